Background: an optimization exercise with open tools, aiming at small area. Do not read the settings as production practice. RTL that was checked went through simulation tests only; none was proved equivalent to the original. Order is by start time. A run may have started before the one above it ended, and the first run may already hold edits. Some runs may be left out. An edit can pass the tests and still lose a function that they never use. Function not checked in run 1: the RTL went through the layout flow alone. Power is estimated from default activity; no workload was simulated.

## config.mk

```make
export PLATFORM = sky130hd
export DESIGN_NAME = Project10_Pong_Top
export DESIGN_NICKNAME = Project10_Pong_Top
export VERILOG_FILES = /design/flow/design.v
export SDC_FILE = /design/flow/constraint.sdc
export NUM_CORES = 4
export LEC_CHECK = 0
export CAP_MARGIN = 20
export CORE_MARGIN = 2
export CORE_UTILIZATION = 40
export SLEW_MARGIN = 20
```

## constraint.sdc

```tcl
create_clock -name core_clock -period 10.0 [get_ports {i_Clk}]
set_input_delay 2.0000 -clock core_clock [delete_from_list [all_inputs] [get_ports {i_Clk}]]
set_output_delay 2.0000 -clock core_clock [all_outputs]
set_load 0.01 [all_outputs]
```

## design.v

```verilog
`default_nettype none
module Debounce_Switch (input i_Clk, input i_Rst, input i_Switch, output o_Switch);
  parameter c_DEBOUNCE_LIMIT = 500;
  reg [17:0] r_Count;
  reg r_State;
  always @(posedge i_Clk)
  begin
    if (i_Rst)
    begin
      r_State <= 1'b0;
      r_Count <= 0;
    end
    else if (i_Switch !== r_State && r_Count < c_DEBOUNCE_LIMIT)
      r_Count <= r_Count + 1;
    else if (r_Count == c_DEBOUNCE_LIMIT)
    begin
      r_State <= i_Switch;
      r_Count <= 0;
    end 
    else
      r_Count <= 0;
  end
  assign o_Switch = r_State;
endmodule
`default_nettype none
module Sync_To_Count 
 #(parameter TOTAL_COLS = 800,
   parameter TOTAL_ROWS = 525)
  (input            i_Clk,
   input            i_Rst,
   input            i_HSync,
   input            i_VSync, 
   output reg       o_HSync,
   output reg       o_VSync,
   output reg [9:0] o_Col_Count,
   output reg [9:0] o_Row_Count);
   wire w_Frame_Start;
  always @(posedge i_Clk)
  begin
    if (i_Rst)
    begin
      o_VSync <= 1'b0;
      o_HSync <= 1'b0;
    end
    else
    begin
      o_VSync <= i_VSync;
      o_HSync <= i_HSync;
    end
  end
  always @(posedge i_Clk)
  begin
    if (i_Rst || w_Frame_Start == 1'b1)
    begin
      o_Col_Count <= 0;
      o_Row_Count <= 0;
    end
    else
    begin
      if (o_Col_Count == TOTAL_COLS-1)
      begin
        if (o_Row_Count == TOTAL_ROWS-1)
        begin
          o_Row_Count <= 0;
        end
        else
        begin
          o_Row_Count <= o_Row_Count + 1;
        end
        o_Col_Count <= 0;
      end
      else
      begin
        o_Col_Count <= o_Col_Count + 1;
      end
    end
  end
  assign w_Frame_Start = (~o_VSync & i_VSync);
endmodule
`default_nettype none
module VGA_Sync_Pulses 
 #(parameter TOTAL_COLS  = 800, 
   parameter TOTAL_ROWS  = 525,
   parameter ACTIVE_COLS = 640, 
   parameter ACTIVE_ROWS = 480)
  (input            i_Clk,
   input            i_Rst,
   output           o_HSync,
   output           o_VSync,
   output reg [9:0] o_Col_Count,
   output reg [9:0] o_Row_Count
  );  
  always @(posedge i_Clk)
  begin
    if (i_Rst)
    begin
      o_Col_Count <= 0;
      o_Row_Count <= 0;
    end
    else if (o_Col_Count == TOTAL_COLS-1)
    begin
      o_Col_Count <= 0;
      if (o_Row_Count == TOTAL_ROWS-1)
        o_Row_Count <= 0;
      else
        o_Row_Count <= o_Row_Count + 1;
    end
    else
      o_Col_Count <= o_Col_Count + 1;
  end
  assign o_HSync = o_Col_Count < ACTIVE_COLS ? 1'b1 : 1'b0;
  assign o_VSync = o_Row_Count < ACTIVE_ROWS ? 1'b1 : 1'b0;
endmodule
`default_nettype none
module VGA_Sync_Porch #(parameter VIDEO_WIDTH = 3,   
                        parameter TOTAL_COLS  = 3,   
                        parameter TOTAL_ROWS  = 3,   
                        parameter ACTIVE_COLS = 2,
                        parameter ACTIVE_ROWS = 2)
  (input i_Clk,
   input i_Rst,
   input i_HSync,
   input i_VSync,
   input [VIDEO_WIDTH-1:0] i_Red_Video,
   input [VIDEO_WIDTH-1:0] i_Grn_Video,
   input [VIDEO_WIDTH-1:0] i_Blu_Video,
   output reg o_HSync,
   output reg o_VSync,
   output reg [VIDEO_WIDTH-1:0] o_Red_Video,
   output reg [VIDEO_WIDTH-1:0] o_Grn_Video,
   output reg [VIDEO_WIDTH-1:0] o_Blu_Video
   );
  parameter c_FRONT_PORCH_HORZ = 18;
  parameter c_BACK_PORCH_HORZ  = 50;
  parameter c_FRONT_PORCH_VERT = 10;
  parameter c_BACK_PORCH_VERT  = 33;
  wire w_HSync;
  wire w_VSync;
  wire [9:0] w_Col_Count;
  wire [9:0] w_Row_Count;
  reg [VIDEO_WIDTH-1:0] r_Red_Video;
  reg [VIDEO_WIDTH-1:0] r_Grn_Video;
  reg [VIDEO_WIDTH-1:0] r_Blu_Video;
  Sync_To_Count #(.TOTAL_COLS(TOTAL_COLS),
                  .TOTAL_ROWS(TOTAL_ROWS)) UUT 
  (.i_Clk      (i_Clk),
   .i_Rst      (i_Rst),
   .i_HSync    (i_HSync),
   .i_VSync    (i_VSync),
   .o_HSync    (w_HSync),
   .o_VSync    (w_VSync),
   .o_Col_Count(w_Col_Count),
   .o_Row_Count(w_Row_Count)
  );
  always @(posedge i_Clk)
  begin
    if (i_Rst)
    begin
      o_HSync <= 1'b0;
      o_VSync <= 1'b0;
    end
    else
    begin
    if ((w_Col_Count < c_FRONT_PORCH_HORZ + ACTIVE_COLS) || 
        (w_Col_Count > TOTAL_COLS - c_BACK_PORCH_HORZ - 1))
      o_HSync <= 1'b1;
    else
      o_HSync <= w_HSync;
    if ((w_Row_Count < c_FRONT_PORCH_VERT + ACTIVE_ROWS) ||
        (w_Row_Count > TOTAL_ROWS - c_BACK_PORCH_VERT - 1))
      o_VSync <= 1'b1;
    else
      o_VSync <= w_VSync;
    end
  end
  always @(posedge i_Clk)
  begin
    if (i_Rst)
    begin
      r_Red_Video <= 0;
      r_Grn_Video <= 0;
      r_Blu_Video <= 0;
      o_Red_Video <= 0;
      o_Grn_Video <= 0;
      o_Blu_Video <= 0;
    end
    else
    begin
    r_Red_Video <= i_Red_Video;
    r_Grn_Video <= i_Grn_Video;
    r_Blu_Video <= i_Blu_Video;
    o_Red_Video <= r_Red_Video;
    o_Grn_Video <= r_Grn_Video;
    o_Blu_Video <= r_Blu_Video;
    end
  end
endmodule
`default_nettype none
module Pong_Paddle_Ctrl
  #(parameter c_PLAYER_PADDLE_X=0,
    parameter c_PADDLE_HEIGHT=6,
    parameter c_GAME_HEIGHT=30)
  (input            i_Clk,
   input            i_Rst,
   input [5:0]      i_Col_Count_Div,
   input [5:0]      i_Row_Count_Div,
   input            i_Paddle_Up,
   input            i_Paddle_Dn,
   output reg       o_Draw_Paddle,
   output reg [5:0] o_Paddle_Y);
  parameter c_PADDLE_SPEED = 2500;
  reg [31:0] r_Paddle_Count;
  wire w_Paddle_Count_En;
  assign w_Paddle_Count_En = i_Paddle_Up ^ i_Paddle_Dn;
  always @(posedge i_Clk)
  begin
    if (i_Rst)
    begin
      r_Paddle_Count <= 0;
      o_Paddle_Y     <= 0;
    end
    else
    begin
    if (w_Paddle_Count_En == 1'b1)
    begin
      if (r_Paddle_Count == c_PADDLE_SPEED)
        r_Paddle_Count <= 0;
      else
        r_Paddle_Count <= r_Paddle_Count + 1;
    end
    if (i_Paddle_Up == 1'b1 && r_Paddle_Count == c_PADDLE_SPEED &&
        o_Paddle_Y !== 0)
      o_Paddle_Y <= o_Paddle_Y - 1;
    else if (i_Paddle_Dn == 1'b1 && r_Paddle_Count == c_PADDLE_SPEED &&
             o_Paddle_Y !== c_GAME_HEIGHT-c_PADDLE_HEIGHT-1)
      o_Paddle_Y <= o_Paddle_Y + 1;
    end
  end
  always @(posedge i_Clk)
  begin
    if (i_Rst)
      o_Draw_Paddle <= 1'b0;
    else if (i_Col_Count_Div == c_PLAYER_PADDLE_X &&
        i_Row_Count_Div >= o_Paddle_Y &&
        i_Row_Count_Div <= o_Paddle_Y + c_PADDLE_HEIGHT)
      o_Draw_Paddle <= 1'b1;
    else
      o_Draw_Paddle <= 1'b0;
  end
endmodule  
`default_nettype none
module Pong_Ball_Ctrl 
  #(parameter c_GAME_WIDTH=40, 
    parameter c_GAME_HEIGHT=30) 
  (input            i_Clk,
   input            i_Rst,
   input            i_Game_Active,
   input [5:0]      i_Col_Count_Div,
   input [5:0]      i_Row_Count_Div,
   output reg       o_Draw_Ball,
   output reg [5:0] o_Ball_X,
   output reg [5:0] o_Ball_Y);
  parameter c_BALL_SPEED = 2500;
  reg [5:0]  r_Ball_X_Prev;
  reg [5:0]  r_Ball_Y_Prev;
  reg [31:0] r_Ball_Count;
  always @(posedge i_Clk)
  begin
    if (i_Rst)
    begin
      o_Ball_X      <= 0;
      o_Ball_Y      <= 0;
      r_Ball_X_Prev <= 0;
      r_Ball_Y_Prev <= 0;
      r_Ball_Count  <= 0;
    end
    else if (i_Game_Active == 1'b0)
    begin
      o_Ball_X      <= c_GAME_WIDTH/2;
      o_Ball_Y      <= c_GAME_HEIGHT/2;
      r_Ball_X_Prev <= c_GAME_WIDTH/2 + 1;
      r_Ball_Y_Prev <= c_GAME_HEIGHT/2 - 1;
    end
    else
    begin
      if (r_Ball_Count < c_BALL_SPEED)
        r_Ball_Count <= r_Ball_Count + 1;
      else
      begin
        r_Ball_Count <= 0;
        r_Ball_X_Prev <= o_Ball_X;
        r_Ball_Y_Prev <= o_Ball_Y;
        if ((r_Ball_X_Prev < o_Ball_X && o_Ball_X == c_GAME_WIDTH-1) ||
            (r_Ball_X_Prev > o_Ball_X && o_Ball_X != 0))
          o_Ball_X <= o_Ball_X - 1;
        else
          o_Ball_X <= o_Ball_X + 1;
        if ((r_Ball_Y_Prev < o_Ball_Y && o_Ball_Y == c_GAME_HEIGHT-1) ||
            (r_Ball_Y_Prev > o_Ball_Y && o_Ball_Y != 0))
          o_Ball_Y <= o_Ball_Y - 1;
        else
          o_Ball_Y <= o_Ball_Y + 1;
      end
    end
  end  
  always @(posedge i_Clk)
  begin
    if (i_Rst)
      o_Draw_Ball <= 1'b0;
    else if (i_Col_Count_Div == o_Ball_X && i_Row_Count_Div == o_Ball_Y)
      o_Draw_Ball <= 1'b1;
    else
      o_Draw_Ball <= 1'b0;
  end
endmodule  
module Pong_Top
  #(parameter c_TOTAL_COLS=800,
    parameter c_TOTAL_ROWS=525,
    parameter c_ACTIVE_COLS=640,
    parameter c_ACTIVE_ROWS=480)
  (input            i_Clk,
   input            i_Rst,
   input            i_HSync,
   input            i_VSync,
   input            i_Game_Start,
   input            i_Paddle_Up_P1,
   input            i_Paddle_Dn_P1,
   input            i_Paddle_Up_P2,
   input            i_Paddle_Dn_P2,
   output reg       o_HSync,
   output reg       o_VSync,
   output [3:0] o_Red_Video,
   output [3:0] o_Grn_Video,
   output [3:0] o_Blu_Video);
  parameter c_GAME_WIDTH  = 40;
  parameter c_GAME_HEIGHT = 30;
  parameter c_SCORE_LIMIT = 9;
  parameter c_PADDLE_HEIGHT = 6;
  parameter c_PADDLE_COL_P1 = 0;   
  parameter c_PADDLE_COL_P2 = c_GAME_WIDTH-1;  
  parameter IDLE    = 3'b000;
  parameter RUNNING = 3'b001;
  parameter P1_WINS = 3'b010;
  parameter P2_WINS = 3'b011;
  parameter CLEANUP = 3'b100;
  reg [2:0] r_SM_Main;
  wire       w_HSync, w_VSync;
  wire [9:0] w_Col_Count, w_Row_Count;
  wire       w_Draw_Paddle_P1, w_Draw_Paddle_P2;
  wire [5:0] w_Paddle_Y_P1, w_Paddle_Y_P2;
  wire       w_Draw_Ball, w_Draw_Any;
  wire       w_Game_Active;
  wire [5:0] w_Ball_X, w_Ball_Y;
  reg [3:0] r_P1_Score;
  reg [3:0] r_P2_Score;
  wire [5:0] w_Col_Count_Div, w_Row_Count_Div;
  Sync_To_Count #(.TOTAL_COLS(c_TOTAL_COLS),
                  .TOTAL_ROWS(c_TOTAL_ROWS)) Sync_To_Count_Inst
    (.i_Clk(i_Clk),
     .i_Rst(i_Rst),
     .i_HSync(i_HSync),
     .i_VSync(i_VSync),
     .o_HSync(w_HSync),
     .o_VSync(w_VSync),
     .o_Col_Count(w_Col_Count),
     .o_Row_Count(w_Row_Count));
  always @(posedge i_Clk)
  begin
    if (i_Rst)
    begin
      o_HSync <= 1'b0;
      o_VSync <= 1'b0;
    end
    else
    begin
      o_HSync <= w_HSync;
      o_VSync <= w_VSync;
    end
  end
  assign w_Col_Count_Div = w_Col_Count[9:4];
  assign w_Row_Count_Div = w_Row_Count[9:4];
  Pong_Paddle_Ctrl #(.c_PLAYER_PADDLE_X(c_PADDLE_COL_P1),
                     .c_GAME_HEIGHT(c_GAME_HEIGHT)) P1_Inst
    (.i_Clk(i_Clk),
     .i_Rst(i_Rst),
     .i_Col_Count_Div(w_Col_Count_Div),
     .i_Row_Count_Div(w_Row_Count_Div),
     .i_Paddle_Up(i_Paddle_Up_P1),
     .i_Paddle_Dn(i_Paddle_Dn_P1),
     .o_Draw_Paddle(w_Draw_Paddle_P1),
     .o_Paddle_Y(w_Paddle_Y_P1));
  Pong_Paddle_Ctrl #(.c_PLAYER_PADDLE_X(c_PADDLE_COL_P2),
                     .c_GAME_HEIGHT(c_GAME_HEIGHT)) P2_Inst
    (.i_Clk(i_Clk),
     .i_Rst(i_Rst),
     .i_Col_Count_Div(w_Col_Count_Div),
     .i_Row_Count_Div(w_Row_Count_Div),
     .i_Paddle_Up(i_Paddle_Up_P2),
     .i_Paddle_Dn(i_Paddle_Dn_P2),
     .o_Draw_Paddle(w_Draw_Paddle_P2),
     .o_Paddle_Y(w_Paddle_Y_P2));
  Pong_Ball_Ctrl Pong_Ball_Ctrl_Inst
    (.i_Clk(i_Clk),
     .i_Rst(i_Rst),
     .i_Game_Active(w_Game_Active),
     .i_Col_Count_Div(w_Col_Count_Div),
     .i_Row_Count_Div(w_Row_Count_Div),
     .o_Draw_Ball(w_Draw_Ball),
     .o_Ball_X(w_Ball_X),
     .o_Ball_Y(w_Ball_Y));
  always @(posedge i_Clk)
  begin
    if (i_Rst)
    begin
      r_SM_Main  <= IDLE;
      r_P1_Score <= 0;
      r_P2_Score <= 0;
    end
    else
    case (r_SM_Main)
    IDLE :
    begin
      if (i_Game_Start == 1'b1)
        r_SM_Main <= RUNNING;
    end
    RUNNING :
    begin
      if (w_Ball_X == 0 && 
          (w_Ball_Y < w_Paddle_Y_P1 || 
           w_Ball_Y > w_Paddle_Y_P1 + c_PADDLE_HEIGHT))
        r_SM_Main <= P2_WINS;
      else if (w_Ball_X == c_GAME_WIDTH-1 && 
               (w_Ball_Y < w_Paddle_Y_P2 ||
                w_Ball_Y > w_Paddle_Y_P2  + c_PADDLE_HEIGHT))
        r_SM_Main <= P1_WINS;
    end
    P1_WINS :
    begin
      if (r_P1_Score == c_SCORE_LIMIT-1)
        r_P1_Score <= 0;
      else
      begin
        r_P1_Score <= r_P1_Score + 1;
        r_SM_Main <= CLEANUP;
      end
    end
    P2_WINS :
    begin
      if (r_P2_Score == c_SCORE_LIMIT-1)
        r_P2_Score <= 0;
      else
      begin
        r_P2_Score <= r_P2_Score + 1;
        r_SM_Main <= CLEANUP;
      end
    end
    CLEANUP :
      r_SM_Main <= IDLE;
    endcase
  end
  assign w_Game_Active = (r_SM_Main == RUNNING) ? 1'b1 : 1'b0;
  assign w_Draw_Any = w_Draw_Ball | w_Draw_Paddle_P1 | w_Draw_Paddle_P2;
  assign o_Red_Video = w_Draw_Any ? 4'b1111 : 4'b0000;
  assign o_Grn_Video = w_Draw_Any ? 4'b1111 : 4'b0000;
  assign o_Blu_Video = w_Draw_Any ? 4'b1111 : 4'b0000;
endmodule  
module Project10_Pong_Top
  (input  i_Clk,        
   input  i_Rst,        
   input  i_Switch_1,
   input  i_Switch_2,
   input  i_Switch_3,
   input  i_Switch_4,
   output o_VGA_HSync,
   output o_VGA_VSync,
   output o_VGA_Red_0,
   output o_VGA_Red_1,
   output o_VGA_Red_2,
   output o_VGA_Grn_0,
   output o_VGA_Grn_1,
   output o_VGA_Grn_2,
   output o_VGA_Blu_0,
   output o_VGA_Blu_1,
   output o_VGA_Blu_2   
   );
  parameter c_VIDEO_WIDTH = 3;
  parameter c_TOTAL_COLS  = 800;
  parameter c_TOTAL_ROWS  = 525;
  parameter c_ACTIVE_COLS = 640;
  parameter c_ACTIVE_ROWS = 480;
  wire w_HSync_VGA, w_VSync_VGA;
  wire w_HSync_Pong, w_VSync_Pong;
  wire w_Switch_1, w_Switch_2, w_Switch_3, w_Switch_4;
  wire w_RX_DV;
  assign w_RX_DV = 1;  
  wire [c_VIDEO_WIDTH-1:0] w_Red_Video_Pong, w_Red_Video_Porch;
  wire [c_VIDEO_WIDTH-1:0] w_Grn_Video_Pong, w_Grn_Video_Porch;
  wire [c_VIDEO_WIDTH-1:0] w_Blu_Video_Pong, w_Blu_Video_Porch;
  VGA_Sync_Pulses #(.TOTAL_COLS(c_TOTAL_COLS),
                    .TOTAL_ROWS(c_TOTAL_ROWS),
                    .ACTIVE_COLS(c_ACTIVE_COLS),
                    .ACTIVE_ROWS(c_ACTIVE_ROWS)) VGA_Sync_Pulses_Inst 
  (.i_Clk(i_Clk),
   .i_Rst(i_Rst),
   .o_HSync(w_HSync_VGA),
   .o_VSync(w_VSync_VGA),
   .o_Col_Count(),
   .o_Row_Count()
  );
  Debounce_Switch Switch_1
    (.i_Clk(i_Clk),
   .i_Rst(i_Rst),
     .i_Switch(i_Switch_1),
     .o_Switch(w_Switch_1));
  Debounce_Switch Switch_2
    (.i_Clk(i_Clk),
   .i_Rst(i_Rst),
     .i_Switch(i_Switch_2),
     .o_Switch(w_Switch_2));
  Debounce_Switch Switch_3
    (.i_Clk(i_Clk),
   .i_Rst(i_Rst),
     .i_Switch(i_Switch_3),
     .o_Switch(w_Switch_3));
  Debounce_Switch Switch_4
    (.i_Clk(i_Clk),
   .i_Rst(i_Rst),
     .i_Switch(i_Switch_4),
     .o_Switch(w_Switch_4));
  Pong_Top #(.c_TOTAL_COLS(c_TOTAL_COLS),
             .c_TOTAL_ROWS(c_TOTAL_ROWS),
             .c_ACTIVE_COLS(c_ACTIVE_COLS),
             .c_ACTIVE_ROWS(c_ACTIVE_ROWS)) Pong_Inst
  (.i_Clk(i_Clk),
   .i_Rst(i_Rst),
   .i_HSync(w_HSync_VGA),
   .i_VSync(w_VSync_VGA),
   .i_Game_Start(w_RX_DV),
   .i_Paddle_Up_P1(w_Switch_1),
   .i_Paddle_Dn_P1(w_Switch_2),
   .i_Paddle_Up_P2(w_Switch_3),
   .i_Paddle_Dn_P2(w_Switch_4),
   .o_HSync(w_HSync_Pong),
   .o_VSync(w_VSync_Pong),
   .o_Red_Video(w_Red_Video_Pong),
   .o_Grn_Video(w_Grn_Video_Pong),
   .o_Blu_Video(w_Blu_Video_Pong));
  VGA_Sync_Porch  #(.VIDEO_WIDTH(c_VIDEO_WIDTH),
                    .TOTAL_COLS(c_TOTAL_COLS),
                    .TOTAL_ROWS(c_TOTAL_ROWS),
                    .ACTIVE_COLS(c_ACTIVE_COLS),
                    .ACTIVE_ROWS(c_ACTIVE_ROWS))
  VGA_Sync_Porch_Inst
   (.i_Clk(i_Clk),
   .i_Rst(i_Rst),
    .i_HSync(w_HSync_Pong),
    .i_VSync(w_VSync_Pong),
    .i_Red_Video(w_Red_Video_Pong),
    .i_Grn_Video(w_Grn_Video_Pong),
    .i_Blu_Video(w_Blu_Video_Pong),
    .o_HSync(o_VGA_HSync),
    .o_VSync(o_VGA_VSync),
    .o_Red_Video(w_Red_Video_Porch),
    .o_Grn_Video(w_Grn_Video_Porch),
    .o_Blu_Video(w_Blu_Video_Porch));
  assign o_VGA_Red_0 = w_Red_Video_Porch[0];
  assign o_VGA_Red_1 = w_Red_Video_Porch[1];
  assign o_VGA_Red_2 = w_Red_Video_Porch[2];
  assign o_VGA_Grn_0 = w_Grn_Video_Porch[0];
  assign o_VGA_Grn_1 = w_Grn_Video_Porch[1];
  assign o_VGA_Grn_2 = w_Grn_Video_Porch[2];
  assign o_VGA_Blu_0 = w_Blu_Video_Porch[0];
  assign o_VGA_Blu_1 = w_Blu_Video_Porch[1];
  assign o_VGA_Blu_2 = w_Blu_Video_Porch[2];
endmodule
```

## run.sh

```bash
#!/bin/bash
# synth_recipe.tcl (not shown) runs the flow's synth.tcl, then flattens the netlist and writes it again
# the make line also repeats each setting of config.mk as NAME=value (left out here)
make -C /OpenROAD-flow-scripts/flow DESIGN_CONFIG=/design/flow/config.mk WORK_HOME=/design/flow/orfs CLKGATE_MAP_FILE= SYNTH_SCRIPT=/design/flow/synth_recipe.tcl finish
```

==> results of run 1 <==
==> power groups by stage <==
stage          Sequential (mW)  Combinational [mW]  Clock [mW]
5_1_grt                   1.21               0.175        1.25
2_1_floorplan             1.22               0.122           0
3_5_place_dp              1.23               0.150           0
4_1_cts                   1.21               0.152        1.20
3_3_place_gp              1.23               0.147           0
6_report                  1.21               0.151        1.16
==> worst paths after layout <==
| check | startpoint | endpoint | slack, ns | depth (start not counted) |
|---|---|---|---|---|
| worst max-delay path | i_Rst | Pong_Inst.P1_Inst.r_Paddle_Count[0] | 6.27 | 4 |
| worst min-delay path | Pong_Inst.o_HSync | VGA_Sync_Porch_Inst.UUT.o_HSync | 0.44 | 1 |
| worst max register to register | Pong_Inst.Pong_Ball_Ctrl_Inst.o_Ball_Y[4] | Pong_Inst.Pong_Ball_Ctrl_Inst.o_Ball_Y[5] | 6.29 | 14 |
| worst min register to register | Pong_Inst.o_HSync | VGA_Sync_Porch_Inst.UUT.o_HSync | 0.44 | 1 |
==> registers in the layout, summed over array words and instances (netlist names), 10 cells and up <==
name	flops
Pong_Inst.P1_Inst.r_Paddle_Count	32
Pong_Inst.P2_Inst.r_Paddle_Count	32
Pong_Inst.Pong_Ball_Ctrl_Inst.r_Ball_Count	32
Pong_Inst.Sync_To_Count_Inst.o_Col_Count	10
Pong_Inst.Sync_To_Count_Inst.o_Row_Count	10
Switch_1.r_Count	18
Switch_2.r_Count	18
Switch_3.r_Count	18
Switch_4.r_Count	18
VGA_Sync_Porch_Inst.UUT.o_Col_Count	10
VGA_Sync_Porch_Inst.UUT.o_Row_Count	10
VGA_Sync_Pulses_Inst.o_Col_Count	10
VGA_Sync_Pulses_Inst.o_Row_Count	10
==> per-layer routing <==
metal / GRT usage / share of wire
met1: 0.1961 / 0.49
met2: 0.2530 / 0.46
met3: 0.02353 / 0.029
met4: 0.03497 / 0.015
met5: 0 / 0
==> per-stage QoR <==
stage / hold slack [ns] / area (um^2) / worst slack [ns] / utilization / power (mW)
2_1_floorplan: 0.4130 / 14430 / 6.667 / - / 1.345
3_3_place_gp: 0.4239 / 14950 / 5.722 / 0.4223 / 1.377
3_5_place_dp: 0.4297 / 14950 / 5.668 / 0.4223 / 1.382
4_1_cts: 0.4429 / 16000 / 6.203 / 0.4519 / 2.562
5_1_grt: 0.4635 / 16010 / 5.996 / 0.4524 / 2.635
6_report: 0.4362 / 16010 / 6.266 / 0.4524 / 2.520
==> area by class of cell <==
class / count / share of cell area
clock buffer: 46 / 0.05994
clock inverter: 12 / 0.005626
inverter: 74 / 0.01735
multi-input combinational: 1243 / 0.5046
sequential: 292 / 0.3651
tap: 461 / 0.03602
timing repair buffer: 20 / 0.01141
==> logic make-up (layout without fill, tap and decap cells) <==
family / count (synthesis) / count (layout)
simple gates: 691 / 691
flops: 292 / 292
compound gates: 222 / 222
xor+xnor: 173 / 173
buf+inv: 125 / 152
fa+ha+maj: 106 / 106
mux: 15 / 15
other cells: 1 / 36
==> layout by cell type, fill, tap and decap left out, drive strengths merged, types with 7 or more instances in the layout <==
master | Yosys | routed
nor4 | 33 | 33
nor2b | 16 | 16
clkdlybuf4s50 | 0 | 15
or2 | 7 | 7
o21a | 9 | 9
conb | 1 | 36
clkbuf | 28 | 47
xnor2 | 86 | 86
or4 | 8 | 8
ha | 101 | 101
nand3 | 73 | 73
nand4 | 51 | 51
and2 | 7 | 7
and3 | 33 | 33
nor2 | 255 | 255
nor3 | 44 | 44
xor2 | 87 | 87
o211ai | 7 | 7
clkinv | 0 | 9
or3 | 20 | 20
a211oi | 12 | 12
and4 | 13 | 13
nand2 | 102 | 102
a21o | 23 | 23
dfxtp | 292 | 292
inv | 74 | 74
o21ai | 48 | 48
a21oi | 75 | 75
nand2b | 7 | 7
mux2i | 14 | 14
o31ai | 12 | 12
==> results.txt, run 1 <==
* Wire length of the first global-routing pass at 47,260 um
* Period minus WS final at 3.734 ns
* Cell internal pwr at 1.948 mW
* Starting utilization of the core area at 0.4039
* Largest family of logic cells by synthesized area: simple AND/OR/NAND/NOR gates
* First-pass DRT Iterations at 5
* Height of the die at 193.1 um
* Final weighted congestion in routability-driven placement at 0.7834
* Type of destination of the critical path: register
* Setup_tns at 0 ns
* Combined buffer and inverter count along the critical path at 2
* Number of antenna violations at the first check in global routing at 0
* Number of different library cells in the post-synthesis netlist at 71
* Leakage power figure at 5.942 nW
* Post-DP HPWL at 18,470 um
* Path class of the lowest-slack min-delay path: reg -> reg
* Via/cell ratio at 5.068
* Post-synthesis compound-gate area fraction at 0.09828
* Setup violators final at 0
* Period utilization at 0.3734
* Most common cell in the synthesized netlist: dfxtp_1
* Standard cell core area at 0.03540 mm^2
* Area occupied by registers at 0.005846 mm^2
* Post-synth top cells: 292 x dfxtp_1, 253 x nor2_1, 102 x nand2_1, 101 x ha_1, 86 x xnor2_1
* Hold bufs inserted after CTS at 0
* Worst slew margin relative to its limit at 0.3130
* Outcome: finished clean
* Measured slew at the worst slew-check pin at 1.031 ns
* Floorplan die width at 193.1 um
* Fraction of synthesized cell area taken by the top area cell type at 0.4089
* Final Hold Fails at 0
* PD cells at 157.4 mW/mm^2
* Die area at 0.03727 mm^2
* Part of the power in the clock network at 0.462
* CTS tree: yes
* Switching power total at 0.5723 mW
* List of cells traversed by the critical path: buf_2 -> buf_4 -> a21o_1 -> nor3_1
* Flip-flop and latch count after synthesis at 292
* Fmax at 267.8 MHz
* Clock-pin slew reported for the worst setup and hold paths after clock tree synthesis at 0.06 ns
* Area fraction in and, or, nand and nor cells after synthesis at 0.2444
* Arithmetic-cell share of the synthesized area counting full adders, half adders and majority gates at 0.09470
* Total inserted antenna cells at 0
* Relative contribution of sequential cells to total power at 0.478
* Required time at the endpoint of the critical path at 10.34 ns
* Average wire per standard cell at 12.55 um
* Fraction of layout instances using a drive strength above 1 at 0.05513
* Max H-tree Level at 2
* Nature of the critical path startpoint: input port
* Final setup skew at 0.009912 ns
* Count of filler cells inserted in the layout at 3,453
* Family of cells with the greatest summed delay on the critical path: buffers and inverters
* Count of standard-cell rows at 69
* Setup repair after global routing missed its margin: false
* Via count of the first global-routing pass at 10,270
* Final Net Count at 1,776
* Netlist area before placement at 0.01430 mm^2
* Maximum cell stage delay along the critical path at 0.80 ns
* Average cell area after synthesis at 8.798 um^2
* Total global routing track utilization at 0.1481
* Max-slew violation count at 0
* Count of unresolved DRC violations after routing at 0
* Fraction of power spent switching nets at 0.2271
* Remaining Overflow, GRT at 0
* Top fanout value on the critical path at 41
* Post-CTS Resized at 0
* Most used DFF post-synth: dfxtp_1
* Share of the yosys chip area belonging to registers at 0.4089
* Standard cell with the maximum stage delay on the critical path: a21o_1
* Kind of critical path: in -> reg
* Remaining antenna violation count at 0
* Fraction of power consumed by combinational cells at 0.060
* Cell Count, Final, Fillers Out at 2,148
* Total of max-cap violations at 0
* 1st-iter DRT viols at 501
* Top Ports at 17
* Synth Instances at 1,625
* Yosys warnings at 11
* Sink count of the clock tree at 292
* Maximum clock insertion buffer count at 3
* Number of enable flip-flop cells after synthesis at 0
* Synth-to-layout area growth at 12.00%
* Post-CTS Setup Repair Bufs at 0
* Vias post-DR at 10,890
* Maximum number of pins on one net before global-route repair at 42
* Share of cell area taken by muxes after synthesis at 0.01059
* Cell total after placement at 2,089
* Dominant cells by area after synthesis: dfxtp_1 41%, ha_1 8.8%, nor2_1 6.6%
* Multi-input gate area at 0.008079 mm^2
* Xor and xnor fraction of the mapped netlist area at 0.1070
* Cell taking the most area after synthesis: dfxtp_1
* Number of buffers added by the clock tree synthesis step at 34
* Async SR Flop Fraction at 0
* DRT Wirelength at 26,970 um
* Data arrival, critical path at 4.07 ns
* Clock tree root driver cell: clkbuf_16
* Insertion delay of the later-clocked pin in the worst-skew pair at 0.50 ns
* Port Buffers at 16
* Worst IR Drop VDD at 0.1407 mV
==> inputs of run 2 (changes only) <==
==> design.v (replaced) <==
`default_nettype none
module Project10_Pong_Top
  (input  i_Clk,
   input  i_Rst,
   input  i_Switch_1,
   input  i_Switch_2,
   input  i_Switch_3,
   input  i_Switch_4,
   output o_VGA_HSync,
   output o_VGA_VSync,
   output o_VGA_Red_0,
   output o_VGA_Red_1,
   output o_VGA_Red_2,
   output o_VGA_Grn_0,
   output o_VGA_Grn_1,
   output o_VGA_Grn_2,
   output o_VGA_Blu_0,
   output o_VGA_Blu_1,
   output o_VGA_Blu_2);
  reg r_Rst_D;
  always @(posedge i_Clk) r_Rst_D <= i_Rst;
  reg [9:0] r_Col, r_Row;
  always @(posedge i_Clk)
    if (i_Rst || r_Rst_D) begin
      r_Col <= 0;
      r_Row <= 0;
    end else if (r_Col == 799) begin
      r_Col <= 0;
      r_Row <= (r_Row == 524) ? 10'd0 : r_Row + 1'b1;
    end else
      r_Col <= r_Col + 1'b1;
  wire [5:0] w_Col_Div = r_Col[9:4];
  wire [5:0] w_Row_Div = r_Row[9:4];
  assign o_VGA_HSync = ~r_Rst_D & ~(r_Col >= 661 && r_Col <= 752);
  assign o_VGA_VSync = ~r_Rst_D &
    ~((r_Col >= 3 && (r_Row == 490 || r_Row == 491)) ||
      (r_Col <  3 && (r_Row == 491 || r_Row == 492)));
  wire [3:0] w_Sw_In = {i_Switch_4, i_Switch_3, i_Switch_2, i_Switch_1};
  reg  [3:0] r_Sw;
  reg  [8:0] r_Db_Count [0:3];
  genvar gi;
  generate for (gi = 0; gi < 4; gi = gi + 1) begin : g_db
    always @(posedge i_Clk)
      if (i_Rst) begin
        r_Sw[gi] <= 1'b0;
        r_Db_Count[gi] <= 0;
      end else if (w_Sw_In[gi] != r_Sw[gi] && r_Db_Count[gi] != 500)
        r_Db_Count[gi] <= r_Db_Count[gi] + 1'b1;
      else if (r_Db_Count[gi] == 500) begin
        r_Sw[gi] <= w_Sw_In[gi];
        r_Db_Count[gi] <= 0;
      end else
        r_Db_Count[gi] <= 0;
  end endgenerate
  reg [11:0] r_P1_Count, r_P2_Count;
  reg [4:0]  r_P1_Y, r_P2_Y;
  wire w_P1_At = (r_P1_Count == 2500);
  wire w_P2_At = (r_P2_Count == 2500);
  always @(posedge i_Clk)
    if (i_Rst) begin
      r_P1_Count <= 0;
      r_P1_Y <= 0;
    end else begin
      if (r_Sw[0] ^ r_Sw[1])
        r_P1_Count <= w_P1_At ? 12'd0 : r_P1_Count + 1'b1;
      if (r_Sw[0] && w_P1_At && r_P1_Y != 0)
        r_P1_Y <= r_P1_Y - 1'b1;
      else if (r_Sw[1] && w_P1_At && r_P1_Y != 23)
        r_P1_Y <= r_P1_Y + 1'b1;
    end
  always @(posedge i_Clk)
    if (i_Rst) begin
      r_P2_Count <= 0;
      r_P2_Y <= 0;
    end else begin
      if (r_Sw[2] ^ r_Sw[3])
        r_P2_Count <= w_P2_At ? 12'd0 : r_P2_Count + 1'b1;
      if (r_Sw[2] && w_P2_At && r_P2_Y != 0)
        r_P2_Y <= r_P2_Y - 1'b1;
      else if (r_Sw[3] && w_P2_At && r_P2_Y != 23)
        r_P2_Y <= r_P2_Y + 1'b1;
    end
  localparam IDLE = 3'd0, RUNNING = 3'd1, P1_WINS = 3'd2, P2_WINS = 3'd3, CLEANUP = 3'd4;
  reg [2:0] r_SM;
  reg [3:0] r_P1_Score, r_P2_Score;
  wire w_Active = (r_SM == RUNNING);
  reg [11:0] r_Ball_Count;
  reg [5:0]  r_Ball_X;
  reg [4:0]  r_Ball_Y;
  reg        r_Ball_R;    
  reg        r_Ball_D;    
  wire w_Ball_At = (r_Ball_Count == 2500);
  always @(posedge i_Clk)
    if (i_Rst)
      r_Ball_Count <= 0;
    else if (w_Active)
      r_Ball_Count <= w_Ball_At ? 12'd0 : r_Ball_Count + 1'b1;
  always @(posedge i_Clk)
    if (!w_Active) begin
      r_Ball_X <= 20;
      r_Ball_Y <= 15;
      r_Ball_R <= 1'b0;
      r_Ball_D <= 1'b1;
    end else if (w_Ball_At) begin
      if (r_Ball_R ? (r_Ball_X == 39) : (r_Ball_X != 0)) begin
        r_Ball_X <= r_Ball_X - 1'b1;
        r_Ball_R <= 1'b0;
      end else begin
        r_Ball_X <= r_Ball_X + 1'b1;
        r_Ball_R <= 1'b1;
      end
      if (r_Ball_D ? (r_Ball_Y == 29) : (r_Ball_Y != 0)) begin
        r_Ball_Y <= r_Ball_Y - 1'b1;
        r_Ball_D <= 1'b0;
      end else begin
        r_Ball_Y <= r_Ball_Y + 1'b1;
        r_Ball_D <= 1'b1;
      end
    end
  wire [5:0] w_B1 = {1'b0, r_Ball_Y} - {1'b0, r_P1_Y};
  wire [5:0] w_B2 = {1'b0, r_Ball_Y} - {1'b0, r_P2_Y};
  wire w_Miss1 = (r_Ball_X == 0)  && !(w_B1 < 7);
  wire w_Miss2 = (r_Ball_X == 39) && !(w_B2 < 7);
  always @(posedge i_Clk)
    if (i_Rst) begin
      r_SM <= IDLE;
      r_P1_Score <= 0;
      r_P2_Score <= 0;
    end else
      case (r_SM)
        IDLE: r_SM <= RUNNING;
        RUNNING:
          if (w_Miss1) r_SM <= P2_WINS;
          else if (w_Miss2) r_SM <= P1_WINS;
        P1_WINS:
          if (r_P1_Score == 8) r_P1_Score <= 0;
          else begin
            r_P1_Score <= r_P1_Score + 1'b1;
            r_SM <= CLEANUP;
          end
        P2_WINS:
          if (r_P2_Score == 8) r_P2_Score <= 0;
          else begin
            r_P2_Score <= r_P2_Score + 1'b1;
            r_SM <= CLEANUP;
          end
        default: r_SM <= IDLE;
      endcase
  wire [5:0] w_D1 = w_Row_Div - {1'b0, r_P1_Y};
  wire [5:0] w_D2 = w_Row_Div - {1'b0, r_P2_Y};
  wire w_Draw =
    (w_Col_Div == r_Ball_X && w_Row_Div == {1'b0, r_Ball_Y}) ||
    (w_Col_Div == 0  && w_D1 < 7) ||
    (w_Col_Div == 39 && w_D2 < 7);
  reg [2:0] r_Video;
  always @(posedge i_Clk)
    if (i_Rst)
      r_Video <= 3'b000;
    else
      r_Video <= {r_Video[1:0], w_Draw};
  assign o_VGA_Red_0 = r_Video[2];
  assign o_VGA_Red_1 = r_Video[2];
  assign o_VGA_Red_2 = r_Video[2];
  assign o_VGA_Grn_0 = r_Video[2];
  assign o_VGA_Grn_1 = r_Video[2];
  assign o_VGA_Grn_2 = r_Video[2];
  assign o_VGA_Blu_0 = r_Video[2];
  assign o_VGA_Blu_1 = r_Video[2];
  assign o_VGA_Blu_2 = r_Video[2];
endmodule
==> run 2 against run 1 <==
Utilization hardly changed; final cell count is 47% lower; still clean on timing, DRC and antenna; critical path depth is 2 higher; critical path type is now reg -> out; flip-flop and latch count is 158 lower; area after synthesis is 48% lower; routed wire length is 47% lower; register-to-register slack better by 0.80 ns.
==> results.txt, run 2 <==
* Number of antenna violations at the first check in global routing at 0 (unchanged)
* Netlist area before placement at 0.007500 mm^2 (-48%)
* Async SR Flop Fraction at 0 (unchanged)
* Fmax at 222.2 MHz (-17%)
* Clock-pin slew reported for the worst setup and hold paths after clock tree synthesis at 0.06 ns (about the same)
* Nature of the critical path startpoint: register
* Required time at the endpoint of the critical path at 8.00 ns (-2.34 ns)
* Count of filler cells inserted in the layout at 1,841 (-47%)
* Total inserted antenna cells at 0 (unchanged)
* Post-synth top cells: 145 x nor2_1, 134 x dfxtp_1, 67 x xor2_1, 66 x nand2_1, 58 x ha_1
* Count of standard-cell rows at 50 (-28%)
* Final setup skew at 0.01128 ns (+0.001373 ns)
* Area occupied by registers at 0.002683 mm^2 (-54%)
* Worst hold slack at 0.4601 ns (+0.02387 ns)
* Maximum clock insertion buffer count at 2 (-1)
* Maximum cell stage delay along the critical path at 0.57 ns (-0.23 ns)
* Post-DP HPWL at 9787 um (-47%)
* Remaining antenna violation count at 0 (unchanged)
* Sink count of the clock tree at 134 (-54%)
* Number of cells on the worst hold path at 1 (unchanged)
* Cell taking the most area after synthesis: dfxtp_1
* Worst slew margin relative to its limit at 0.4016 (+0.08857)
* Yosys warnings at 2 (-9)
* Switching power total at 0.2863 mW (-50%)
* Max-slew violation count at 0 (unchanged)
* Via/cell ratio at 5.063 (about the same)
* Wire length of the first global-routing pass at 24,770 um (-48%)
* Arithmetic-cell share of the synthesized area counting full adders, half adders and majority gates at 0.1181 (+0.02342)
* Number of different library cells in the post-synthesis netlist at 60 (-15%)
* 1st-iter DRT viols at 248 (-50%)
* Worst IR Drop VDD at 0.1123 mV (-20%)
* Fraction of power spent switching nets at 0.2315 (+0.004444)
* Top fanout value on the critical path at 6 (-85%)
* Hold path start: r_Video[0]
* Type of destination of the critical path: primary output
* Setup_tns at 0 ns (unchanged)
* Post-CTS Resized at 0 (unchanged)
* Xor and xnor fraction of the mapped netlist area at 0.1273 (+0.02026)
* Average wire per standard cell at 12.49 um (-0.52%)
* Standard cell with the maximum stage delay on the critical path: clkdlybuf4s50_1
* Floorplan die width at 140.9 um (-27%)
* Instance area after placement at 0.007791 mm^2 (-48%)
* Remaining Overflow, GRT at 0 (unchanged)
* Most used DFF post-synth: dfxtp_1
* DRT Wirelength at 14,180 um (-47%)
* Number of enable flip-flop cells after synthesis at 0 (unchanged)
* Fin area at 0.008408 mm^2 (-47%)
* Most frequent standard cell in the layout excluding fill and tap cells: nor2_1
* Worst r2r src: r_Ball_X[0]
* Combined buffer and inverter count along the critical path at 1 (-1)
* PD cells at 147.1 mW/mm^2 (-6.6%)
* Path class of the lowest-slack min-delay path: reg -> reg
* Count of unresolved DRC violations after routing at 0 (unchanged)
* Flip-flop and latch count after synthesis at 134 (-54%)
* Final Net Count at 960 (-46%)
* Height of the die at 140.9 um (-27%)
* Share of the yosys chip area belonging to registers at 0.3577 (-0.05120)
* Standard cell core area at 0.01858 mm^2 (-48%)
* Part of the power in the clock network at 0.531 (+0.069)
* Most common cell in the synthesized netlist: nor2_1
* Relative contribution of sequential cells to total power at 0.441 (-0.037)
* Hold bufs inserted after CTS at 0 (unchanged)
* Fraction of synthesized cell area taken by the top area cell type at 0.3577 (-0.05120)
* CTS tree: yes
* Number of flip-flops under the largest register name at 36
* Fraction of layout instances using a drive strength above 1 at 0.04772 (-0.007403)
* Fraction of power consumed by combinational cells at 0.029 (-0.031)
* Vias post-DR at 5,747 (-47%)
* Period minus WS final at 4.501 ns (+0.7670 ns)
* Family of cells with the greatest summed delay on the critical path: simple AND/OR/NAND/NOR gates
* Leakage power figure at 3.236 nW (-46%)
* Commonest cells after routing, fill and taps aside: 145 x nor2_1, 134 x dfxtp_1, 67 x xor2_1
* First-pass DRT Iterations at 4 (-1)
* Clock tree root driver cell: clkbuf_16
* Post-CTS Setup Repair Bufs at 0 (unchanged)
* Register name with the most flops: r_Db_Count
* Worst R2R Setup Slack at 7.09 ns (+0.80 ns)
* Die area at 0.01986 mm^2 (-47%)
* Top Ports at 17 (unchanged)
* Post-synthesis compound-gate area fraction at 0.09910 (+0.0008145)
* Total global routing track utilization at 0.1499 (+0.001723)
* Data arrival, critical path at 2.50 ns (-1.57 ns)
* Period utilization at 0.4501 (+0.07670)
* Share of cell area taken by muxes after synthesis at 0.01268 (+0.002089)
* Synth Instances at 886 (-45%)
* Via count of the first global-routing pass at 5,485 (-47%)
* Starting utilization of the core area at 0.4036 (about the same)
* Worst reg-to-reg path cell count at 10 (-4)
* Final Hold Fails at 0 (unchanged)
* List of cells traversed by the critical path: nor3_1 -> nand4b_1 -> a21oi_1 -> o22ai_1 -> a41oi_1 -> clkdlybuf4s50_1
* Final weighted congestion in routability-driven placement at 0.7893 (+0.75%)
* Area fraction in and, or, nand and nor cells after synthesis at 0.2387 (-0.005616)
* Final core utilization at 0.4525 (about the same)
* Capture point of the worst reg-to-reg path: r_Ball_X[5]
* Multi-input gate area at 0.004469 mm^2 (-45%)
* Max H-tree Level at 4 (+2)
* Setup violators final at 0 (unchanged)
* Kind of critical path: reg -> out
* Synth-to-layout area growth at 12.11%
* Cell internal pwr at 0.9503 mW (-51%)
* Number of buffers added by the clock tree synthesis step at 17 (-50%)
* Port Buffers at 16 (unchanged)
* Average cell area after synthesis at 8.465 um^2 (-3.8%)
* Insertion delay of the later-clocked pin in the worst-skew pair at 0.43 ns (-0.07 ns)
* Dominant cells by area after synthesis: dfxtp_1 36%, ha_1 9.7%, xor2_1 7.8%
* Outcome: finished clean
* Setup repair after global routing missed its margin: false
* Total of max-cap violations at 0 (unchanged)
* Largest family of logic cells by synthesized area: simple AND/OR/NAND/NOR gates
* End point of the worst hold path: r_Video[1]
* Measured slew at the worst slew-check pin at 0.8958 ns (-0.1347 ns)
* Maximum number of pins on one net before global-route repair at 40 (-4.8%)
==> run 2: cell count changes after synthesis, sizes merged, moves of 30 or more <==
| cell | delta |
|---|---|
| a21oi | -32 |
| dfxtp | -158 |
| ha | -43 |
| nand2 | -36 |
| nand3 | -36 |
| nand4 | -30 |
| nor2 | -109 |
| nor3 | -30 |
| o21ai | -32 |
| xnor2 | -44 |
==> run 2: kinds of logic (layout without fill, tap and decap cells) <==
group,Yosys count,count (layout)
xor+xnor,109,109
fa+ha+maj,66,66
compound gates,115,115
flops,134,134
buf+inv,82,97
simple gates,371,371
mux,9,9
==> run 2: metal layers <==
metal,vias up,GRT usage,routed length [um]
li1,3038,-,-
met1,2643,0.1924,7147
met2,47,0.2488,6511
met3,19,0.03261,338
met4,0,0.05421,178
met5,-,0,0
==> run 2: how the worst max path moves through the flow <==
stage             start          end  depth (start not counted)
6_report       r_Col[7]  o_VGA_VSync                          6
5_1_grt        r_Col[6]  o_VGA_VSync                          6
4_1_cts        r_Col[6]  o_VGA_VSync                          6
3_5_place_dp   r_Col[6]  o_VGA_VSync                          6
3_3_place_gp   r_Col[6]  o_VGA_VSync                          6
2_1_floorplan  r_Col[6]  o_VGA_VSync                          6
==> run 2: final cells by class <==
class                           count  area share
Clock buffer                       17     0.05060
Clock inverter                     15     0.02277
Inverter                           47     0.02098
Multi-Input combinational cell    670      0.5315
Sequential cell                   134      0.3190
Tap cell                          234     0.03482
Timing Repair Buffer               18     0.02024
==> run 2: power groups by stage <==
stage | registers [mW] | logic [mW] | clock network, mW
finish | 0.545 | 0.0353 | 0.657
global route | 0.546 | 0.0398 | 0.699
CTS | 0.545 | 0.0359 | 0.672
detailed placement | 0.557 | 0.0355 | 0
global placement | 0.557 | 0.0352 | 0
floorplan | 0.554 | 0.0259 | 0
==> run 2: through the flow <==
step	power [mW]	setup slack (ns)	cells
3_3_place_gp	0.5918	5.979	1103
5_1_grt	1.284	5.346	1135
2_1_floorplan	0.5800	6.575	886
6_report	1.237	5.499	1135
4_1_cts	1.253	5.467	1135
3_5_place_dp	0.5921	5.929	1103
==> run 2: worst reg2reg max path, stage by stage, from the launching register on <==
cell and delay (ns):
dfxtp_1 0.55, nand4_1 0.17, o31ai_1 0.33, and2_1 0.34, ha_1 0.30, a211oi_1 0.32, o21ai_0 0.19, nand4_1 0.12
nor3b_1 0.26, xnor2_1 0.16, nor2_1 0.05
==> inputs of run 3 (changes only) <==
==> design.v (replaced) <==
`default_nettype none
module Project10_Pong_Top
  (input  i_Clk,
   input  i_Rst,
   input  i_Switch_1,
   input  i_Switch_2,
   input  i_Switch_3,
   input  i_Switch_4,
   output o_VGA_HSync,
   output o_VGA_VSync,
   output o_VGA_Red_0,
   output o_VGA_Red_1,
   output o_VGA_Red_2,
   output o_VGA_Grn_0,
   output o_VGA_Grn_1,
   output o_VGA_Grn_2,
   output o_VGA_Blu_0,
   output o_VGA_Blu_1,
   output o_VGA_Blu_2);
  reg r_Rst_D;
  always @(posedge i_Clk) r_Rst_D <= i_Rst;
  reg [9:0] r_Col, r_Row;
  wire w_Clr_Cnt = i_Rst | r_Rst_D;
  wire w_Col_Wrap = r_Col[9] & r_Col[8] & (&r_Col[4:0]);    
  wire w_Row_Wrap = r_Row[9] & r_Row[3] & r_Row[2];                    
  always @(posedge i_Clk) begin
    if (w_Clr_Cnt || w_Col_Wrap) r_Col <= 0;
    else r_Col <= r_Col + 1'b1;
    if (w_Clr_Cnt || (w_Col_Wrap && w_Row_Wrap)) r_Row <= 0;
    else if (w_Col_Wrap) r_Row <= r_Row + 1'b1;
  end
  wire [5:0] w_Col_Div = r_Col[9:4];
  wire [5:0] w_Row_Div = r_Row[9:4];
  assign o_VGA_HSync = ~r_Rst_D & ~(r_Col >= 661 && r_Col <= 752);
  assign o_VGA_VSync = ~r_Rst_D &
    ~((r_Col >= 3 && (r_Row == 490 || r_Row == 491)) ||
      (r_Col <  3 && (r_Row == 491 || r_Row == 492)));
  localparam [8:0] DB_SEED = 9'd68;
  localparam [8:0] DB_MASK = 9'd443;
  localparam [8:0] DB_VAL  = 9'd273;
  wire [3:0] w_Sw_In = {i_Switch_4, i_Switch_3, i_Switch_2, i_Switch_1};
  reg  [3:0] r_Sw;
  genvar gi;
  generate for (gi = 0; gi < 4; gi = gi + 1) begin : g_db
    reg  [8:0] r_Cnt;
    wire w_At  = ((r_Cnt & DB_MASK) == DB_VAL);
    wire w_Adv = (w_Sw_In[gi] ^ r_Sw[gi]) & ~w_At & ~i_Rst;
    always @(posedge i_Clk) begin
      r_Cnt <= w_Adv ? {~r_Cnt[7:0], r_Cnt[3] ^ r_Cnt[8]} : DB_SEED;
      if (i_Rst)
        r_Sw[gi] <= 1'b0;
      else if (w_At)
        r_Sw[gi] <= w_Sw_In[gi];
    end
  end endgenerate
  localparam [11:0] CT_MASK = 12'd4023;
  localparam [11:0] CT_VAL  = 12'd1204;
  reg [11:0] r_P1_Count, r_P2_Count;
  reg [4:0]  r_P1_Y, r_P2_Y;
  wire w_P1_At = ((r_P1_Count & CT_MASK) == CT_VAL);
  wire w_P2_At = ((r_P2_Count & CT_MASK) == CT_VAL);
  wire w_P1_En = r_Sw[0] ^ r_Sw[1];
  wire w_P2_En = r_Sw[2] ^ r_Sw[3];
  always @(posedge i_Clk)
    if (i_Rst || (w_P1_En && w_P1_At))
      r_P1_Count <= 0;
    else if (w_P1_En)
      r_P1_Count <= {r_P1_Count[10:0], ~(r_P1_Count[0] ^ r_P1_Count[11])};
  always @(posedge i_Clk)
    if (i_Rst || (w_P2_En && w_P2_At))
      r_P2_Count <= 0;
    else if (w_P2_En)
      r_P2_Count <= {r_P2_Count[10:0], ~(r_P2_Count[0] ^ r_P2_Count[11])};
  always @(posedge i_Clk)
    if (i_Rst)
      r_P1_Y <= 0;
    else if (r_Sw[0] && w_P1_At && r_P1_Y != 0)
      r_P1_Y <= r_P1_Y - 1'b1;
    else if (r_Sw[1] && w_P1_At && r_P1_Y != 23)
      r_P1_Y <= r_P1_Y + 1'b1;
  always @(posedge i_Clk)
    if (i_Rst)
      r_P2_Y <= 0;
    else if (r_Sw[2] && w_P2_At && r_P2_Y != 0)
      r_P2_Y <= r_P2_Y - 1'b1;
    else if (r_Sw[3] && w_P2_At && r_P2_Y != 23)
      r_P2_Y <= r_P2_Y + 1'b1;
  localparam IDLE = 3'd0, RUNNING = 3'd1, P1_WINS = 3'd2, P2_WINS = 3'd3, CLEANUP = 3'd4;
  reg [2:0] r_SM;
  reg [3:0] r_P1_Score, r_P2_Score;
  wire w_Active = (r_SM == RUNNING);
  reg [11:0] r_Ball_Count;
  reg [5:0]  r_Ball_Z;
  reg [4:0]  r_Ball_Y;
  reg        r_Ball_R;
  reg        r_Ball_D;    
  wire w_Ball_At = ((r_Ball_Count & CT_MASK) == CT_VAL);
  wire w_At_Right = r_Ball_R & (r_Ball_Z == 39);     
  wire w_At_Left  = ~r_Ball_R & (&r_Ball_Z);         
  always @(posedge i_Clk)
    if (i_Rst || (w_Active && w_Ball_At))
      r_Ball_Count <= 0;
    else if (w_Active)
      r_Ball_Count <= {r_Ball_Count[10:0], ~(r_Ball_Count[0] ^ r_Ball_Count[11])};
  always @(posedge i_Clk)
    if (!w_Active) begin
      r_Ball_Z <= ~6'd20;
      r_Ball_R <= 1'b0;
      r_Ball_Y <= 15;
      r_Ball_D <= 1'b1;
    end else if (w_Ball_At) begin
      if (w_At_Right) begin
        r_Ball_Z <= ~6'd38;
        r_Ball_R <= 1'b0;
      end else if (w_At_Left) begin
        r_Ball_Z <= 6'd1;
        r_Ball_R <= 1'b1;
      end else
        r_Ball_Z <= r_Ball_Z + 1'b1;
      if (r_Ball_D ? (r_Ball_Y == 29) : (r_Ball_Y != 0)) begin
        r_Ball_Y <= r_Ball_Y - 1'b1;
        r_Ball_D <= 1'b0;
      end else begin
        r_Ball_Y <= r_Ball_Y + 1'b1;
        r_Ball_D <= 1'b1;
      end
    end
  wire [4:0] w_Miss_Pad = r_Ball_R ? r_P2_Y : r_P1_Y;
  wire [5:0] w_Miss_Off = {1'b0, r_Ball_Y} - {1'b0, w_Miss_Pad};
  wire w_Miss = (w_At_Right | w_At_Left) & ~(w_Miss_Off < 7);
  always @(posedge i_Clk)
    if (i_Rst) begin
      r_SM <= IDLE;
      r_P1_Score <= 0;
      r_P2_Score <= 0;
    end else
      case (r_SM)
        IDLE: r_SM <= RUNNING;
        RUNNING:
          if (w_Miss) r_SM <= r_Ball_R ? P1_WINS : P2_WINS;
        P1_WINS:
          if (r_P1_Score == 8) r_P1_Score <= 0;
          else begin
            r_P1_Score <= r_P1_Score + 1'b1;
            r_SM <= CLEANUP;
          end
        P2_WINS:
          if (r_P2_Score == 8) r_P2_Score <= 0;
          else begin
            r_P2_Score <= r_P2_Score + 1'b1;
            r_SM <= CLEANUP;
          end
        default: r_SM <= IDLE;
      endcase
  wire [4:0] w_Draw_Pad = w_Col_Div[0] ? r_P2_Y : r_P1_Y;
  wire [5:0] w_Draw_Off = w_Row_Div - {1'b0, w_Draw_Pad};
  wire w_Ball_Col = ((w_Col_Div ^ r_Ball_Z) == {6{~r_Ball_R}});
  wire w_Draw =
    (w_Ball_Col && w_Row_Div == {1'b0, r_Ball_Y}) ||
    ((w_Col_Div == 0 || w_Col_Div == 39) && w_Draw_Off < 7);
  reg [2:0] r_Video;
  always @(posedge i_Clk)
    if (i_Rst)
      r_Video <= 3'b000;
    else
      r_Video <= {r_Video[1:0], w_Draw};
  assign o_VGA_Red_0 = r_Video[2];
  assign o_VGA_Red_1 = r_Video[2];
  assign o_VGA_Red_2 = r_Video[2];
  assign o_VGA_Grn_0 = r_Video[2];
  assign o_VGA_Grn_1 = r_Video[2];
  assign o_VGA_Grn_2 = r_Video[2];
  assign o_VGA_Blu_0 = r_Video[2];
  assign o_VGA_Blu_1 = r_Video[2];
  assign o_VGA_Blu_2 = r_Video[2];
endmodule
==> run 3 against run 2 <==
Count of clock-buffer cells in the layout stayed put; area after synthesis is 14% lower; die area is 14% lower; final cell count is 15% lower; global-route usage is 0.59 points higher; critical endpoint unchanged; highest routed layer unchanged.
==> results.txt, run 3 <==
* Required time at the endpoint of the critical path at 8.00 ns (about the same)
* Total inserted antenna cells at 0 (unchanged)
* Outcome: finished clean
* Most used DFF post-synth: dfxtp_1
* Switching power total at 0.2816 mW (-1.6%)
* Clock-pin slew reported for the worst setup and hold paths after clock tree synthesis at 0.06 ns (about the same)
* Number of enable flip-flop cells after synthesis at 0 (unchanged)
* Kind of critical path: reg -> out
* Max-slew violation count at 0 (unchanged)
* Average wire per standard cell at 12.58 um (+0.74%)
* Data arrival, critical path at 2.63 ns (+0.13 ns)
* Clock tree root driver cell: clkbuf_16
* Relative contribution of sequential cells to total power at 0.450 (+0.009)
* Cell internal pwr at 0.9315 mW (-2.0%)
* Sink count of the clock tree at 134 (unchanged)
* Cell taking the most area after synthesis: dfxtp_1
* Period utilization at 0.4628 (+0.01272)
* Standard cell core area at 0.01577 mm^2 (-15%)
* Number of buffers added by the clock tree synthesis step at 17 (unchanged)
* DRT Wirelength at 12,140 um (-14%)
* Insertion delay of the later-clocked pin in the worst-skew pair at 0.41 ns (-0.02 ns)
* Top Ports at 17 (unchanged)
* Async SR Flop Fraction at 0 (unchanged)
* Count of standard-cell rows at 46 (-8.0%)
* Standard cell with the maximum stage delay on the critical path: nor4_1
* Total Power at 1.213 mW (-1.9%)
* Netlist area before placement at 0.006416 mm^2 (-14%)
* Height of the die at 130.7 um (-7.3%)
* 1st-iter DRT viols at 189 (-24%)
* Vias post-DR at 4,843 (-16%)
* Synth-to-layout area growth at 13.51%
* Total of max-cap violations at 0 (unchanged)
* Wire length of the first global-routing pass at 21,420 um (-14%)
* Total global routing track utilization at 0.1558 (+0.005904)
* Hold bufs inserted after CTS at 0 (unchanged)
* Fmax at 216.1 MHz (-2.7%)
* Die area at 0.01707 mm^2 (-14%)
* First-pass DRT Iterations at 5 (+1)
* Most frequent standard cell in the layout excluding fill and tap cells: dfxtp_1
* Post-DP HPWL at 8379 um (-14%)
* Max H-tree Level at 4 (unchanged)
* CTS tree: yes
* Yosys warnings at 1 (-1)
* Top fanout value on the critical path at 14 (+8)
* Type of destination of the critical path: primary output
* Starting utilization of the core area at 0.4069 (+0.003219)
* List of cells traversed by the critical path: nor4_1 -> nand3_1 -> a2111oi_0 -> a21oi_1 -> clkdlybuf4s50_1
* Commonest cells after routing, fill and taps aside: 134 x dfxtp_1, 113 x nand2_1, 84 x nor2_1
* Register name with the most flops: g_db.r_Cnt
* Remaining antenna violation count at 0 (unchanged)
* Average cell area after synthesis at 8.694 um^2 (+2.7%)
* Maximum cell stage delay along the critical path at 0.55 ns (-0.02 ns)
* Fraction of power consumed by combinational cells at 0.025 (-0.004)
* Worst IR Drop VDD at 0.1627 mV (+45%)
* Via/cell ratio at 5.019 (-0.88%)
* Share of the yosys chip area belonging to registers at 0.4181 (+0.06041)
* Period minus WS final at 4.628 ns (+0.1272 ns)
* Leakage power figure at 2.656 nW (-18%)
* Post-CTS Setup Repair Bufs at 0 (unchanged)
* Via count of the first global-routing pass at 4,773 (-13%)
* Synth Instances at 738 (-17%)
* Dominant cells by area after synthesis: dfxtp_1 42%, nand2_1 6.6%, ha_1 6.2%
* Nature of the critical path startpoint: register
* Floorplan die width at 130.7 um (-7.3%)
* Post-synth top cells: 134 x dfxtp_1, 113 x nand2_1, 84 x nor2_1, 59 x a21oi_1, 35 x xnor2_1
* Setup_tns at 0 ns (unchanged)
* Final setup skew at 0.007365 ns (-0.003919 ns)
* Measured slew at the worst slew-check pin at 0.9671 ns (+0.07128 ns)
* Fraction of layout instances using a drive strength above 1 at 0.06676 (+0.01903)
* Port Buffers at 16 (unchanged)
* Number of cells on the worst hold path at 1 (unchanged)
* Worst slew margin relative to its limit at 0.3506 (-0.05092)
* Part of the power in the clock network at 0.525 (-0.006)
* Setup repair after global routing missed its margin: false
* Final Hold Fails at 0 (unchanged)
* Worst reg-to-reg path cell count at 10 (unchanged)
* Flip-flop and latch count after synthesis at 134 (unchanged)
* Count of unresolved DRC violations after routing at 0 (unchanged)
* Remaining Overflow, GRT at 0 (unchanged)
* Number of antenna violations at the first check in global routing at 0 (unchanged)
* Most common cell in the synthesized netlist: dfxtp_1
* Final core utilization at 0.4618 (+0.009313)
* Fraction of power spent switching nets at 0.2321 (+0.0006043)
* Number of different library cells in the post-synthesis netlist at 64 (+6.7%)
* Number of flip-flops under the largest register name at 36 (unchanged)
* Final Net Count at 779 (-19%)
* Post-CTS Resized at 0 (unchanged)
* PD cells at 166.6 mW/mm^2 (+13%)
* Maximum clock insertion buffer count at 2 (unchanged)
* Setup violators final at 0 (unchanged)
* Maximum number of pins on one net before global-route repair at 54 (+35%)
* Count of filler cells inserted in the layout at 1,521 (-17%)
* Fraction of synthesized cell area taken by the top area cell type at 0.4181 (+0.06041)
* Final weighted congestion in routability-driven placement at 0.8289 (+5.0%)
* Path class of the lowest-slack min-delay path: reg -> reg
## run 3: changes by cell type after synthesis, sizes merged, moves of 15 or more
cell   change
a21oi     +17
ha        -26
inv       -27
nand2     +47
nand4     -15
nor2      -61
xor2      -46
## run 3: through the flow
stage	area [um^2]	worst slack, ns	hold WS (ns)	cells
6_report	7283	5.372	0.3810	965
5_1_grt	7283	5.104	0.3894	965
4_1_cts	7283	5.330	0.3837	965
3_5_place_dp	6674	5.789	0.3686	933
3_3_place_gp	6674	5.821	0.3607	933
2_1_floorplan	6416	6.399	0.3581	738
## run 3: area by class of cell
type / instances / area [um^2] / share of cell area
Clock inverter: 15 / 183.9 / 0.02525
Multi-Input combinational cell: 545 / 3476 / 0.4772
Timing Repair Buffer: 18 / 170.2 / 0.02336
Sequential cell: 134 / 2683 / 0.3683
Inverter: 20 / 75.07 / 0.01031
Clock buffer: 17 / 425.4 / 0.05841
Tap cell: 216 / 270.3 / 0.03711
## run 3: cells by family after synthesis
kind of cell,count (synthesis),synth area share
fa+ha+maj,37,0.07800
flops,134,0.4181
buf+inv,59,0.04095
xor+xnor,56,0.07644
compound gates,126,0.1227
mux,16,0.02496
simple gates,310,0.2389
## run 3: worst paths after layout
path | start | slack, ns | endpoint
setup / recovery | r_Col[4] | 5.37 | o_VGA_VSync
hold / removal | g_db[1].r_Cnt[5] | 0.38 | g_db[1].r_Cnt[6]
setup reg to reg | r_P1_Y[1] | 7.09 | r_P1_Y[4]
hold reg to reg | g_db[1].r_Cnt[5] | 0.38 | g_db[1].r_Cnt[6]
## run 3: power groups by stage
stage               sequential, mW  clock [mW]  combinational [mW]
finish                       0.546       0.637              0.0297
detailed placement           0.558           0              0.0303
CTS                          0.546       0.655              0.0303
floorplan                    0.557           0              0.0214
global route                 0.547       0.677              0.0339
global placement             0.558           0              0.0296
## run 3: worst max-delay path: cells and delay by family, from the launching register on
| kind | cells | cell delay, ns |
|---|---|---|
| buf+inv | 1 | 0.49 |
| simple gates | 2 | 0.68 |
| compound gates | 2 | 0.58 |
| flops | 1 | 0.48 |
## run 3: metal layers
layer,track usage,vias to the layer above,part of all wire
met5,0,-,0
met4,0.05444,0,0.0095
met3,0.04072,10,0.028
met2,0.2705,49,0.49
met1,0.1870,2254,0.47
li1,-,2530,-
==> inputs of run 4 (changes only) <==
==> flow/run.sh (new file) <==
#!/bin/bash
# Own layout flow: the standard ORFS flow (standard.sh) with three changes
# that only affect how the layout is built:
#  - synthesis maps logic with an area-oriented ABC script (flow/abc_area.script)
#    instead of ORFS's speed script; everything else in synthesis is unchanged
#    (same synth_recipe.tcl, same registers);
#  - clock tree synthesis uses small clock buffers and no dummy loads;
#  - port buffers are minimum-size buffers.
# Each tool's output goes to the ORFS logs under orfs/logs and to flow_make.log.
set -euo pipefail
W=$(pwd)
F=$W/flow

# Synthesis script: ORFS synth.tcl with the ABC call pointed at our script.
sed "s#log_cmd abc {\*}\$abc_args#log_cmd abc {*}[lreplace \$abc_args 1 1 $F/abc_area.script]#" \
  "$FLOW_HOME/scripts/synth.tcl" > "$W/own_synth.tcl"
grep -q "abc_area.script" "$W/own_synth.tcl"
sed "s#source \$::env(SCRIPTS_DIR)/synth.tcl#source $W/own_synth.tcl#" \
  "$W/synth_recipe.tcl" > "$W/own_synth_recipe.tcl"
grep -q "own_synth.tcl" "$W/own_synth_recipe.tcl"

cat >> "$W/config.mk" <<'EOT'
export CTS_ARGS = -sink_clustering_enable -repair_clock_nets -dont_use_dummy_load -buf_list sky130_fd_sc_hd__clkbuf_4 -root_buf sky130_fd_sc_hd__clkbuf_8
export BUFFER_PORTS_ARGS = -buffer_cell sky130_fd_sc_hd__buf_1
EOT

sed "s#$W/synth_recipe.tcl#$W/own_synth_recipe.tcl#g" "$W/standard.sh" > "$W/own_standard.sh"
grep -q "own_synth_recipe.tcl" "$W/own_standard.sh"
bash "$W/own_standard.sh" > "$W/flow_make.log" 2>&1
==> flow/abc_area.script (new file) <==
strash
balance
rewrite
refactor
balance
rewrite
rewrite -z
balance
refactor -z
rewrite -z
balance
dch -f
amap
==> standard.sh (new file) <==
#!/bin/bash
# synth_recipe.tcl (not shown) runs the flow's synth.tcl, then flattens the netlist and writes it again
# the make line also repeats each setting of config.mk as NAME=value (left out here)
make -C /OpenROAD-flow-scripts/flow DESIGN_CONFIG=/design/flow/config.mk WORK_HOME=/design/flow/orfs CLKGATE_MAP_FILE= SYNTH_SCRIPT=/design/flow/synth_recipe.tcl "${@:-finish}"
--- a/config.mk
+++ b/config.mk
@@ -9,3 +9,5 @@
 export CORE_MARGIN = 2
 export CORE_UTILIZATION = 40
 export SLEW_MARGIN = 20
+export CTS_ARGS = -sink_clustering_enable -repair_clock_nets -dont_use_dummy_load -buf_list sky130_fd_sc_hd__clkbuf_4 -root_buf sky130_fd_sc_hd__clkbuf_8
+export BUFFER_PORTS_ARGS = -buffer_cell sky130_fd_sc_hd__buf_1
removed: run.sh
==> run 4 against run 3 <==
Area after synthesis down 7.7%; final area decreased by 13%; sequential share of layout area grew 5.6 points; final cell count is 5.8% lower; count of clock-buffer cells in the layout is the same; clock power is 61% lower; synthesized cell count shrank 5.8%; sequential power grew 2%; via count rose by 3.1%; global-route usage rose by 0.95 points; utilization is 2.5 points lower; hold slack lost 0.0011 ns; largest cell class unchanged; largest power group is now registers.
==> results.txt, run 4 <==
* Setup repair after global routing missed its margin: false
* Most common cell in the synthesized netlist: dfxtp_1
* Cell Count, Final, Fillers Out at 909 (-5.8%)
* Async SR Flop Fraction at 0 (unchanged)
* Count of unresolved DRC violations after routing at 0 (unchanged)
* Vias post-DR at 4,994 (+3.1%)
* Met3 demand-to-capacity share in global routing at 0.04800 (+0.007287)
* Post-synthesis compound-gate area fraction at 0.2055 (+0.08283)
* Fmax at 226.5 MHz (+4.9%)
* Post-CTS Resized at 0 (unchanged)
* Top Ports at 17 (unchanged)
* First-pass DRT Iterations at 5 (unchanged)
* Family of cells with the greatest summed delay on the critical path: simple AND/OR/NAND/NOR gates
* Arithmetic-cell share of the synthesized area counting full adders, half adders and majority gates at 0.08448 (+0.006474)
* Outcome: finished clean
* Standard cell core area at 0.01448 mm^2 (-8.2%)
* DRT Wirelength at 12,130 um (about the same)
* Flip-flop and latch count after synthesis at 134 (unchanged)
* Sink count of the clock tree at 134 (unchanged)
* Worst IR Drop VDD at 0.06424 mV (-61%)
* GR Layer Usage met1 at 0.2085 (+0.02151)
* Nature of the critical path startpoint: register
* Instance area after placement at 0.006192 mm^2 (-7.2%)
* Worst slew margin relative to its limit at 0.4413 (+0.09063)
* Via count of the first global-routing pass at 4,783 (+0.21%)
* Post-DP HPWL at 8843 um (+5.5%)
* Measured slew at the worst slew-check pin at 0.8361 ns (-0.1310 ns)
* Area fraction in and, or, nand and nor cells after synthesis at 0.1892 (-0.04966)
* Final Net Count at 770 (-1.2%)
* Fraction of layout instances using a drive strength above 1 at 0.03034 (-0.03641)
* Fin area at 0.006326 mm^2 (-13%)
* Commonest cells after routing, fill and taps aside: 134 x dfxtp_1, 119 x nor2_1, 89 x clkinv_1
* Height of the die at 125.7 um (-3.8%)
* Die area at 0.01580 mm^2 (-7.4%)
* Period minus WS final at 4.414 ns (-0.2141 ns)
* Insertion delay of the later-clocked pin in the worst-skew pair at 0.43 ns (+0.02 ns)
* Netlist area before placement at 0.005924 mm^2 (-7.7%)
* Path class of the lowest-slack min-delay path: reg -> reg
* Starting utilization of the core area at 0.4092 (+0.002322)
* Period utilization at 0.4414 (-0.02141)
* Most frequent cell on the critical path: a21oi_1
* Number of enable flip-flop cells after synthesis at 0 (unchanged)
* Number of different library cells in the post-synthesis netlist at 44 (-31%)
* List of cells traversed by the critical path: clkinv_1 -> nand3_1 -> or3_1 -> a21oi_1 -> or4_1 -> o41ai_1 -> a21oi_1 -> buf_1
* Most frequent standard cell in the layout excluding fill and tap cells: dfxtp_1
* Final weighted congestion in routability-driven placement at 0.9516 (+15%)
* PD cells at 133.7 mW/mm^2 (-20%)
* Hold bufs inserted after CTS at 0 (unchanged)
* Final core utilization at 0.4369 (-0.02492)
* Setup violators final at 0 (unchanged)
* Type of destination of the critical path: primary output
* Total global routing track utilization at 0.1652 (+0.009469)
* Maximum cell stage delay along the critical path at 0.55 ns (about the same)
* Total of max-cap violations at 0 (unchanged)
* Cell taking the most area after synthesis: dfxtp_1
* Via/cell ratio at 5.494 (+9.5%)
* Top fanout value on the critical path at 11 (-3)
* Required time at the endpoint of the critical path at 8.00 ns (about the same)
* Register name with the most flops: g_db.r_Cnt
* Remaining Overflow, GRT at 0 (unchanged)
* Fraction of synthesized cell area taken by the top area cell type at 0.4528 (+0.03470)
* Floorplan die width at 125.7 um (-3.8%)
* Max H-tree Level at 4 (unchanged)
* Port Buffers at 16 (unchanged)
* Clock tree root driver cell: clkbuf_8
* Remaining antenna violation count at 0 (unchanged)
* Worst R2R Setup Slack at 6.49 ns (-0.60 ns)
* Share of cell area taken by muxes after synthesis at 0 (-0.02496)
* Number of antenna violations at the first check in global routing at 0 (unchanged)
* Maximum clock insertion buffer count at 2 (unchanged)
* Xor and xnor fraction of the mapped netlist area at 0.001478 (-0.07496)
* Share of the yosys chip area belonging to registers at 0.4528 (+0.03470)
* Number of buffers added by the clock tree synthesis step at 17 (unchanged)
* Total inserted antenna cells at 0 (unchanged)
* Final Hold Fails at 0 (unchanged)
* Wire length of the first global-routing pass at 21,670 um (+1.2%)
* Average cell area after synthesis at 8.524 um^2 (-2.0%)
* Layer carrying the most global-route usage: met2
* Yosys warnings at 1 (unchanged)
* Number of flip-flops under the largest register name at 36 (unchanged)
* Post-CTS Setup Repair Bufs at 0 (unchanged)
* Dominant cells by area after synthesis: dfxtp_1 45%, nor2_1 7.5%, ha_1 6.8%
* Cell total after placement at 892 (-4.4%)
* Average wire per standard cell at 13.34 um (+6.1%)
* Worst hold slack at 0.3799 ns (-0.001066 ns)
* Leakage power figure at 2.237 nW (-16%)
* Largest family of logic cells by synthesized area: compound AO/OA/AOI/OAI gates
* Maximum number of pins on one net before global-route repair at 26 (-52%)
* Data arrival, critical path at 2.41 ns (-0.22 ns)
* Final setup skew at 0.02808 ns (+0.02072 ns)
* Count of standard-cell rows at 44 (-4.3%)
* Synth-to-layout area growth at 6.779%
* Kind of critical path: reg -> out
* Max-slew violation count at 0 (unchanged)
* Most used DFF post-synth: dfxtp_1
* Met2 GRT Util at 0.2642 (-0.006298)
* CTS tree: yes
* 1st-iter DRT viols at 364 (+93%)
* Combined buffer and inverter count along the critical path at 2 (+1)
* Clock-pin slew reported for the worst setup and hold paths after clock tree synthesis at 0.12 ns (+0.06 ns)
* Post-synth top cells: 134 x dfxtp_1, 119 x nor2_1, 89 x clkinv_1, 57 x o22ai_1, 34 x nand2_1
* Synth Instances at 695 (-5.8%)
* Standard cell with the maximum stage delay on the critical path: dfxtp_1
* Setup_tns at 0 ns (unchanged)
[run 4: power by group]
| part | internal (mW) | switching [mW] | leakage [nW] | total, mW |
|---|---|---|---|---|
| logic | 0.0140 | 0.0270 | 1.07 | 0.0411 |
| clock network | 0.0832 | 0.165 | 0.0808 | 0.248 |
| registers | 0.547 | 0.00963 | 1.09 | 0.557 |
[run 4: metrics by stage]
step           power, mW  worst slack (ns)
2_1_floorplan     0.5975             6.405
3_3_place_gp      0.6085             6.135
3_5_place_dp      0.6105             6.047
4_1_cts           0.8573             5.577
5_1_grt           0.8884             5.377
6_report          0.8455             5.586
[run 4: layout make-up]
cell class | count | area (um^2)
Fill cell | 1410 | 8153
Multi-Input combinational cell | 464 | 2848
Sequential cell | 134 | 2683
Inverter | 89 | 334.1
Tap cell | 184 | 230.2
Clock buffer | 17 | 133.9
Timing Repair Buffer | 21 | 97.59
[run 4: cells by family after synthesis]
kind of cell | count (synthesis)
buf+inv | 97
xor+xnor | 1
fa+ha+maj | 37
compound gates | 184
simple gates | 242
flops | 134
[run 4: final timing paths]
kind,startpoint,endpoint,depth (start not counted)
setup reg to reg,r_Ball_R,r_SM[0],14
hold reg to reg,g_db[0].r_Cnt[2],g_db[0].r_Cnt[3],1
hold / removal,g_db[0].r_Cnt[2],g_db[0].r_Cnt[3],1
setup / recovery,r_Col[4],o_VGA_VSync,8
[run 4: layer usage]
metal,share of wire,routed length (um),up-vias
met4,0.015,185,0
met3,0.042,514,18
met1,0.48,5859,2305
met5,0,0,-
li1,-,-,2581
met2,0.46,5571,90
==> inputs of run 5 (changes only) <==
==> flow/abc_area.script (replaced) <==
strash
&get -n
&dc2
&syn2
&dch
&put
balance
rewrite
refactor
balance
rewrite
rewrite -z
balance
refactor -z
rewrite -z
balance
dch -f
amap
==> run 5 against run 4 <==
Sequential share of layout area rose by 0.68 points; non-clock buffer count down 3; hold slack got worse by 0.0052 ns; utilization fell by 0.53 points; sequential power decreased by 1%; flip-flop and latch count unchanged; count of clock-buffer cells in the layout did not move; routed wire length fell by 2.2%; first-iteration DRC count is 1.6% higher; critical path type unchanged; critical endpoint unchanged.
==> results.txt, run 5 <==
* Outcome: finished clean
* Setup repair after global routing missed its margin: false
* Number of flip-flops under the largest register name at 36 (unchanged)
* Clock tree root driver cell: clkbuf_8
* Post-CTS Resized at 0 (unchanged)
* Setup violators final at 0 (unchanged)
* Number of cells on the worst hold path at 1 (unchanged)
* Type of destination of the critical path: primary output
* Share of the yosys chip area belonging to registers at 0.4588 (+0.006008)
* Period utilization at 0.4119 (-0.02954)
* Count of standard-cell rows at 44 (unchanged)
* Fraction of synthesized cell area taken by the top area cell type at 0.4588 (+0.006008)
* Fraction of power spent switching nets at 0.2286 (-0.009354)
* Measured slew at the worst slew-check pin at 0.9655 ns (+0.1294 ns)
* Wire length of the first global-routing pass at 20,700 um (-4.5%)
* Final weighted congestion in routability-driven placement at 0.8138 (-14%)
* Top Ports at 17 (unchanged)
* Count of unresolved DRC violations after routing at 0 (unchanged)
* Total inserted antenna cells at 0 (unchanged)
* Cell internal pwr at 0.6370 mW (-1.1%)
* Number of different library cells in the post-synthesis netlist at 46 (+4.5%)
* First-pass DRT Iterations at 5 (unchanged)
* Post-synthesis compound-gate area fraction at 0.2024 (-0.003051)
* Number of antenna violations at the first check in global routing at 0 (unchanged)
* Leakage power figure at 2.200 nW (-1.7%)
* Port Buffers at 16 (unchanged)
* Vias post-DR at 4,832 (-3.2%)
* Required time at the endpoint of the critical path at 8.00 ns (about the same)
* Synth Instances at 676 (-2.7%)
* Synth-to-layout area growth at 6.484%
* Most common cell in the synthesized netlist: dfxtp_1
* Die area at 0.01560 mm^2 (-1.3%)
* Share of cell area taken by muxes after synthesis at 0 (unchanged)
* Top fanout value on the critical path at 8 (-3)
* Fraction of power consumed by combinational cells at 0.035 (-0.014)
* Worst reg-to-reg path cell count at 13 (-1)
* Clock-pin slew reported for the worst setup and hold paths after clock tree synthesis at 0.12 ns (about the same)
* Final Hold Fails at 0 (unchanged)
* Most used DFF post-synth: dfxtp_1
* Remaining Overflow, GRT at 0 (unchanged)
* Standard cell core area at 0.01442 mm^2 (-0.38%)
* Netlist area before placement at 0.005847 mm^2 (-1.3%)
* Data arrival, critical path at 2.12 ns (-0.29 ns)
* Worst r2r src: r_P1_Count[9]
* Most frequent standard cell in the layout excluding fill and tap cells: dfxtp_1
* Cell taking the most area after synthesis: dfxtp_1
* Floorplan die width at 124.9 um (-0.64%)
* Starting utilization of the core area at 0.4054 (-0.003816)
* Final setup skew at 0.03829 ns (+0.01020 ns)
* Worst R2R Setup Slack at 6.67 ns (+0.18 ns)
* Arithmetic-cell share of the synthesized area counting full adders, half adders and majority gates at 0.08560 (+0.001121)
* Insertion delay of the later-clocked pin in the worst-skew pair at 0.43 ns (about the same)
* Average wire per standard cell at 13.37 um (+0.20%)
* Number of enable flip-flop cells after synthesis at 0 (unchanged)
* Setup_tns at 0 ns (unchanged)
* Post-synth top cells: 134 x dfxtp_1, 129 x nor2_1, 71 x clkinv_1, 53 x o22ai_1, 40 x nand2_1
* Kind of critical path: reg -> out
* Met1 layer wirelength in the final routing at 5749 um (-1.9%)
* Number of buffers added by the clock tree synthesis step at 17 (unchanged)
* Path class of the lowest-slack min-delay path: reg -> reg
* Max H-tree Level at 4 (unchanged)
* Period minus WS final at 4.119 ns (-0.2954 ns)
* Xor and xnor fraction of the mapped netlist area at 0.002996 (+0.001518)
* Switching power total at 0.1888 mW (-6.2%)
* Yosys warnings at 1 (unchanged)
* End point of the worst hold path: g_db[0].r_Cnt[6]
* Via count of the first global-routing pass at 4,622 (-3.4%)
* Fraction of layout instances using a drive strength above 1 at 0.02703 (-0.003318)
* Dominant cells by area after synthesis: dfxtp_1 46%, nor2_1 8.3%, ha_1 6.8%
* Worst IR Drop VDD at 0.05827 mV (-9.3%)
* Hold path start: g_db[0].r_Cnt[5]
* Hold bufs inserted after CTS at 0 (unchanged)
* Total of max-cap violations at 0 (unchanged)
* Max-slew violation count at 0 (unchanged)
* CTS tree: yes
* Remaining antenna violation count at 0 (unchanged)
* Capture point of the worst reg-to-reg path: r_P1_Y[4]
* Maximum number of pins on one net before global-route repair at 25 (-3.8%)
* Async SR Flop Fraction at 0 (unchanged)
* Post-DP HPWL at 8505 um (-3.8%)
* Final Net Count at 748 (-2.9%)
* Height of the die at 124.9 um (-0.64%)
* Total global routing track utilization at 0.1588 (-0.006436)
* Nature of the critical path startpoint: register
* Part of the power in the clock network at 0.298 (+0.005)
* Max layer used: met4
* Register name with the most flops: g_db.r_Cnt
* Met2 wire length at 5540 um (-0.56%)
* Total Power at 0.8257 mW (-2.3%)
* Commonest cells after routing, fill and taps aside: 134 x dfxtp_1, 129 x nor2_1, 71 x clkinv_1
* Fmax at 242.8 MHz (+7.2%)
* Routed wl met3 at 436 um (-15%)
* Post-CTS Setup Repair Bufs at 0 (unchanged)
* 1st-iter DRT viols at 370 (+1.6%)
* Largest family of logic cells by synthesized area: compound AO/OA/AOI/OAI gates
* Via/cell ratio at 5.448 (-0.84%)
* PD cells at 132.6 mW/mm^2 (-0.77%)
* Maximum clock insertion buffer count at 2 (unchanged)
* DRT Wirelength at 11,860 um (-2.2%)
* Worst slew margin relative to its limit at 0.3564 (-0.08492)
* Flip-flop and latch count after synthesis at 134 (unchanged)
* Area fraction in and, or, nand and nor cells after synthesis at 0.1943 (+0.005079)
* Relative contribution of sequential cells to total power at 0.667 (+0.009)
* Average cell area after synthesis at 8.649 um^2 (+1.5%)
* Sink count of the clock tree at 134 (unchanged)
-- run 5: kinds of logic after synthesis --
family	count (synthesis)
XOR/XNOR	2
buffers and inverters	79
AND/OR/NAND/NOR	247
adder cells (fa/ha/maj)	37
flip-flops	134
AO/OA/AOI/OAI	177
-- run 5: routing by layer --
metal / global-route usage / vias up
li1: - / 2505
met1: 0.1971 / 2239
met2: 0.2633 / 78
met3: 0.04725 / 10
met4: 0.05686 / 0
met5: 0 / -
-- run 5: metrics by stage --
stage	util	instance area [um^2]	hold WS, ns	instances	setup WS (ns)
2_1_floorplan	-	5847	0.3527	676	6.570
3_3_place_gp	0.4224	6092	0.3614	870	6.327
3_5_place_dp	0.4224	6092	0.3718	870	6.238
4_1_cts	0.4316	6226	0.3728	887	5.876
5_1_grt	0.4316	6226	0.3897	887	5.676
6_report	0.4316	6226	0.3747	887	5.881
-- run 5: area by class of cell --
type                            count  area (um^2)
Sequential cell                   134         2683
Fill cell                        1431         8198
Inverter                           71        266.5
Multi-Input combinational cell    463         2838
Tap cell                          184        230.2
Timing Repair Buffer               18        75.07
Clock buffer                       17        133.9
-- run 5: how the worst max path moves through the flow --
stage	depth (start not counted)	slack [ns]	endpoint	startpoint
after global placement	5	6.33	g_db[1].r_Cnt[0]	i_Rst
after detailed placement	5	6.24	g_db[0].r_Cnt[0]	i_Rst
final	5	5.88	o_VGA_VSync	r_Col[5]
after global routing	5	5.68	o_VGA_VSync	r_Col[5]
after floorplan	4	6.57	o_VGA_VSync	r_Col[5]
after CTS	5	5.88	o_VGA_VSync	r_Col[5]
-- run 5: power groups by stage --
stage	Clock [mW]	Combinational [mW]	Sequential (mW)
floorplan	0	0.0219	0.561
global placement	0	0.0287	0.563
detailed placement	0	0.0298	0.563
CTS	0.257	0.0297	0.551
global route	0.279	0.0333	0.553
finish	0.246	0.0292	0.551
-- run 5: worst max-delay path, cell delays in order (launching register included) --
cell	delay, ns
dfxtp_1	0.40
or4_1	0.58
nor4_1	0.29
o21ai_0	0.13
a31oi_1	0.15
buf_1	0.17
==> inputs of run 6 (changes only) <==
--- a/design.v
+++ b/design.v
@@ -85,10 +85,11 @@
       r_P2_Y <= r_P2_Y - 1'b1;
     else if (r_Sw[3] && w_P2_At && r_P2_Y != 23)
       r_P2_Y <= r_P2_Y + 1'b1;
-  localparam IDLE = 3'd0, RUNNING = 3'd1, P1_WINS = 3'd2, P2_WINS = 3'd3, CLEANUP = 3'd4;
-  reg [2:0] r_SM;
-  reg [3:0] r_P1_Score, r_P2_Score;
-  wire w_Active = (r_SM == RUNNING);
+  reg r_SM_Run, r_SM_Win, r_SM_Sel;
+  reg [3:0] r_P1_Score, r_P2_Score;    
+  wire w_Active = r_SM_Run;
+  wire w_P1_Wins = r_SM_Win & ~r_SM_Sel;
+  wire w_P2_Wins = r_SM_Win & r_SM_Sel;
   reg [11:0] r_Ball_Count;
   reg [5:0]  r_Ball_Z;
   reg [4:0]  r_Ball_Y;
@@ -130,28 +131,22 @@
   wire w_Miss = (w_At_Right | w_At_Left) & ~(w_Miss_Off < 7);
   always @(posedge i_Clk)
     if (i_Rst) begin
-      r_SM <= IDLE;
+      r_SM_Run <= 1'b0;
+      r_SM_Win <= 1'b0;
+      r_SM_Sel <= 1'b0;
       r_P1_Score <= 0;
       r_P2_Score <= 0;
-    end else
-      case (r_SM)
-        IDLE: r_SM <= RUNNING;
-        RUNNING:
-          if (w_Miss) r_SM <= r_Ball_R ? P1_WINS : P2_WINS;
-        P1_WINS:
-          if (r_P1_Score == 8) r_P1_Score <= 0;
-          else begin
-            r_P1_Score <= r_P1_Score + 1'b1;
-            r_SM <= CLEANUP;
-          end
-        P2_WINS:
-          if (r_P2_Score == 8) r_P2_Score <= 0;
-          else begin
-            r_P2_Score <= r_P2_Score + 1'b1;
-            r_SM <= CLEANUP;
-          end
-        default: r_SM <= IDLE;
-      endcase
+    end else begin
+      r_SM_Run <= r_SM_Run ? ~w_Miss : (~r_SM_Win & ~r_SM_Sel);
+      r_SM_Win <= (r_SM_Run & w_Miss) | (w_P1_Wins & r_P1_Score[3]) |
+                  (w_P2_Wins & r_P2_Score[3]);
+      r_SM_Sel <= (r_SM_Run & w_Miss & r_Ball_R) |
+                  (r_SM_Win & (r_SM_Sel | ~r_P1_Score[3]));
+      if (w_P1_Wins)
+        r_P1_Score <= r_P1_Score[3] ? 4'd0 : r_P1_Score + 1'b1;
+      if (w_P2_Wins)
+        r_P2_Score <= r_P2_Score[3] ? 4'd0 : r_P2_Score + 1'b1;
+    end
   wire [4:0] w_Draw_Pad = w_Col_Div[0] ? r_P2_Y : r_P1_Y;
   wire [5:0] w_Draw_Off = w_Row_Div - {1'b0, w_Draw_Pad};
   wire w_Ball_Col = ((w_Col_Div ^ r_Ball_Z) == {6{~r_Ball_R}});
--- a/flow/run.sh
+++ b/flow/run.sh
@@ -1,9 +1,10 @@
 #!/bin/bash
-# Own layout flow: the standard ORFS flow (standard.sh) with three changes
-# that only affect how the layout is built:
+# Own layout flow: the standard ORFS flow (standard.sh) with these changes,
+# which only affect how the layout is built:
 #  - synthesis maps logic with an area-oriented ABC script (flow/abc_area.script)
-#    instead of ORFS's speed script; everything else in synthesis is unchanged
-#    (same synth_recipe.tcl, same registers);
+#    instead of ORFS's speed script, and leaves adders to ABC (no full/half-adder
+#    cell extraction, no Kogge-Stone carry lookahead); everything else in
+#    synthesis is unchanged (same synth_recipe.tcl, same registers);
 #  - clock tree synthesis uses small clock buffers and no dummy loads;
 #  - port buffers are minimum-size buffers.
 # Each tool's output goes to the ORFS logs under orfs/logs and to flow_make.log.
@@ -24,6 +25,9 @@
 export BUFFER_PORTS_ARGS = -buffer_cell sky130_fd_sc_hd__buf_1
 EOT
 
-sed "s#$W/synth_recipe.tcl#$W/own_synth_recipe.tcl#g" "$W/standard.sh" > "$W/own_standard.sh"
+sed -e "s#$W/synth_recipe.tcl#$W/own_synth_recipe.tcl#g" \
+    -e "s#CLKGATE_MAP_FILE= #CLKGATE_MAP_FILE= ADDER_MAP_FILE= SYNTH_OPERATIONS_ARGS=-noshare #" \
+    "$W/standard.sh" > "$W/own_standard.sh"
 grep -q "own_synth_recipe.tcl" "$W/own_standard.sh"
+grep -q "ADDER_MAP_FILE= " "$W/own_standard.sh"
 bash "$W/own_standard.sh" > "$W/flow_make.log" 2>&1
==> run 6 against run 5 <==
Synthesized cell count is 3.3% lower; die area is 9.0% lower; largest cell class is now sequential cells; still clean on timing, DRC and antenna; final area is 8.9% lower.
==> results.txt, run 6 <==
* Leakage power figure at 1.933 nW (-12%)
* Fmax at 237.2 MHz (-2.3%)
* Clock tree root driver cell: clkbuf_8
* DRT Wirelength at 10,620 um (-10%)
* Xor and xnor fraction of the mapped netlist area at 0.003302 (+0.0003060)
* First-pass DRT Iterations at 5 (unchanged)
* Most common cell in the synthesized netlist: nor2_1
* Path class of the lowest-slack min-delay path: reg -> reg
* 1st-iter DRT viols at 301 (-19%)
* Worst IR Drop VDD at 0.05673 mV (-2.6%)
* Post-CTS Setup Repair Bufs at 0 (unchanged)
* Count of filler cells inserted in the layout at 1,290 (-9.9%)
* Height of the die at 119.2 um (-4.6%)
* Netlist area before placement at 0.005305 mm^2 (-9.3%)
* Relative contribution of sequential cells to total power at 0.673 (+0.006)
* Outcome: finished clean
* Share of cell area taken by muxes after synthesis at 0 (unchanged)
* Max H-tree Level at 4 (unchanged)
* Commonest cells after routing, fill and taps aside: 150 x nor2_1, 134 x dfxtp_1, 67 x clkinv_1
* Nature of the critical path startpoint: register
* Worst r2r src: r_Col[4]
* Worst slew margin relative to its limit at 0.3020 (-0.05431)
* Measured slew at the worst slew-check pin at 1.047 ns (+0.08146 ns)
* Final setup skew at 0.03357 ns (-0.004715 ns)
* Post-CTS Resized at 0 (unchanged)
* PD cells at 144.6 mW/mm^2 (+9.0%)
* Area fraction in and, or, nand and nor cells after synthesis at 0.2236 (+0.02928)
* Setup violators final at 0 (unchanged)
* Fraction of power spent switching nets at 0.2247 (-0.003938)
* Fraction of power consumed by combinational cells at 0.032 (-0.003)
* Period utilization at 0.4217 (+0.009800)
* Wire length of the first global-routing pass at 18,610 um (-10%)
* Synth Instances at 654 (-3.3%)
* Arithmetic-cell share of the synthesized area counting full adders, half adders and majority gates at 0 (-0.08560)
* Top fanout value on the critical path at 4 (-4)
* Dominant cells by area after synthesis: dfxtp_1 51%, nor2_1 11%, o22ai_1 6.1%
* Async SR Flop Fraction at 0 (unchanged)
* Vias post-DR at 4,619 (-4.4%)
* Clock-pin slew reported for the worst setup and hold paths after clock tree synthesis at 0.10 ns (-0.02 ns)
* Worst setup path startpoint: r_Col[7]
* Number of antenna violations at the first check in global routing at 0 (unchanged)
* Post-synth top cells: 150 x nor2_1, 134 x dfxtp_1, 67 x clkinv_1, 52 x o22ai_1, 39 x nand2_1
* Setup repair after global routing missed its margin: false
* Total global routing track utilization at 0.1610 (+0.002154)
* Final Hold Fails at 0 (unchanged)
* Final Net Count at 689 (-7.9%)
* Cell Count, Final, Fillers Out at 857 (-3.4%)
* Count of standard-cell rows at 42 (-4.5%)
* Average cell area after synthesis at 8.112 um^2 (-6.2%)
* Instance area after placement at 0.005540 mm^2 (-9.1%)
* Worst hold slack at 0.3864 ns (+0.01178 ns)
* Fraction of synthesized cell area taken by the top area cell type at 0.5057 (+0.04685)
* Sink count of the clock tree at 134 (unchanged)
* Yosys warnings at 1 (unchanged)
* Maximum number of pins on one net before global-route repair at 22 (-12%)
* Count of unresolved DRC violations after routing at 0 (unchanged)
* Switching power total at 0.1844 mW (-2.3%)
* Insertion delay of the later-clocked pin in the worst-skew pair at 0.43 ns (about the same)
* Standard cell core area at 0.01309 mm^2 (-9.3%)
* Via/cell ratio at 5.390 (-1.1%)
* Fin area at 0.005674 mm^2 (-8.9%)
* Number of enable flip-flop cells after synthesis at 0 (unchanged)
* Port Buffers at 16 (unchanged)
* Part of the power in the clock network at 0.295 (-0.003)
* Cell internal pwr at 0.6362 mW (-0.12%)
* Period minus WS final at 4.217 ns (+0.09800 ns)
* Kind of critical path: reg -> out
* Number of flip-flops under the largest register name at 36 (unchanged)
* Register name with the most flops: g_db.r_Cnt
* Post-DP HPWL at 7623 um (-10%)
* Required time at the endpoint of the critical path at 8.00 ns (about the same)
* Flip-flop and latch count after synthesis at 134 (unchanged)
* Total of max-cap violations at 0 (unchanged)
* Die area at 0.01420 mm^2 (-9.0%)
* Average wire per standard cell at 12.39 um (-7.3%)
* Type of destination of the critical path: primary output
* CTS tree: yes
* Synth-to-layout area growth at 6.958%
* Maximum clock insertion buffer count at 2 (unchanged)
* Remaining Overflow, GRT at 0 (unchanged)
* Via count of the first global-routing pass at 4,240 (-8.3%)
* Total inserted antenna cells at 0 (unchanged)
* Post-synthesis compound-gate area fraction at 0.2087 (+0.006287)
* Most frequent standard cell in the layout excluding fill and tap cells: nor2_1
* Top Ports at 17 (unchanged)
* Share of the yosys chip area belonging to registers at 0.5057 (+0.04685)
* Data arrival, critical path at 2.22 ns (+0.10 ns)
* Hold path start: g_db[3].r_Cnt[2]
* Floorplan die width at 119.2 um (-4.6%)
* Max-slew violation count at 0 (unchanged)
* Largest family of logic cells by synthesized area: simple AND/OR/NAND/NOR gates
* Number of buffers added by the clock tree synthesis step at 17 (unchanged)
* Most used DFF post-synth: dfxtp_1
* Cell total after placement at 840 (-3.4%)
* Final weighted congestion in routability-driven placement at 0.8537 (+4.9%)
* Cell taking the most area after synthesis: dfxtp_1
* Fraction of layout instances using a drive strength above 1 at 0.02790 (+0.0008731)
* Setup_tns at 0 ns (unchanged)
* Starting utilization of the core area at 0.4054 (about the same)
* Number of different library cells in the post-synthesis netlist at 38 (-17%)
* Hold bufs inserted after CTS at 0 (unchanged)
* Remaining antenna violation count at 0 (unchanged)
[run 6: area by class of cell]
cell class | count | area (um^2) | share of cell area
Inverter | 67 | 251.5 | 0.04432
Sequential cell | 134 | 2683 | 0.4728
Tap cell | 176 | 220.2 | 0.03881
Clock buffer | 17 | 133.9 | 0.02359
Multi-Input combinational cell | 445 | 2311 | 0.4073
Timing Repair Buffer | 18 | 75.07 | 0.01323
[run 6: critical path, stage by stage, from the launching register on]
cell     delay [ns]
dfxtp_1        0.34
or4_1          0.51
nor4_1         0.29
nor3_1         0.08
a31oi_1        0.17
nor4_1         0.06
a31oi_1        0.19
buf_1          0.18
[run 6: per-layer routing]
layer	vias to the layer above	track usage	wire [um]
met1	2116	0.2005	5110
met2	82	0.2575	4846
met5	-	0	0
li1	2401	-	-
met3	20	0.04358	389
met4	0	0.07813	275
[run 6: power by group through the flow]
stage	logic (mW)	registers (mW)	clock network (mW)
3_5_place_dp	0.0265	0.564	0
5_1_grt	0.0302	0.554	0.280
6_report	0.0263	0.552	0.242
4_1_cts	0.0265	0.552	0.255
2_1_floorplan	0.0202	0.562	0
3_3_place_gp	0.0258	0.564	0
[run 6: kinds of logic (layout without fill, tap and decap cells)]
logic type,after synthesis,count (layout)
compound gates,173,173
xor+xnor,2,2
buf+inv,75,102
flops,134,134
simple gates,270,270
[run 6: stage by stage]
stage / setup slack [ns] / utilization / power [mW]
after floorplan: 6.441 / - / 0.5822
after global routing: 5.615 / 0.4336 / 0.8636
after detailed placement: 6.214 / 0.4234 / 0.5906
final: 5.783 / 0.4336 / 0.8205
after global placement: 6.257 / 0.4234 / 0.5896
after CTS: 5.767 / 0.4336 / 0.8335
[run 6: path summary, 6_finish.rpt]
kind | to | slack [ns] | cells past startpoint
max | o_VGA_VSync | 5.78 | 7
min | g_db[3].r_Cnt[3] | 0.39 | 1
max reg2reg | r_Row[9] | 6.97 | 14
min reg2reg | g_db[3].r_Cnt[3] | 0.39 | 1
==> inputs of run 7 (changes only) <==
--- a/design.v
+++ b/design.v
@@ -17,22 +17,21 @@
    output o_VGA_Blu_0,
    output o_VGA_Blu_1,
    output o_VGA_Blu_2);
-  reg r_Rst_D;
-  always @(posedge i_Clk) r_Rst_D <= i_Rst;
   reg [9:0] r_Col, r_Row;
-  wire w_Clr_Cnt = i_Rst | r_Rst_D;
-  wire w_Col_Wrap = r_Col[9] & r_Col[8] & (&r_Col[4:0]);    
+  wire w_Start    = r_Col[9] & r_Col[8] & r_Col[7];                    
+  wire w_Col_Wrap = r_Col[9] & r_Col[8] & ~r_Col[7] & (&r_Col[4:0]);   
   wire w_Row_Wrap = r_Row[9] & r_Row[3] & r_Row[2];                    
   always @(posedge i_Clk) begin
-    if (w_Clr_Cnt || w_Col_Wrap) r_Col <= 0;
+    if (i_Rst) r_Col <= 10'd1023;
+    else if (w_Col_Wrap) r_Col <= 0;
     else r_Col <= r_Col + 1'b1;
-    if (w_Clr_Cnt || (w_Col_Wrap && w_Row_Wrap)) r_Row <= 0;
+    if (i_Rst || (w_Col_Wrap && w_Row_Wrap)) r_Row <= 0;
     else if (w_Col_Wrap) r_Row <= r_Row + 1'b1;
   end
   wire [5:0] w_Col_Div = r_Col[9:4];
   wire [5:0] w_Row_Div = r_Row[9:4];
-  assign o_VGA_HSync = ~r_Rst_D & ~(r_Col >= 661 && r_Col <= 752);
-  assign o_VGA_VSync = ~r_Rst_D &
+  assign o_VGA_HSync = ~w_Start & ~(r_Col >= 661 && r_Col <= 752);
+  assign o_VGA_VSync = ~w_Start &
     ~((r_Col >= 3 && (r_Row == 490 || r_Row == 491)) ||
       (r_Col <  3 && (r_Row == 491 || r_Row == 492)));
   localparam [8:0] DB_SEED = 9'd68;
@@ -71,20 +70,27 @@
       r_P2_Count <= 0;
     else if (w_P2_En)
       r_P2_Count <= {r_P2_Count[10:0], ~(r_P2_Count[0] ^ r_P2_Count[11])};
-  always @(posedge i_Clk)
-    if (i_Rst)
-      r_P1_Y <= 0;
-    else if (r_Sw[0] && w_P1_At && r_P1_Y != 0)
-      r_P1_Y <= r_P1_Y - 1'b1;
-    else if (r_Sw[1] && w_P1_At && r_P1_Y != 23)
-      r_P1_Y <= r_P1_Y + 1'b1;
-  always @(posedge i_Clk)
-    if (i_Rst)
-      r_P2_Y <= 0;
-    else if (r_Sw[2] && w_P2_At && r_P2_Y != 0)
-      r_P2_Y <= r_P2_Y - 1'b1;
-    else if (r_Sw[3] && w_P2_At && r_P2_Y != 23)
-      r_P2_Y <= r_P2_Y + 1'b1;
+  wire w_P1_Mu = r_Sw[0] & w_P1_At & (|r_P1_Y);
+  wire w_P1_Md = r_Sw[1] & w_P1_At & ~w_P1_Mu &
+                 ~(r_P1_Y[4] & r_P1_Y[2] & r_P1_Y[1] & r_P1_Y[0]);
+  wire w_P2_Mu = r_Sw[2] & w_P2_At & (|r_P2_Y);
+  wire w_P2_Md = r_Sw[3] & w_P2_At & ~w_P2_Mu &
+                 ~(r_P2_Y[4] & r_P2_Y[2] & r_P2_Y[1] & r_P2_Y[0]);
+  wire [4:0] w_P1_T, w_P2_T;
+  genvar gp;
+  generate for (gp = 0; gp < 5; gp = gp + 1) begin : g_pt
+    if (gp == 0) begin : g0
+      assign w_P1_T[0] = w_P1_Mu | w_P1_Md;
+      assign w_P2_T[0] = w_P2_Mu | w_P2_Md;
+    end else begin : gn
+      assign w_P1_T[gp] = (w_P1_Md & (&r_P1_Y[gp-1:0])) | (w_P1_Mu & ~(|r_P1_Y[gp-1:0]));
+      assign w_P2_T[gp] = (w_P2_Md & (&r_P2_Y[gp-1:0])) | (w_P2_Mu & ~(|r_P2_Y[gp-1:0]));
+    end
+  end endgenerate
+  always @(posedge i_Clk) begin
+    r_P1_Y <= i_Rst ? 5'd0 : (r_P1_Y ^ w_P1_T);
+    r_P2_Y <= i_Rst ? 5'd0 : (r_P2_Y ^ w_P2_T);
+  end
   reg r_SM_Run, r_SM_Win, r_SM_Sel;
   reg [3:0] r_P1_Score, r_P2_Score;    
   wire w_Active = r_SM_Run;
@@ -103,6 +109,18 @@
       r_Ball_Count <= 0;
     else if (w_Active)
       r_Ball_Count <= {r_Ball_Count[10:0], ~(r_Ball_Count[0] ^ r_Ball_Count[11])};
+  wire w_Bot = r_Ball_D & r_Ball_Y[4] & r_Ball_Y[3] & r_Ball_Y[2] & r_Ball_Y[0];   
+  wire w_Top = ~r_Ball_D & ~(|r_Ball_Y);                                            
+  wire w_Down = r_Ball_D ^ w_Bot ^ w_Top;     
+  wire [4:0] w_Y_T;
+  genvar gb;
+  generate for (gb = 0; gb < 5; gb = gb + 1) begin : g_yt
+    if (gb == 0) begin : g0
+      assign w_Y_T[0] = 1'b1;
+    end else begin : gn
+      assign w_Y_T[gb] = w_Down ? (&r_Ball_Y[gb-1:0]) : ~(|r_Ball_Y[gb-1:0]);
+    end
+  end endgenerate
   always @(posedge i_Clk)
     if (!w_Active) begin
       r_Ball_Z <= ~6'd20;
@@ -118,13 +136,8 @@
         r_Ball_R <= 1'b1;
       end else
         r_Ball_Z <= r_Ball_Z + 1'b1;
-      if (r_Ball_D ? (r_Ball_Y == 29) : (r_Ball_Y != 0)) begin
-        r_Ball_Y <= r_Ball_Y - 1'b1;
-        r_Ball_D <= 1'b0;
-      end else begin
-        r_Ball_Y <= r_Ball_Y + 1'b1;
-        r_Ball_D <= 1'b1;
-      end
+      r_Ball_Y <= r_Ball_Y ^ w_Y_T;
+      r_Ball_D <= w_Down;
     end
   wire [4:0] w_Miss_Pad = r_Ball_R ? r_P2_Y : r_P1_Y;
   wire [5:0] w_Miss_Off = {1'b0, r_Ball_Y} - {1'b0, w_Miss_Pad};
@@ -158,7 +171,7 @@
     if (i_Rst)
       r_Video <= 3'b000;
     else
-      r_Video <= {r_Video[1:0], w_Draw};
+      r_Video <= {r_Video[1:0], w_Draw | w_Start};
   assign o_VGA_Red_0 = r_Video[2];
   assign o_VGA_Red_1 = r_Video[2];
   assign o_VGA_Red_2 = r_Video[2];
==> run 7 against run 6 <==
Synthesized cell count is 2.8% lower; global-route usage is 0.070 points higher; critical path depth is 1 higher; flip-flop and latch count shrank 1; combinational power grew to 2.9 times the previous value; sequential share of layout area increased by 0.36 points; final cell count is 2.7% lower; non-clock buffer count shrank 1; clock power barely moved; die area shrank 1.3%; count of clock-buffer cells in the layout unchanged; critical endpoint unchanged; highest routed layer unchanged.
==> results.txt, run 7 <==
* Fraction of layout instances using a drive strength above 1 at 0.02719 (-0.0007098)
* Max-slew violation count at 0 (unchanged)
* Final Hold Fails at 0 (unchanged)
* Count of unresolved DRC violations after routing at 0 (unchanged)
* Worst IR Drop VDD at 0.06346 mV (+12%)
* Data arrival, critical path at 2.28 ns (+0.06 ns)
* Synth-to-layout area growth at 6.815%
* Commonest cells after routing, fill and taps aside: 152 x nor2_1, 133 x dfxtp_1, 64 x clkinv_1
* Flip-flop and latch count after synthesis at 133 (-0.75%)
* Type of destination of the critical path: primary output
* Starting utilization of the core area at 0.4130 (+0.007524)
* Most used DFF post-synth: dfxtp_1
* Required time at the endpoint of the critical path at 8.00 ns (about the same)
* Wire length of the first global-routing pass at 18,500 um (-0.60%)
* Period minus WS final at 4.280 ns (+0.06321 ns)
* Number of flip-flops under the largest register name at 36 (unchanged)
* Xor and xnor fraction of the mapped netlist area at 0.003348 (+0.00004579)
* Post-placement worst setup slack at 5.295 ns (-0.9191 ns)
* Floorplan die width at 118.4 um (-0.66%)
* Synth Instances at 636 (-2.8%)
* Slack of the critical path at 5.720 ns (-0.06321 ns)
* Nature of the critical path startpoint: register
* Fraction of power spent switching nets at 0.2514 (+0.02669)
* 1st-iter DRT viols at 357 (+19%)
* Port Buffers at 16 (unchanged)
* Share of the yosys chip area belonging to registers at 0.5088 (+0.003187)
* Register name with the most flops: g_db.r_Cnt
* Dominant cells by area after synthesis: dfxtp_1 51%, nor2_1 11%, o22ai_1 6.1%
* Total inserted antenna cells at 0 (unchanged)
* Part of the power in the clock network at 0.271 (-0.024)
* Remaining antenna violation count at 0 (unchanged)
* Setup violators final at 0 (unchanged)
* Leakage power figure at 1.947 nW (+0.69%)
* Total Power at 0.8811 mW (+7.4%)
* Path class of the lowest-slack min-delay path: reg -> reg
* Top fanout value on the critical path at 9 (+5)
* Most common cell in the synthesized netlist: nor2_1
* Post-synth top cells: 152 x nor2_1, 133 x dfxtp_1, 64 x clkinv_1, 51 x o22ai_1, 36 x nand2_1
* Worst r2r src: r_Col[4]
* Via/cell ratio at 5.414 (+0.44%)
* Fraction of power consumed by combinational cells at 0.087 (+0.055)
* Total of max-cap violations at 0 (unchanged)
* Die area at 0.01401 mm^2 (-1.3%)
* Fraction of synthesized cell area taken by the top area cell type at 0.5088 (+0.003187)
* Final core utilization at 0.4411 (+0.007459)
* Count of standard-cell rows at 41 (-2.4%)
* Number of buffers added by the clock tree synthesis step at 17 (unchanged)
* Worst setup path startpoint: r_Col[4]
* Average cell area after synthesis at 8.227 um^2 (+1.4%)
* Hold bufs inserted after CTS at 0 (unchanged)
* Outcome: finished clean
* PD cells at 157.6 mW/mm^2 (+9.0%)
* Cell internal pwr at 0.6596 mW (+3.7%)
* Area fraction in and, or, nand and nor cells after synthesis at 0.2253 (+0.001666)
* Height of the die at 118.4 um (-0.66%)
* Top Ports at 17 (unchanged)
* Cell Count, Final, Fillers Out at 834 (-2.7%)
* Kind of critical path: reg -> out
* Yosys warnings at 1 (unchanged)
* Period utilization at 0.4280 (+0.006321)
* Final Net Count at 670 (-2.8%)
* Area occupied by registers at 0.002663 mm^2 (-0.75%)
* Standard cell core area at 0.01267 mm^2 (-3.2%)
* Relative contribution of sequential cells to total power at 0.642 (-0.031)
* Multi-input gate area at 0.002270 mm^2 (-1.8%)
* Cell total after placement at 817 (-2.7%)
* Final setup skew at 0.03608 ns (+0.002509 ns)
* Maximum clock insertion buffer count at 2 (unchanged)
* Clock tree root driver cell: clkbuf_8
* Number of different library cells in the post-synthesis netlist at 46 (+21%)
* Most frequent cell on the critical path: nor3_1
* Clock-pin slew reported for the worst setup and hold paths after clock tree synthesis at 0.12 ns (+0.02 ns)
* Fin area at 0.005589 mm^2 (-1.5%)
* Netlist area before placement at 0.005233 mm^2 (-1.4%)
* Number of antenna violations at the first check in global routing at 0 (unchanged)
* Async SR Flop Fraction at 0 (unchanged)
* Maximum number of pins on one net before global-route repair at 23 (+4.5%)
* Standard cell with the maximum stage delay on the critical path: nor4_1
* Hold path start: g_db[3].r_Cnt[2]
* Setup repair after global routing missed its margin: false
* Via count of the first global-routing pass at 4,138 (-2.4%)
* Vias post-DR at 4,515 (-2.3%)
* CTS tree: yes
* Maximum cell stage delay along the critical path at 0.43 ns (-0.08 ns)
* Share of cell area taken by muxes after synthesis at 0 (unchanged)
* Post-DP HPWL at 7794 um (+2.2%)
* Total global routing track utilization at 0.1617 (+0.0006952)
* Sink count of the clock tree at 133 (-0.75%)
* Measured slew at the worst slew-check pin at 1.093 ns (+0.04629 ns)
* Post-CTS Resized at 0 (unchanged)
* Post-synthesis compound-gate area fraction at 0.2052 (-0.003561)
* Worst R2R Setup Slack at 6.86 ns (-0.11 ns)
* Arithmetic-cell share of the synthesized area counting full adders, half adders and majority gates at 0 (unchanged)
* Final weighted congestion in routability-driven placement at 0.7930 (-7.1%)
* Remaining Overflow, GRT at 0 (unchanged)
* First-pass DRT Iterations at 5 (unchanged)
* Insertion delay of the later-clocked pin in the worst-skew pair at 0.43 ns (about the same)
* Cell taking the most area after synthesis: dfxtp_1
* Instance area after placement at 0.005455 mm^2 (-1.5%)
* Fmax at 233.7 MHz (-1.5%)
* Largest family of logic cells by synthesized area: simple AND/OR/NAND/NOR gates
* Worst slew margin relative to its limit at 0.2650 (-0.03709)
* Family of cells with the greatest summed delay on the critical path: simple AND/OR/NAND/NOR gates
* Worst hold slack at 0.3399 ns (-0.04653 ns)
* Max H-tree Level at 4 (unchanged)
* Average wire per standard cell at 12.89 um (+4.0%)
* List of cells traversed by the critical path: clkinv_1 -> nand3_1 -> nor4_1 -> nor3_1 -> a31oi_1 -> nor3_1 -> a32oi_1 -> buf_1
* Count of filler cells inserted in the layout at 1,266 (-1.9%)
* Most frequent standard cell in the layout excluding fill and tap cells: nor2_1
* DRT Wirelength at 10,750 um (+1.2%)
* Switching power total at 0.2215 mW (+20%)
* Setup_tns at 0 ns (unchanged)
* Combined buffer and inverter count along the critical path at 2 (+1)
* Post-CTS Setup Repair Bufs at 0 (unchanged)
* Number of enable flip-flop cells after synthesis at 0 (unchanged)
[run 7: cell types whose count changed in the layout (fill, tap and decap cells not counted), moves of 4 or more]
cell and delta:
a2111oi_0 +4, a21oi_1 -5, a22oi_1 -4, a31oi_1 -5, nand3_1 +6, nand4_1 +4, nor3_1 -13
[run 7: layout make-up]
| class | count | share of cell area |
|---|---|---|
| Clock buffer | 17 | 0.02395 |
| Inverter | 64 | 0.04298 |
| Multi-Input combinational cell | 431 | 0.4061 |
| Sequential cell | 133 | 0.4764 |
| Tap cell | 172 | 0.03850 |
| Timing Repair Buffer | 17 | 0.01209 |
[run 7: metal layers]
layer	wire [um]	global-route usage	vias to the layer above
met5	0	0	-
met4	106	0.05878	0
met3	453	0.05261	9
met2	4969	0.2630	79
met1	5218	0.2001	2081
li1	-	-	2346
[run 7: kinds of logic (layout without fill, tap and decap cells)]
group	after synthesis	in the layout
flip-flops	133	133
buffers and inverters	72	98
XOR/XNOR	2	2
AO/OA/AOI/OAI	163	163
AND/OR/NAND/NOR	266	266
[run 7: path summary, 6_finish.rpt]
path / cells past startpoint / endpoint
min: 1 / g_db[3].r_Cnt[3]
max: 8 / o_VGA_VSync
max reg2reg: 11 / r_Row[8]
min reg2reg: 1 / g_db[3].r_Cnt[3]
[run 7: power by group through the flow]
stage	logic, mW	clock network, mW	registers (mW)
3_5_place_dp	0.0768	0	0.578
2_1_floorplan	0.0597	0	0.573
6_report	0.0762	0.239	0.566
5_1_grt	0.0869	0.275	0.569
4_1_cts	0.0772	0.254	0.566
3_3_place_gp	0.0758	0	0.578
==> inputs of run 8 (changes only) <==
--- a/design.v
+++ b/design.v
@@ -102,7 +102,7 @@
   reg        r_Ball_R;
   reg        r_Ball_D;    
   wire w_Ball_At = ((r_Ball_Count & CT_MASK) == CT_VAL);
-  wire w_At_Right = r_Ball_R & (r_Ball_Z == 39);     
+  wire w_At_Right = r_Ball_R & r_Ball_Z[5] & r_Ball_Z[2] & r_Ball_Z[1] & r_Ball_Z[0];   
   wire w_At_Left  = ~r_Ball_R & (&r_Ball_Z);         
   always @(posedge i_Clk)
     if (i_Rst || (w_Active && w_Ball_At))
@@ -112,6 +112,15 @@
   wire w_Bot = r_Ball_D & r_Ball_Y[4] & r_Ball_Y[3] & r_Ball_Y[2] & r_Ball_Y[0];   
   wire w_Top = ~r_Ball_D & ~(|r_Ball_Y);                                            
   wire w_Down = r_Ball_D ^ w_Bot ^ w_Top;     
+  wire [5:0] w_Z_T;
+  genvar gz;
+  generate for (gz = 0; gz < 6; gz = gz + 1) begin : g_zt
+    if (gz == 0) begin : g0
+      assign w_Z_T[0] = 1'b1;
+    end else begin : gn
+      assign w_Z_T[gz] = &r_Ball_Z[gz-1:0];
+    end
+  end endgenerate
   wire [4:0] w_Y_T;
   genvar gb;
   generate for (gb = 0; gb < 5; gb = gb + 1) begin : g_yt
@@ -135,7 +144,7 @@
         r_Ball_Z <= 6'd1;
         r_Ball_R <= 1'b1;
       end else
-        r_Ball_Z <= r_Ball_Z + 1'b1;
+        r_Ball_Z <= r_Ball_Z ^ w_Z_T;
       r_Ball_Y <= r_Ball_Y ^ w_Y_T;
       r_Ball_D <= w_Down;
     end
@@ -165,7 +174,7 @@
   wire w_Ball_Col = ((w_Col_Div ^ r_Ball_Z) == {6{~r_Ball_R}});
   wire w_Draw =
     (w_Ball_Col && w_Row_Div == {1'b0, r_Ball_Y}) ||
-    ((w_Col_Div == 0 || w_Col_Div == 39) && w_Draw_Off < 7);
+    ((w_Col_Div == 0 || (w_Col_Div[5] & ~w_Col_Div[3] & (&w_Col_Div[2:0]))) && w_Draw_Off < 7);
   reg [2:0] r_Video;
   always @(posedge i_Clk)
     if (i_Rst)
==> flow/abc_area.script (replaced) <==
strash
&get -n
&syn2
&dch
&put
balance
rewrite
refactor
balance
rewrite
rewrite -z
balance
refactor -z
rewrite -z
balance
&get -n
&deepsyn -T 30
&put
dch -f
amap
==> run 8 against run 7 <==
Utilization about the same; critical path type unchanged; still clean; flip-flop and latch count unchanged; highest routed layer unchanged; combinational power decreased by 7.9%; critical endpoint unchanged; sequential power decreased by 1%; total power decreased by 1.6%; non-clock buffer count increased by 1; register-to-register slack got worse by 0.03 ns; first-iteration DRC count decreased by 24%; sequential share of layout area decreased by 0.053 points.
==> results.txt, run 8 <==
* Outcome: finished clean
* Share of the yosys chip area belonging to registers at 0.5090 (about the same)
* Number of buffers added by the clock tree synthesis step at 17 (unchanged)
* GR Layer Usage met1 at 0.2069 (+0.006818)
* Netlist area before placement at 0.005231 mm^2 (about the same)
* Total global routing track utilization at 0.1554 (-0.006246)
* Hold bufs inserted after CTS at 0 (unchanged)
* Max H-tree Level at 4 (unchanged)
* Switching power total at 0.2140 mW (-3.4%)
* Post-CTS Resized at 0 (unchanged)
* Met3 demand-to-capacity share in global routing at 0.04585 (-0.006757)
* Fraction of layout instances using a drive strength above 1 at 0.02849 (+0.001295)
* Final Net Count at 675 (+0.75%)
* Number of enable flip-flop cells after synthesis at 0 (unchanged)
* Required time at the endpoint of the critical path at 8.00 ns (about the same)
* Most common cell in the synthesized netlist: dfxtp_1
* Maximum number of pins on one net before global-route repair at 31 (+35%)
* Via/cell ratio at 5.155 (-4.8%)
* Post-CTS Setup Repair Bufs at 0 (unchanged)
* Height of the die at 118.4 um (about the same)
* Synth-to-layout area growth at 6.960%
* Nature of the critical path startpoint: register
* Flip-flop and latch count after synthesis at 133 (unchanged)
* Final Hold Fails at 0 (unchanged)
* Final weighted congestion in routability-driven placement at 0.8600 (+8.4%)
* Most used DFF post-synth: dfxtp_1
* Leakage power figure at 1.860 nW (-4.4%)
* Fraction of power consumed by combinational cells at 0.081 (-0.006)
* Setup violators final at 0 (unchanged)
* Setup_tns at 0 ns (unchanged)
* Commonest cells after routing, fill and taps aside: 133 x dfxtp_1, 118 x nor2_1, 105 x clkinv_1
* Starting utilization of the core area at 0.4129 (about the same)
* Top fanout value on the critical path at 9 (unchanged)
* Top Ports at 17 (unchanged)
* Total of max-cap violations at 0 (unchanged)
* Async SR Flop Fraction at 0 (unchanged)
* Worst IR Drop VDD at 0.07563 mV (+19%)
* Area occupied by registers at 0.002663 mm^2 (unchanged)
* Wire length of the first global-routing pass at 17,900 um (-3.2%)
* Count of standard-cell rows at 41 (unchanged)
* Insertion delay of the later-clocked pin in the worst-skew pair at 0.42 ns (about the same)
* Port Buffers at 16 (unchanged)
* Measured slew at the worst slew-check pin at 0.7691 ns (-0.3241 ns)
* Max-slew violation count at 0 (unchanged)
* Setup repair after global routing missed its margin: false
* CTS tree: yes
* PD cells at 155.0 mW/mm^2 (-1.7%)
* Synth Instances at 640 (+0.63%)
* Met2 GRT Util at 0.2337 (-0.02926)
* Type of destination of the critical path: primary output
* Post-DP HPWL at 7501 um (-3.8%)
* Fraction of power spent switching nets at 0.2468 (-0.004601)
* Cell internal pwr at 0.6531 mW (-0.98%)
* Part of the power in the clock network at 0.274 (+0.003)
* Remaining Overflow, GRT at 0 (unchanged)
* Cell Count, Final, Fillers Out at 839 (+0.60%)
* Most frequent standard cell in the layout excluding fill and tap cells: dfxtp_1
* Sink count of the clock tree at 133 (unchanged)
* Floorplan die width at 118.4 um (about the same)
* Count of filler cells inserted in the layout at 1,267 (+0.079%)
* Kind of critical path: reg -> out
* Number of different library cells in the post-synthesis netlist at 41 (-11%)
* Vias post-DR at 4,325 (-4.2%)
* Worst slew margin relative to its limit at 0.4841 (+0.2191)
* Period minus WS final at 4.058 ns (-0.2214 ns)
* Count of unresolved DRC violations after routing at 0 (unchanged)
* Standard cell core area at 0.01267 mm^2 (unchanged)
* Dominant cells by area after synthesis: dfxtp_1 51%, nor2_1 8.5%, clkinv_1 7.5%
* Die area at 0.01401 mm^2 (about the same)
* 1st-iter DRT viols at 270 (-24%)
* Fraction of synthesized cell area taken by the top area cell type at 0.5090 (about the same)
* Via count of the first global-routing pass at 4,003 (-3.3%)
* Remaining antenna violation count at 0 (unchanged)
* Register name with the most flops: g_db.r_Cnt
* Average cell area after synthesis at 8.174 um^2 (-0.65%)
* Layer carrying the most global-route usage: met2
* Clock tree root driver cell: clkbuf_8
* Multi-input gate area at 0.002115 mm^2 (-6.8%)
* Final setup skew at 0.03417 ns (-0.001913 ns)
* Clock-pin slew reported for the worst setup and hold paths after clock tree synthesis at 0.10 ns (-0.02 ns)
* Total inserted antenna cells at 0 (unchanged)
* Path class of the lowest-slack min-delay path: reg -> reg
* Cell total after placement at 822 (+0.61%)
* Period utilization at 0.4058 (-0.02214)
* Number of flip-flops under the largest register name at 36 (unchanged)
* First-pass DRT Iterations at 4 (-1)
* Post-synth top cells: 133 x dfxtp_1, 118 x nor2_1, 105 x clkinv_1, 49 x o22ai_1, 38 x nand2_1
* Average wire per standard cell at 12.22 um (-5.2%)
* Number of antenna violations at the first check in global routing at 0 (unchanged)
* DRT Wirelength at 10,250 um (-4.6%)
* Data arrival, critical path at 2.06 ns (-0.22 ns)
* Yosys warnings at 1 (unchanged)
* Fmax at 246.4 MHz (+5.5%)
* Cell taking the most area after synthesis: dfxtp_1
* Maximum clock insertion buffer count at 2 (unchanged)
* Relative contribution of sequential cells to total power at 0.645 (+0.003)
## run 8: final timing paths
check        slack, ns  cells after the start             start               end
max               5.94                      6          r_Col[4]       o_VGA_VSync
min               0.35                      1  g_db[3].r_Cnt[2]  g_db[3].r_Cnt[3]
min reg2reg       0.35                      1  g_db[3].r_Cnt[2]  g_db[3].r_Cnt[3]
max reg2reg       6.83                     12          r_Col[4]          r_Row[8]
## run 8: cell type report
type                            count  area share
Clock buffer                       17     0.02393
Inverter                          105     0.07044
Sequential cell                   133      0.4758
Multi-Input combinational cell    394      0.3779
Timing Repair Buffer               18     0.01342
Tap cell                          172     0.03846
## run 8: kinds of logic (layout without fill, tap and decap cells)
group / after synthesis / in the layout / share of synthesized area
AND/OR/NAND/NOR: 237 / 237 / 0.2062
AO/OA/AOI/OAI: 156 / 156 / 0.1964
flip-flops: 133 / 133 / 0.5090
buffers and inverters: 113 / 140 / 0.08682
XOR/XNOR: 1 / 1 / 0.001675
## run 8: per-layer routing
| layer | wire, um | vias to the layer above | part of all wire |
|---|---|---|---|
| met5 | 0 | - | 0 |
| li1 | - | 2286 | - |
| met4 | 156 | 0 | 0.015 |
| met3 | 415 | 12 | 0.040 |
| met2 | 4401 | 65 | 0.43 |
| met1 | 5278 | 1962 | 0.51 |
## run 8: power groups by stage
stage / clock (mW) / combinational, mW / sequential [mW]
2_1_floorplan: 0 / 0.0536 / 0.568
3_3_place_gp: 0 / 0.0693 / 0.571
3_5_place_dp: 0 / 0.0705 / 0.571
4_1_cts: 0.251 / 0.0707 / 0.559
5_1_grt: 0.272 / 0.0800 / 0.562
6_report: 0.238 / 0.0702 / 0.559
## run 8: per-stage QoR
step	total power [mW]	utilization	area (um^2)	hold slack [ns]	worst slack, ns
3_3_place_gp	0.6403	0.4310	5461	0.3733	6.016
2_1_floorplan	0.6213	-	5231	0.3682	6.835
3_5_place_dp	0.6420	0.4310	5461	0.3731	5.970
4_1_cts	0.8805	0.4416	5595	0.3550	5.962
6_report	0.8671	0.4416	5595	0.3540	5.942
5_1_grt	0.9141	0.4416	5595	0.3637	5.783
## run 8: critical path, stage by stage (launching register included)
cell and delay [ns]:
dfxtp_1 0.56, clkinv_1 0.37, nand4_1 0.23, nor4_1 0.08
nor2b_1 0.13, o21a_1 0.18, buf_1 0.12

## port drivers added, routing unchanged
Ports are ideal in the flow. The routed layouts listed here were re-timed in OpenROAD.
Step 1 assumes that a clkbuf_16 drives the clock port and a buf_2 every other input.
Step 2 times the ports against the registers' clock, not the clock port: input delays grow and output delays shrink by t, the midpoint of the rising clock arrivals with the driver on.
a / b / c = ideal / step 1 / step 2; a / b = the first two.
run | t (ns) | slack for setup (ns) | worst setup path after step 2 | cell pins on the clock port's net
run 1 | 0.548 | 6.266 / 6.294 / 5.747 | input to register | 1
run 2 | 0.460 | 5.499 / 5.461 / 5.921 | register to output | 1
run 3 | 0.451 | 5.372 / 5.331 / 5.782 | register to output | 1
run 4 | 0.455 | 5.586 / 5.549 / 6.004 | register to output | 1
run 5 | 0.448 | 5.881 / 5.842 / 6.261 | input to register | 1
run 6 | 0.447 | 5.783 / 5.748 / 6.195 | register to output | 1
run 7 | 0.440 | 5.720 / 5.687 / 5.369 | input to register | 1
run 8 | 0.429 | 5.942 / 5.907 / 5.996 | input to register | 1
After both steps every run listed still meets setup and hold. The setup slack of run 1, which loses most, moves by +0.028 ns with the drivers and by -0.519 ns with both steps.
